From an optimization exercise on the open Yosys and OpenROAD flow, aimed at small area; shortcuts taken in it are not production practice.
The RTL was checked by simulation tests, not by an equivalence proof against the original design.
The runs stand in the order in which they began. Some may have run side by side, so a run need not build on the results above it, and the first need not be the original design.
The series may have gaps, and a smaller design here may also do less where the tests do not look.
No activity file was given, so power comes from the tool's default toggle rates.

File: flow/config.mk
export PLATFORM = sky130hd
export DESIGN_NAME = core_pipeline
export DESIGN_NICKNAME = core_pipeline
export VERILOG_FILES = /design/flow/design.v
export SDC_FILE = /design/flow/constraint.sdc
export NUM_CORES = 4
export LEC_CHECK = 0
export CAP_MARGIN = 20
export CORE_MARGIN = 2
export CORE_UTILIZATION = 45
export PLACE_DENSITY = 0.6
export SLEW_MARGIN = 20
File: flow/constraint.sdc
create_clock -name core_clock -period 6.0 [get_ports {clk}]
set_input_delay 1.2000 -clock core_clock [delete_from_list [all_inputs] [get_ports {clk}]]
set_output_delay 1.2000 -clock core_clock [all_outputs]
set_load 0.01 [all_outputs]
File: flow/design.v
module control(
    input [15:0] instr,
    output reg memRead,
    output reg memWrite,
    output reg aluToReg,
    output reg constToReg,
    output reg aluEn,
    output reg halt,
    output reg S2Imm,
    output reg regWrite,
    output reg [2:0] op0,
    output reg [2:0] op1,
    output reg [2:0] op2
);
always @(*) begin
    memRead = 0;
    memWrite = 0;
    aluToReg = 1;
    constToReg = 0;
    aluEn = 1;
    halt = 0;
    S2Imm = 0;
    regWrite = 0;
    op0 = instr[8:6];
    op1 = instr[5:3];
    op2 = instr[2:0];
    case(instr[15:12])     
        4'b0000: begin     
                     aluEn = 0;
                     op0 = instr[2:0];
                     op1 = instr[2:0];     
                     op2 = instr[2:0];
                 end
        4'b0001: begin     
                     aluEn = 0;
                     op0 = instr[2:0];
                     op1 = instr[2:0];
                     op2 = instr[2:0];
                 end
        4'b0010: begin     
                     aluEn = 0;
                     op0 = instr[8:6];
                     op1 = instr[8:6];     
                     op2 = instr[2:0];     
                 end
        4'b0011: begin     
                     aluEn = 0;
                     op0 = instr[8:6];
                     op1 = instr[8:6];     
                     op2 = instr[8:6];
                 end
    endcase
    case(instr[15:11])     
        5'b0100_0: begin     
                       memRead = 1;
                       aluToReg = 0;
                       aluEn = 0;
                       regWrite = 1;
                       op0 = instr[10:8];     
                       op1 = instr[2:0];     
                       op2 = instr[2:0];
                   end
        5'b0100_1: begin     
                       memRead = 1;
                       memWrite = 1;
                       aluEn = 0;
                       op0 = instr[10:8];
                       op1 = instr[10:8];     
                       op2 = instr[2:0];     
                   end
        5'b0101_0: begin     
                       aluToReg = 0;
                       constToReg = 1;
                       aluEn = 0;
                       regWrite = 1;
                       op0 = instr[10:8];
                       op1 = instr[10:8];
                       op2 = instr[10:8];
                   end
    endcase
    case(instr[15:9])     
        7'b0101_100,     
        7'b0101_101,     
        7'b0101_110,     
        7'b0101_111,     
        7'b0110_000,     
        7'b0110_001,     
        7'b0110_010,     
        7'b0110_011,     
        7'b0110_100,     
        7'b0110_101: begin     
                         aluEn = 1;
                         S2Imm = 0;
                         regWrite = 1;
                         op0 = instr[8:6];
                         op1 = instr[5:3];
                         op2 = instr[2:0];
                     end
        7'b0110_110,     
        7'b0110_111,     
        7'b0111_000: begin     
                         aluEn = 1;
                         S2Imm = 1;
                         regWrite = 1;
                         op0 = instr[8:6];
                         op1 = instr[8:6];     
                         op2 = instr[8:6];     
                     end
    endcase
    case(instr)
        16'b0111_0011_1111_1111: aluEn= 0;     
        16'b0111_0010_0000_0000: begin
                                     aluEn= 0;
                                     halt = 1;     
                                 end
    endcase
end
endmodule 
module register_file #(
    parameter index_width = 3,
    parameter reg_width = 32
)(
    input rstn,
    input clk,
    input we,
    input [index_width-1 : 0] op0,     
    input [index_width-1 : 0] op1,     
    input [index_width-1 : 0] op2,     
    input  [reg_width-1 : 0] D,
    output [reg_width-1 : 0] S1,
    output [reg_width-1 : 0] S2
);
reg [reg_width-1 : 0] regs [0 : (1<<index_width)-1];
integer addr_internal;
assign S1 = regs[op1];
assign S2 = regs[op2];
always @(posedge clk) begin
    if(!rstn)
        for(addr_internal=0;  addr_internal < (1<<index_width); addr_internal=addr_internal+1)
            regs[addr_internal] <= 0;
    if(we)
        regs[op0] <= D;
end
endmodule 
module mux2 #(
    parameter data_width = 1
)(
    input [data_width-1 : 0] in0,
    input [data_width-1 : 0] in1,
    input sel,
    output [data_width-1 : 0] out
);
assign out = sel ? in1 : in0;
endmodule
module mux2hetero #(
    parameter data_width_in0out = 1,
    parameter data_width_in1 = 1
)(
    input [data_width_in0out-1 : 0] in0,
    input [data_width_in1-1 : 0] in1,
    input sel,
    output [data_width_in0out-1 : 0] out
);
assign out = sel ? in1 : in0;
endmodule
module sign_extend #(
    parameter in_width = 16,
    parameter out_width = 32
)(
    input [in_width-1 : 0] in,
    output [out_width-1 : 0] out
);
generate
if(in_width>out_width)
    $error("bad usage of sign_extend.v");
endgenerate
assign out =  in[in_width-1]  ?  {{(out_width-in_width){1'b1}}, in}  :  in;
endmodule
module agu #(
    parameter pc_width = 10,
    parameter addr_width = 16,
    parameter data_width = 32,
    parameter pc_step = 1
)(
    input halt,
    input en,
    input isPipeLoading,
    input [5:0] func,
    input [pc_width-1 : 0] pc_in,
    input [data_width-1 : 0] S1,
    input [data_width-1 : 0] S2,
    input [7:0] const_in,
    output reg isJmp,
    output reg [pc_width-1 : 0] pc_out,
    output reg [addr_width-1 : 0] addr,
    output reg [data_width-1 : 0] wr_data
);
wire [pc_width-1 : 0] offset;
reg flag;
always @(*) begin
    isJmp = 0;
    addr = 0;
    wr_data = 0;
    flag = 0;
    if(!halt) begin
        if(en) begin
            isJmp = 1;
            case(func[5:3])         
                3'b000: pc_out = S1;     
                3'b001: pc_out = pc_in + offset;     
                3'b010: begin         
                            case(func[2:0])
                                3'b000: flag = $signed(S1) < 1'sb0;
                                3'b001: flag = $signed(S1) >= 1'sb0;
                                3'b010: flag = S1==0;
                                3'b011: flag = S1!=0;
                            endcase
                            pc_out = flag ? S2 : pc_in + pc_step;
                            isJmp  = flag;
                        end
                3'b011: begin         
                            case(func[2:0])
                                3'b000: flag = $signed(S1) < 1'sb0;
                                3'b001: flag = $signed(S1) >= 1'sb0;
                                3'b010: flag = S1==0;
                                3'b011: flag = S1!=0;
                            endcase
                            pc_out = flag ? pc_in+offset : pc_in + pc_step;
                            isJmp  = flag;
                        end
                default: begin     
                    pc_out = isPipeLoading  ?  pc_in  :  pc_in + pc_step;
                    isJmp  = 0;
                end
            endcase
            addr = 0;
            wr_data = 0;
            case(func[5:2])         
                4'b1000: addr = S1;     
                4'b1001: begin     
                             addr = S1;
                             wr_data = S2;
                         end
                4'b1010: wr_data  =  {S1[data_width-1 : 24],  const_in};     
            endcase
        end
        else
            pc_out = isPipeLoading  ?  pc_in  :  pc_in + pc_step;
    end
    else begin
        pc_out = pc_in;
        isJmp  = 1;
    end
end
sign_extend #(
    .in_width(6),
    .out_width(pc_width)
)sign_extend0(
    .in(const_in[5:0]),
    .out(offset)
);
endmodule
module alu #(
    parameter data_width = 32
)(
    input [data_width-1 : 0] S1,
    input [data_width-1 : 0] S2,
    input en,
    input [4:0] func,
    output reg [data_width-1 : 0] D
);
integer val;
integer i;
always @(*) begin
    if(en)
        case(func)
            5'b01_100: D = $signed(S1) + $signed(S2);
            5'b01_101: D = 0; 
            5'b01_110: D = $signed(S1) - $signed(S2);
            5'b01_111: D = 0; 
            5'b10_000: D = S1 & S2;
            5'b10_001: D = S1 | S2;
            5'b10_010: D = S1 ^ S2;
            5'b10_011: D = ~(S1 & S2);
            5'b10_100: D = ~(S1 | S2);
            5'b10_101: D = ~(S1 ^ S2);
            5'b10_110: D = S1 >> S2;
            5'b10_111: D = $signed(S1) >>> $signed(S2);
            5'b11_000: D = S1 << S2;
            default: D = 0;
        endcase
    else
        D = 0;
end
endmodule
module wb_if_stage #(
    parameter pc_width = 10
)(
    input      clk,
    input      rstn,
    input      halt_ext,
    input      [pc_width-1 : 0] pc_wb,
    output reg [pc_width-1 : 0] pc_if     
);
always @(posedge clk)
    if (!halt_ext)
        pc_if <= (rstn) ? pc_wb : 0;
endmodule
module if_id_stage #(
    parameter pc_width = 10,
    parameter instr_width = 16
)(
    input      clk,
    input      rstn,
    input      halt_ext,
    input      isJmp,
    input      [pc_width-1 : 0] pc_next,
    output reg isPipeLoading_id,
    input      [pc_width-1 : 0] pc_curr_if,
    output reg [pc_width-1 : 0] pc_curr_id
);
always @(posedge clk)
    if (!halt_ext) begin
        pc_curr_id       <= rstn ? (isJmp ? pc_next + 3
                                          : pc_curr_if) : 3;
        isPipeLoading_id <= !rstn || isJmp;
    end
endmodule
module id_ex_stage #(
    parameter pc_width = 10,
    parameter func_width = 6,
    parameter const_width = 8,
    parameter index_width = 3,
    parameter reg_width = 32
)(
    input      clk,
    input      rstn,
    input      halt_ext,
    input      isJmp,
    input      [pc_width-1 : 0] pc_next,
    input      isPipeLoading_id,
    output reg isPipeLoading_ex,
    input      [pc_width-1 : 0] pc_curr_id,
    output reg [pc_width-1 : 0] pc_curr_ex,
    input      [func_width-1 : 0] func_id,
    output reg [func_width-1 : 0] func_ex,
    input      [const_width-1 : 0] const_id,
    output reg [const_width-1 : 0] const_ex,
    input      memRead_id,
    output reg memRead_ex,
    input      memWrite_id,
    output reg memWrite_ex,
    input      aluToReg_id,
    output reg aluToReg_ex,
    input      constToReg_id,
    output reg constToReg_ex,
    input      aluEn_id,
    output reg aluEn_ex,
    input      halt_instr_id,
    output reg halt_instr_ex,
    input      regWrite_id,
    output reg regWrite_ex,
    input      [index_width-1 : 0] op0_id,
    output reg [index_width-1 : 0] op0_ex,
    input      [reg_width-1 : 0] S1_id,
    output reg [reg_width-1 : 0] S1_ex,
    input      [reg_width-1 : 0] S2_id,
    output reg [reg_width-1 : 0] S2_ex
);
always @(posedge clk)
    if(!halt_ext) begin
        pc_curr_ex       <= rstn ? (isJmp ? pc_next + 2
                                          : pc_curr_id) : 2;
        isPipeLoading_ex <= !rstn||isJmp||isPipeLoading_id;
        func_ex          <= (rstn&&!isJmp) ? func_id       : 6'b11_1001;
        const_ex         <= (rstn&&!isJmp) ? const_id      : 8'b1111_1111;
        memRead_ex       <= (rstn&&!isJmp) ? memRead_id    : 0;
        memWrite_ex      <= (rstn&&!isJmp) ? memWrite_id   : 0;
        aluToReg_ex      <= (rstn&&!isJmp) ? aluToReg_id   : 1;
        constToReg_ex    <= (rstn&&!isJmp) ? constToReg_id : 0;
        aluEn_ex         <= (rstn&&!isJmp) ? aluEn_id      : 0;
        halt_instr_ex    <= (rstn&&!isJmp) ? halt_instr_id : 0;
        regWrite_ex      <= (rstn&&!isJmp) ? regWrite_id   : 0;
        op0_ex           <= (rstn&&!isJmp) ? op0_id        : 0;
        S1_ex            <= (rstn&&!isJmp) ? S1_id         : 0;
        S2_ex            <= (rstn&&!isJmp) ? S2_id         : 0;
    end
endmodule
module ex_wb_stage #(
    parameter pc_width = 10,
    parameter index_width = 3,
    parameter reg_width = 32
)(
    input      clk,
    input      rstn,
    input      halt_ext,
    input      isJmp_ex,
    output reg isJmp_wb,
    input      [pc_width-1 : 0] pc_next_ex,
    output reg [pc_width-1 : 0] pc_next_wb,
    input      aluToReg_ex,
    output reg aluToReg_wb,
    input      constToReg_ex,
    output reg constToReg_wb,
    input      regWrite_ex,
    output reg regWrite_wb,
    input      [index_width-1 : 0] op0_ex,
    output reg [index_width-1 : 0] op0_wb,
    input      [reg_width-1 : 0] resAlu_ex,
    output reg [reg_width-1 : 0] resAlu_wb,
    input      [7 : 0] dataConst_ex,
    output reg [7 : 0] dataConst_wb
);
always @(posedge clk)
    if (!halt_ext) begin
        isJmp_wb      <= rstn ? (isJmp_ex&&!isJmp_wb) : 0;
        pc_next_wb    <= rstn ? (isJmp_wb  ? pc_next_wb + 1
                                           : pc_next_ex)   : 1;
        aluToReg_wb   <= (rstn&&!isJmp_ex) ? aluToReg_ex   : 1;
        constToReg_wb <= (rstn&&!isJmp_ex) ? constToReg_ex : 0;
        regWrite_wb   <= (rstn&&!isJmp_ex) ? regWrite_ex   : 0;
        op0_wb        <= (rstn&&!isJmp_ex) ? op0_ex        : 0;
        resAlu_wb     <= (rstn&&!isJmp_ex) ? resAlu_ex     : 0;
        dataConst_wb  <= (rstn&&!isJmp_ex) ? dataConst_ex  : 0;
    end
endmodule
module core_pipeline(
    input rstn,
    input clk,
    input halt_ext,
    output wire [10-1 : 0] pc_curr_if,
    input wire [16-1 : 0] instr_rom_id,
    output wire memRead_ex,
    output wire memWrite_ex,
    output wire [16-1 : 0] addrRam_ex,
    output wire [32-1 : 0] wr_dataRam_ex,
    input wire [32-1 : 0] dataRam_wb
);
wire [10-1 : 0] pc_curr_id;
wire [10-1 : 0] pc_curr_ex;
wire [10-1 : 0] pc_next_ex;
wire [10-1 : 0] pc_next_wb;
wire [16-1 : 0] instr_id_run;     
reg  [16-1 : 0] last_instr_id;
wire [16-1 : 0] instr_id;
wire [7:0] const_ex;
wire [5:0] func_ex;
wire isPipeLoading_id;
wire isPipeLoading_ex;
wire isJmp_ex;
wire isJmp_wb;
reg rstn_seq;
reg halt_ext_seq;
wire memRead_id;
wire memWrite_id;
wire aluToReg_id;
wire aluToReg_ex;
wire aluToReg_wb;
wire constToReg_id;
wire constToReg_ex;
wire constToReg_wb;
wire aluEn_id;
wire aluEn_ex;
wire halt_instr_id;
wire halt_instr_ex;
wire S2Imm_id;
wire regWrite_id;
wire regWrite_ex;
wire regWrite_wb;
wire [2:0] op0_id;
wire [2:0] op0_ex;
wire [2:0] op0_wb;
wire [2:0] op1_id;
wire [2:0] op2_id;
wire [32-1 : 0] D_wb;
wire [32-1 : 0] S1_id;
wire [32-1 : 0] S1_ex;
wire [32-1 : 0] S2reg_id;
wire [32-1 : 0] S2_id;
wire [32-1 : 0] S2_ex;
wire [32-1 : 0] resAlu_ex;
wire [32-1 : 0] resAlu_wb;
wire [        7 : 0] dataConst_wb;
wire [32-1 : 0] resMem_wb;
wb_if_stage #(
    .pc_width(10)
)wb_if_stage0(
    .clk(clk),
    .rstn(rstn),
    .halt_ext(halt_ext),
    .pc_wb(pc_next_wb),
    .pc_if(pc_curr_if)     
);
always @(posedge clk)  rstn_seq <= rstn;
assign instr_id_run = (rstn_seq && !isJmp_wb) ? instr_rom_id : 16'b0111_0011_1111_1111;
if_id_stage #(
    .pc_width(10),
    .instr_width(16)
)if_id_stage0(
    .clk(clk),
    .rstn(rstn),
    .halt_ext(halt_ext),
    .isJmp(isJmp_wb),
    .pc_next(pc_next_wb),
    .isPipeLoading_id(isPipeLoading_id),
    .pc_curr_if(pc_curr_if),
    .pc_curr_id(pc_curr_id)
);
always @(posedge clk) begin     
    last_instr_id <= halt_ext_seq ? last_instr_id : instr_id_run;
    halt_ext_seq  <= halt_ext;
end
assign instr_id = halt_ext_seq ? last_instr_id : instr_id_run;     
control control0(     
    .instr(instr_id),
    .memRead(memRead_id),
    .memWrite(memWrite_id),
    .aluToReg(aluToReg_id),
    .constToReg(constToReg_id),
    .aluEn(aluEn_id),
    .halt(halt_instr_id),
    .S2Imm(S2Imm_id),
    .regWrite(regWrite_id),
    .op0(op0_id),
    .op1(op1_id),
    .op2(op2_id)
);
register_file #(     
    .index_width(3),
    .reg_width(32)
)register_file0(
    .rstn(rstn),
    .clk(clk),
    .we(regWrite_wb),
    .op0(op0_wb),     
    .op1(op1_id),     
    .op2(op2_id),     
    .D(D_wb),
    .S1(S1_id),
    .S2(S2reg_id)
);
mux2hetero #(     
    .data_width_in0out(32),
    .data_width_in1(6)
)mux2hetero0(
    .in0(S2reg_id),
    .in1(instr_id[5:0]),
    .sel(S2Imm_id),
    .out(S2_id)
);
id_ex_stage #(
    .pc_width(10),
    .func_width(6),
    .const_width(8),
    .index_width(3),
    .reg_width(32)
)id_ex_stage0(
    .clk(clk),
    .rstn(rstn),
    .halt_ext(halt_ext),
    .isJmp(isJmp_wb),
    .pc_next(pc_next_wb),
    .isPipeLoading_id(isPipeLoading_id),
    .isPipeLoading_ex(isPipeLoading_ex),
    .pc_curr_id(pc_curr_id),
    .pc_curr_ex(pc_curr_ex),
    .func_id(instr_id[14:9]),
    .func_ex(func_ex),
    .const_id(instr_id[7:0]),
    .const_ex(const_ex),
    .memRead_id(memRead_id),
    .memRead_ex(memRead_ex),
    .memWrite_id(memWrite_id),
    .memWrite_ex(memWrite_ex),
    .aluToReg_id(aluToReg_id),
    .aluToReg_ex(aluToReg_ex),
    .constToReg_id(constToReg_id),
    .constToReg_ex(constToReg_ex),
    .aluEn_id(aluEn_id),
    .aluEn_ex(aluEn_ex),
    .halt_instr_id(halt_instr_id),
    .halt_instr_ex(halt_instr_ex),
    .regWrite_id(regWrite_id),
    .regWrite_ex(regWrite_ex),
    .op0_id(op0_id),
    .op0_ex(op0_ex),
    .S1_id(S1_id),
    .S1_ex(S1_ex),
    .S2_id(S2_id),
    .S2_ex(S2_ex)
);
agu #(     
    .pc_width(10),
    .addr_width(16),
    .data_width(32),
    .pc_step(4)
)agu0(
    .halt(halt_instr_ex),
    .en(~aluEn_ex),
    .isPipeLoading(isPipeLoading_ex),
    .func(func_ex),
    .pc_in(pc_curr_ex),
    .S1(S1_ex),
    .S2(S2_ex),
    .const_in(const_ex),
    .isJmp(isJmp_ex),
    .pc_out(pc_next_ex),
    .addr(addrRam_ex),
    .wr_data(wr_dataRam_ex)
);
alu #(
    .data_width(32)
)alu0(     
    .S1(S1_ex),
    .S2(S2_ex),
    .en(aluEn_ex),
    .func(func_ex[4:0]),
    .D(resAlu_ex)
);
ex_wb_stage #(
    .pc_width(10),
    .index_width(3),
    .reg_width(32)
)ex_wb_stage0(
    .clk(clk),
    .rstn(rstn),
    .halt_ext(halt_ext),
    .isJmp_ex(isJmp_ex),
    .isJmp_wb(isJmp_wb),
    .pc_next_ex(pc_next_ex),
    .pc_next_wb(pc_next_wb),
    .aluToReg_ex(aluToReg_ex),
    .aluToReg_wb(aluToReg_wb),
    .constToReg_ex(constToReg_ex),
    .constToReg_wb(constToReg_wb),
    .regWrite_ex(regWrite_ex),
    .regWrite_wb(regWrite_wb),
    .op0_ex(op0_ex),
    .op0_wb(op0_wb),
    .resAlu_ex(resAlu_ex),
    .resAlu_wb(resAlu_wb),
    .dataConst_ex(wr_dataRam_ex[7:0]),
    .dataConst_wb(dataConst_wb)
);
mux2hetero #(     
    .data_width_in0out(32),
    .data_width_in1(8)
)mux2hetero_1(
    .in0(dataRam_wb),
    .in1(dataConst_wb),
    .sel(constToReg_wb),
    .out(resMem_wb)
);
mux2 #(     
    .data_width(32)
)mux2_0(
    .in0(resMem_wb),
    .in1(resAlu_wb),
    .sel(aluToReg_wb),
    .out(D_wb)
);
endmodule
File: flow/run.sh
#!/bin/bash
# synth_recipe.tcl (not shown) runs the flow's synth.tcl, then flattens the netlist and writes it again
# the make line also repeats each setting of config.mk as NAME=value (left out here)
make -C /OpenROAD-flow-scripts/flow DESIGN_CONFIG=/design/flow/config.mk WORK_HOME=/design/flow/orfs CLKGATE_MAP_FILE= SYNTH_SCRIPT=/design/flow/synth_recipe.tcl finish
==> results of run 1 <==
==> metrics by stage <==
stage / power [mW] / setup slack (ns) / cell area (um2)
CTS: 9.40 / 0.950 / 35800
global placement: 5.97 / 0.846 / 34000
floorplan: 5.29 / 0.859 / 31900
detailed placement: 6.00 / 0.744 / 34000
global route: 9.73 / 0.817 / 35900
finish: 9.43 / 0.919 / 35900
==> flip-flops by register name, summed over array words and instances (netlist names), 3 cells and up <==
signal / cells
id_ex_stage0.S1_ex: 32
ex_wb_stage0.op0_wb: 3
ex_wb_stage0.dataConst_wb: 8
id_ex_stage0.func_ex: 6
id_ex_stage0.const_ex: 8
last_instr_id: 16
ex_wb_stage0.resAlu_wb: 32
id_ex_stage0.S2_ex: 32
wb_if_stage0.pc_if: 10
ex_wb_stage0.pc_next_wb: 10
id_ex_stage0.pc_curr_ex: 10
id_ex_stage0.op0_ex: 3
register_file0.regs: 256
if_id_stage0.pc_curr_id: 10
==> path summary, 6_finish.rpt <==
| check | end | cells after the start |
|---|---|---|
| setup reg to reg | ex_wb_stage0.resAlu_wb[2]$_SDFFCE_PN0N_ | 9 |
| hold reg to reg | ex_wb_stage0.aluToReg_wb$_SDFFCE_PP1N_ | 1 |
| hold / removal | ex_wb_stage0.aluToReg_wb$_SDFFCE_PP1N_ | 1 |
| setup / recovery | wr_dataRam_ex[10] | 7 |
==> layer usage <==
layer  part of all wire [%]  vias up  track usage, %  wire length, um
li1                       -    12241               -                -
met1                     40    13840            46.7            51700
met2                     46     1600            53.7            58700
met3                    8.8      385            5.12            11300
met4                    5.5        6            16.6             7090
met5                  0.024        -               0               31
==> power groups by stage <==
stage / Clock (mW) / Combinational, mW / Sequential [mW]
6_report: 3.42 / 2.09 / 3.91
5_1_grt: 3.58 / 2.23 / 3.92
4_1_cts: 3.46 / 2.05 / 3.90
3_5_place_dp: 0 / 2.04 / 3.96
3_3_place_gp: 0 / 2.02 / 3.95
2_1_floorplan: 0 / 1.49 / 3.81
==> kinds of logic (layout without fill, tap and decap cells) <==
family	Yosys count	count (layout)	synth area share [%]
multiplexers	336	336	14.2
XOR/XNOR	85	85	2.33
adder cells (fa/ha/maj)	112	112	4.43
AO/OA/AOI/OAI	802	802	16.8
buffers and inverters	345	399	4.65
AND/OR/NAND/NOR	1117	1117	15.8
flip-flops	451	451	41.8
other	0	3	0
==> worst reg2reg max path, delay by kind of cell (launching register included) <==
family,cells,cell delay [ns]
and+or+nand+nor,3,1.96
AOI/OAI and AO/OA,5,1.89
DFF,1,0.57
buffers and inverters,1,0.32
==> layout by cell type, fill, tap and decap left out, types with 79 or more instances in the layout <==
| master | instances |
|---|---|
| a21oi_1 | 200 |
| clkdlybuf4s50_1 | 109 |
| ha_1 | 110 |
| o21ai_0 | 140 |
| mux4_2 | 91 |
| nand2_1 | 256 |
| nor2_1 | 501 |
| inv_1 | 87 |
| edfxtp_1 | 433 |
| buf_4 | 93 |
| o22ai_1 | 79 |
| mux2i_1 | 224 |
==> layout make-up <==
cell class / instances / area (um2) / area share [%]
antenna: 3 / 7.51 / 0.0209
clock buffer: 57 / 1280 / 3.56
clock inverter: 36 / 571 / 1.59
inverter: 97 / 369 / 1.03
multi-input combinational: 2452 / 17200 / 47.9
sequential: 451 / 13400 / 37.3
tap: 940 / 1180 / 3.28
timing repair buffer: 209 / 1910 / 5.34
==> notes.md, run 1 <==
- Summed over its instances, the top area cell type makes up 40.7% of the synthesized netlist area.
- The residual DRC count is 0.
- Counting I/O delays and the setup requirement, the final critical path takes 5.08 ns.
- The worst-case IR drop observed on VDD is 0.302 mV.
- The net switching fraction of the power is 30.7%.
- At the end of routability-driven placement, the weighted congestion stood at 1.04.
- The cell at the slowest stage of the critical path is nor4b_2.
- The count of synthesis-stage warnings from yosys is 9.
- Of all flip-flops after synthesis, the portion carrying an async set or reset was 0%.
- The slew at the pin closest to its max-slew limit is 1.16 ns.
- On the final layout, the worst hold slack is 0.515 ns.
- The tool flagged a number of max-cap violations equal to 0.
- The total of hold buffers inserted after clock tree synthesis is 0.
- Sequential cells were found to cover 41.8% of the synthesized design area.
- The average cell area after synthesis is 9.83 um2.
- The number of design-rule violations left by the first detailed-router iteration is 3658.
- In this design, the stage delay of the slowest critical-path cell is 0.84 ns.
- Among all cell types in the netlist, the one instantiated most often is nor2_1.
- The area added between synthesis and finish is 12.3%.
- In the final routed layout, each cell accounts on average for 30.3 um.
- The final number of max-transition violations was 0.
- Setup repair after global routing left no endpoint under its margin.
- Setup violations remaining at the end of the flow were counted as 0.
- The quantity of I/O buffers inserted on ports is 110.
- The worst setup path is of the flop to output pin kind.
- The sequential power share is 41.5%.
- The post-CTS clock slew at the launch and capture registers of the worst setup and hold paths is 0.06 ns.
- The commonest cells after synthesis are 502 x nor2_1, 433 x edfxtp_1, 256 x nand2_1.
- The required time of the critical path is 4.80 ns.
- The wire-length estimate of the detail-placed layout is 90.0 mm.
- 111 I/O pins were placed.
- The wire length of the first global-routing pass is 186 mm.
- The number of synthesized flops with an enable pin is 433.
- The total power density per cell area is 263 nW/um2.
- The longest clock path from root to sink contains 3 buffers.
- After detailed placement, the design holds a cell count of 4149.
- The worst setup slack for register-to-register paths is 0.93 ns.
- The number of buffer and inverter stages on the critical path is 4.
- The clock reaches the later pin of the worst-skew pair after 0.64 ns.
- Among all flip-flop cells after synthesis, the most frequent one is edfxtp_1.
- The number of distinct library cell variants in the gate-level netlist after synthesis is 98.
- Global routing used 34.3% of the available tracks across all layers.
- The highest fanout seen on the critical path is 29.
- The worst pin sits at a relative slew slack of 22.5%.
- The combinational share of power is 22.2%.
- After routing, the total negative slack on setup checks comes to 0 ns.
- The floorplan step defined a die boundary enclosing 73100 um2.
- The reported leakage power is 12.7 nW.
- The worst setup path is launched from a flop.
- By area the synthesized netlist is led by edfxtp_1 41%, mux2i_1 7.0%, mux4_2 6.4%.
- For this run, the share of the core covered by cells in the final layout is 51.1%.
- Synthesis handed over a netlist of 3248 instances.
- For this run, the post-layout net count is 3424.
- The flow ran to the end and the layout has no timing, DRC or antenna violations.
- The most prevalent standard cell on the critical path is buf_4.
- The source of the critical timing path is id_ex_stage0.func_ex[3]$_SDFFCE_PN1N_.
- The width of the die is 270 um.
- The standard-cell row count is 97.
- For this design, the sink count on the clock tree is 451.
- For this design the total switching power over the nets is 2.90 mW.
- The flip-flop and latch count after synthesis is 451.
- The initial utilization of the core area, before any placement, comes to 45.5%.
- The number of buffers inserted during clock tree synthesis is 50.
- The number of global-route vias before repair was 26930.
- The root buffer cell chosen for the clock tree is clkbuf_16.
- The final worst clock skew is 0.0661 ns.
- The count of buffers added by post-CTS timing repair for setup is 0.
- STA classifies the critical path endpoint as an output pin.
- The cell area that synthesis handed to floorplanning was 31900 um2.
- Entering global routing, the biggest net connects 104 pins.
- The final-report hold violation count was 0.
- In this run the remaining antenna-violating nets after routing total 0.
- The final worst-path cycle share is 84.7%.
- The maximum frequency from static timing analysis is 197 MHz.
- The number of antenna violations at the first check in global routing is 5.
- The startpoint identified for the worst register-to-register timing path is id_ex_stage0.S2_ex[19]$_SDFFCE_PP0N_.
- The dominant delay contributor by cell family on the critical path is buffers and inverters.
- The H-tree generated during clock tree synthesis spans 2 levels.
- The number of cells in the finished layout apart from fillers is 4245.
- The post-detailed-route via-to-cell ratio is 6.61.
- The share of cells above drive strength 1 is 10.4%.
- The class of the worst hold path is flop to flop.
- In this run the vertical extent of the chip is 270 um.
- For this block, the routed nets add up to 129 mm of wire.
- The launch instance of the worst min-delay path is id_ex_stage0.aluToReg_ex$_SDFFCE_PN1N_.
- The critical path data arrival time is 3.88 ns.
- The share of total power in the clock network is 36.3%.
- Gates resized during post-CTS repair numbered 0.
- The biggest area consumer among synthesized cells is edfxtp_1.
- The CTS tree is yes.
- The first detailed-routing pass took 7 iterations.
- The filler cells instantiated in the layout total 6452.
- The signal on the critical path passes through buf_4 -> clkinv_1 -> nor4b_2 -> buf_4 -> a22oi_1 -> nor2_1 -> clkdlybuf4s50_1.
- The remaining global-route overflow is 0.
- The floorplan core area is 70100 um2.
- The internal power of the cells totals 6.53 mW.
- The via count is 28072.
==> run 2, diff against run 1 <==
==> flow/design.v (replaced) <==
module cp_dec8(input en, input [2:0] a, output [7:0] y);
assign y = en ? (8'd1 << a) : 8'd0;
endmodule
module cp_rdport(input [255:0] rf, input [7:0] s, output [31:0] y);
assign y = ({32{s[0]}} & rf[  0+:32]) | ({32{s[1]}} & rf[ 32+:32]) |
           ({32{s[2]}} & rf[ 64+:32]) | ({32{s[3]}} & rf[ 96+:32]) |
           ({32{s[4]}} & rf[128+:32]) | ({32{s[5]}} & rf[160+:32]) |
           ({32{s[6]}} & rf[192+:32]) | ({32{s[7]}} & rf[224+:32]);
endmodule
module cp_rdportx(input [255:0] rf, input [7:0] s, input [31:0] x, output [31:0] y);
assign y = ({32{s[0]}} & rf[  0+:32]) | ({32{s[1]}} & rf[ 32+:32]) |
           ({32{s[2]}} & rf[ 64+:32]) | ({32{s[3]}} & rf[ 96+:32]) |
           ({32{s[4]}} & rf[128+:32]) | ({32{s[5]}} & rf[160+:32]) |
           ({32{s[6]}} & rf[192+:32]) | ({32{s[7]}} & rf[224+:32]) | x;
endmodule
module cp_rot(input [31:0] a, input [3:0] s1, input [3:0] s2, input [1:0] s3, output [31:0] y);
wire [31:0] r1 = ({32{s1[0]}} & a) | ({32{s1[1]}} & {a[0],   a[31:1]}) |
                 ({32{s1[2]}} & {a[1:0], a[31:2]}) | ({32{s1[3]}} & {a[2:0], a[31:3]});
wire [31:0] r2 = ({32{s2[0]}} & r1) | ({32{s2[1]}} & {r1[3:0],  r1[31:4]}) |
                 ({32{s2[2]}} & {r1[7:0], r1[31:8]}) | ({32{s2[3]}} & {r1[11:0], r1[31:12]});
assign y       = ({32{s3[0]}} & r2) | ({32{s3[1]}} & {r2[15:0], r2[31:16]});
endmodule
module cp_lu(input [31:0] a, input [31:0] b, input [3:0] t, output [31:0] y);
genvar i;
generate for (i = 0; i < 32; i = i + 1) begin : g
    assign y[i] = t[{a[i], b[i]}];
end endgenerate
endmodule
module cp_carry(input [31:0] a, input [31:0] b, input cin, output [31:0] c);
reg [31:0] G, P;
integer i, l;
always @(*) begin
    G = a & b;
    P = a ^ b;
    G[0] = G[0] | (P[0] & cin);
    for (l = 1; l < 32; l = l * 2)
        for (i = 2*l-1; i < 32; i = i + 2*l) begin
            G[i] = G[i] | (P[i] & G[i-l]);
            P[i] = P[i] & P[i-l];
        end
    for (l = 8; l >= 1; l = l / 2)
        for (i = 3*l-1; i < 32; i = i + 2*l) begin
            G[i] = G[i] | (P[i] & G[i-l]);
            P[i] = P[i] & P[i-l];
        end
end
assign c = {G[30:0], cin};
endmodule
module cp_ao2(input [31:0] a, input [31:0] b, input sa, input sb, output [31:0] y);
assign y = ({32{sa}} & a) | ({32{sb}} & b);
endmodule
module core_pipeline(
    input rstn,
    input clk,
    input halt_ext,
    output reg  [9:0]  pc_curr_if,
    input  wire [15:0] instr_rom_id,
    output reg         memRead_ex,
    output reg         memWrite_ex,
    output wire [15:0] addrRam_ex,
    output wire [31:0] wr_dataRam_ex,
    input  wire [31:0] dataRam_wb
);
integer i;
reg        rstn_seq, halt_seq;
reg [15:0] last_instr;
reg        last_nop;
reg        isPL_id;           
reg        isJmp_wb;
wire [15:0] b      = halt_seq ? last_instr : instr_rom_id;
wire        id_nop = halt_seq ? last_nop   : !rstn_seq;
always @(posedge clk) begin
    rstn_seq   <= rstn;
    halt_seq   <= halt_ext;
    last_instr <= b;
    last_nop   <= id_nop;
end
wire g0000   = b[15:12] == 4'b0000;
wire g0001   = b[15:12] == 4'b0001;
wire g0011   = b[15:12] == 4'b0011;
wire condGrp = b[15:13] == 3'b001;
wire isLoad  = b[15:11] == 5'b01000;
wire isStore = b[15:11] == 5'b01001;
wire isLoadC = b[15:11] == 5'b01010;
wire isArith = b[15:11] == 5'b01011;                
wire isF     = isArith & b[9];                       
wire isAS    = isArith & !b[9];                      
wire isLogic = b[15:12] == 4'b0110 && !(b[11] & b[10]);
wire isShR   = b[15:10] == 6'b011011;                
wire isShL   = b[15:9]  == 7'b0111000;
wire isShift = isShR | isShL;
wire isHalt  = b == 16'b0111_0010_0000_0000;
wire isJc    = condGrp & !b[11];
wire isRel   = g0001 | g0011 | isHalt;               
wire regWr   = isLoad | isLoadC | isArith | isLogic | isShift;
reg [2:0] op1;
always @(*) begin
    if (isLoad)                        op1 = b[2:0];
    else if (isStore)                  op1 = b[10:8];
    else if (isArith | isLogic)        op1 = b[5:3];
    else                               op1 = b[8:6];   
end
wire [2:0] op0 = (isLoad | isLoadC) ? b[10:8] : b[8:6];
reg q_if, q_id, q_ex, q_wb, qk_ex;
wire [9:0] pc_id = pc_curr_if + ((isPL_id | q_id) ? 10'd3 : q_if ? 10'h3fb : 10'h3ff);
wire [9:0] relT  = pc_id + {{4{b[5]}}, b[5:0]};
reg  [255:0] rf;
wire [7:0]   s1sel, s2sel;
wire         en2 = !(isRel | isLoadC | isShift | isF);
cp_dec8 u_d1(1'b1, op1, s1sel);
cp_dec8 u_d2(en2, b[2:0], s2sel);
wire [5:0] n = b[5:0];
reg  [31:0] mask;
always @(*)
    for (i = 0; i < 32; i = i + 1)
        mask[i] = n[5] | (isShL ? (i < n[4:0]) : (31 - i < n[4:0]));
reg [31:0] xt;
always @(*) begin
    xt = 32'd0;
    if (isShift)      xt = mask;
    else if (isRel)   xt[9:0] = relT;
    else if (isLoadC) xt[7:0] = b[7:0];
end
wire [31:0] S1, S2;
cp_rdport  u_p1(rf, s1sel, S1);
cp_rdportx u_p2(rf, s2sel, xt, S2);
wire [4:0] r = !isShift ? 5'd0 : isShL ? 5'd0 - n[4:0] : n[4:0];
wire [3:0] rs1 = 4'd1 << r[1:0];
wire [3:0] rs2 = 4'd1 << r[3:2];
wire [1:0] rs3 = r[4] ? 2'b10 : 2'b01;
wire [31:0] rot;
cp_rot u_rot(S1, rs1, rs2, rs3, rot);
wire fill = isShR & b[9] & S1[31];
reg [3:0] tt;
always @(*) begin
    if (isAS)             tt = b[10] ? 4'b1001 : 4'b0110;    
    else if (isShift)     tt = {fill, 1'b1, fill, 1'b0};      
    else if (isLogic)
        case (b[11:9])
            3'b000:  tt = 4'b1000;    
            3'b001:  tt = 4'b1110;    
            3'b010:  tt = 4'b0110;    
            3'b011:  tt = 4'b0111;    
            3'b100:  tt = 4'b0001;    
            default: tt = 4'b1001;    
        endcase
    else                  tt = 4'b1010;                       
end
wire [31:0] y;
cp_lu u_lu(rot, S2, tt, y);
wire        sub = b[10];
wire [31:0] c;
cp_carry u_c(S1, S2 ^ {32{sub}}, sub, c);
wire [31:0] X = y ^ (c & {32{isAS}});
wire flag = b[9] ^ (b[10] ? (S1 == 32'd0) : S1[31]);
wire jt   = g0000 | g0001 | isHalt | (isJc & flag);
reg [15:0] A_ex;
reg [31:0] X_ex;
reg        regWrite_ex, jt_ex;
reg [2:0]  op0_ex;
wire flush = !rstn | isJmp_wb | id_nop;
always @(posedge clk)
    if (!halt_ext) begin
        A_ex        <= S1[15:0];
        X_ex        <= X;
        op0_ex      <= op0;
        memRead_ex  <= !flush & (isLoad | isStore);
        memWrite_ex <= !flush & isStore;
        regWrite_ex <= !flush & regWr;
        jt_ex       <= !flush & jt;
        qk_ex       <= !flush & isPL_id & condGrp & !jt;
    end
assign addrRam_ex    = A_ex;
assign wr_dataRam_ex = X_ex;
reg [31:0] X_wb;
reg [2:0]  op0_wb;
reg        regWrite_wb, load_wb;
always @(posedge clk)
    if (!halt_ext) begin
        X_wb        <= X_ex;
        op0_wb      <= op0_ex;
        load_wb     <= memRead_ex;
        regWrite_wb <= rstn & regWrite_ex;
        isJmp_wb    <= rstn & jt_ex & !isJmp_wb;
        isPL_id     <= !rstn | isJmp_wb;
        pc_curr_if  <= !rstn ? 10'd0 : isJmp_wb ? X_wb[9:0] :
                       pc_curr_if + (q_wb ? 10'd5 : q_if ? 10'h3fd : 10'd1);
        q_if        <= rstn & !isJmp_wb & q_wb;
        q_id        <= rstn & !isJmp_wb & q_if;
        q_ex        <= rstn & !isJmp_wb & q_id;
        q_wb        <= rstn & !isJmp_wb & (q_ex | qk_ex);
    end
wire [31:0] D;
wire [7:0]  wsel;
cp_ao2  u_d(dataRam_wb, X_wb, rstn & load_wb, rstn & !load_wb, D);
cp_dec8 u_dw(regWrite_wb, op0_wb, wsel);
always @(posedge clk)
    for (i = 0; i < 8; i = i + 1)
        if (!rstn || wsel[i]) rf[i*32 +: 32] <= D;
endmodule
--- a/flow/config.mk
+++ b/flow/config.mk
@@ -11,2 +11,3 @@
 export PLACE_DENSITY = 0.6
 export SLEW_MARGIN = 20
+export SYNTH_HIERARCHICAL = 1
==> notes.md, run 2 <==
- The residual DRC count is 0.
- The maximum frequency from static timing analysis is 171 MHz.
- The detail route stage leaves a number of antenna-violating nets equal to 0.
- The final worst clock skew is 0.0407 ns.
- The pin count of the biggest net entering global routing is 48.
- The most prevalent standard cell on the critical path is buf_4.
- Global routing used 34.1% of the available tracks.
- The critical path contains buffers and inverters numbering 6 combined.
- At the end of routability-driven placement, the weighted congestion stood at 0.966.
- The cell at the slowest stage of the critical path is clkdlybuf4s50_1.
- The floorplan step defined a die boundary enclosing 51100 um2.
- Leaving out fill and tap cells, the most frequent cell in the layout is edfxtp_1.
- In this run the number of H-tree levels came out at 2.
- CTS saw 384 sinks.
- For this design the static power due to leakage is 10.6 nW.
- The first global-routing pass estimated 126 mm of wire.
- At the placement stage, the worst setup path has a slack of -0.612 ns.
- Of all nets on the critical path, the largest fanout is 8.
- The flow ran to the end and the layout has no timing, DRC or antenna violations.
- The floorplan core area is 48800 um2.
- STA puts the critical path data required time at 6.34 ns.
- The average wire per cell in the routed design is 30.2 um.
- In the final layout, the share of cells above drive strength 1 is 26.0%.
- The detailed router finished its first iteration with 2214 violations.
- The total power density per cell area is 330 nW/um2.
- The number of global-route vias before repair is 19053.
- The number of antenna violations at the first check in global routing is 3.
- The start-to-end type of the worst setup path is primary input to flop.
- Compared with the post-synthesis result, the final layout area differs by 27.0%.
- The post-layout worst setup margin is 0.136 ns.
- The total of max-cap violations is 0.
- The starting density of the core is 45.5%.
- Setup violations remaining at the end of the flow were counted as 0.
- The count of cells in the finished layout, fillers not included, comes to 2919.
- Counting along the longest clock path gives a buffer depth of 3.
- The net count reported at finish is 2325.
- The Yosys step of the flow raised 8 warnings.
- The via count is 19679.
- The CTS tree is yes.
- The width of the die is 226 um.
- Once placement completed, the tool counted placed cells totaling 2822.
- The number of buffers inserted during clock tree synthesis is 43.
- The dominant delay contributor by cell family on the critical path is compound AO/OA/AOI/OAI gates.
- In the final layout, the registers with the most flip-flops are rf: 256 flops, X_ex: 32 flops, X_wb: 32 flops.
- The final routed wirelength across all metal layers is 88.0 mm.
- The final number of max-transition violations is 0.
- IR analysis of the VDD net gives a maximum drop of 0.299 mV.
- The sort of element at the start of the critical path is a primary input.
- The post-CTS clock slew at the launch and capture registers of the worst setup and hold paths is 0.06 ns.
- CTS placed an instance of clkbuf_16 at the clock tree root.
- Headroom to the max-slew limit came out at 33.7%.
- The die is 226 um tall.
- At the worst endpoint, the arrival time is 6.20 ns.
- The category of the worst setup path capture point is a flop.
- The critical path goes through clkdlybuf4s50_1 -> mux2i_2 -> buf_4 -> buf_4 -> nand2_1 -> a2111o_1 -> a21oi_2 -> a311oi_4 -> and4b_2 -> buf_4 -> buf_4 -> a222oi_1 -> nand3_1 -> xnor2_1 -> ha_1 -> and2_4 -> a221o_1 -> o211ai_2 -> a31oi_2 -> buf_4 -> or2_2 -> a21o_1 -> nand2_1 -> xnor2_2.
- The final-report hold violation count is 0.
- During I/O placement, the number of pins put on the boundary was 111.
- On the worst path, the slowest cell contributes a delay of 0.42 ns.
- Clock latency on the worst-skew pair, taken at its later pin, is 0.61 ns.
- In this run the worst hold path is classified as flop to flop.
- Summing every instance area after synthesis gives 22200 um2.
- The number of flip-flops in the largest register is 256.
- Once detailed placement completed, the half-perimeter wirelength came to 60.5 mm.
- Counting flops per register, the top entry is rf.
- The final worst-path cycle share is 97.7%.
- The average cell area after synthesis is 12.1 um2.
- The quantity of I/O buffers inserted on ports is 110.
- After floorplanning, the core was divided into 81 placement rows.
- In the synthesized netlist, the number of instances is 1838.
- The routed design could run at a clock period as short as 5.86 ns.
- The post-layout total power is 9.30 mW.
- The slew at the pin closest to its max-slew limit is 0.995 ns.
- In the layout the commonest cells are 365 x edfxtp_1, 317 x buf_4, 154 x a22o_1.
- The remaining global-route overflow is 0.
- The first detailed-routing pass took 6 iterations.
- The post-detailed-route via-to-cell ratio is 6.74.
run 2: metrics by stage:
step | utilization, % | TNS [ns] | instance area, um2 | hold slack [ns]
2_1_floorplan | - | 0 | 22200 | 0.400
3_3_place_gp | 54.1 | -14.45 | 26400 | 0.409
3_5_place_dp | 54.1 | -14.95 | 26400 | 0.405
4_1_cts | 57.0 | 0 | 27900 | 0.423
5_1_grt | 57.7 | -0.0391 | 28200 | 0.436
6_report | 57.7 | 0 | 28200 | 0.420
run 2: cell type report:
type	count	area, um2
fill	4119	20700
sequential	384	11300
multi-input combinational	1297	10300
timing repair buffer	458	4090
clock buffer	46	1090
tap	664	831
clock inverter	33	360
inverter	32	124
antenna	5	12.5
run 2: worst register-to-register path, stage by stage (launching register included):
cell and delay, ns:
dfxtp_2 0.49, buf_6 0.38, mux2i_4 0.31, buf_4 0.17
buf_4 0.11, nand2_1 0.07, o22a_1 0.18, nor2_1 0.08
buf_4 0.15, nor3_1 0.06, a221o_2 0.42, and4b_2 0.33
buf_12 0.18, buf_4 0.22, a22oi_1 0.22, nand4_1 0.25
buf_4 0.25, a22o_1 0.28, o21ai_1 0.19, o2111ai_1 0.21
a22o_1 0.34, mux4_2 0.32, xnor2_1 0.31
run 2: report_power, final:
group	internal [mW]	switching (mW)
sequential	3.29	0.191
clock	1.59	1.14
combinational	1.44	1.65
run 2: repair_timing:
| action | 4_1_cts | 5_1_grt |
|---|---|---|
| buffers inserted | 0 | 13 |
| endpoints found under the hold margin | 0 | 0 |
| hold buffers | 0 | 0 |
| pin swaps | 0 | 36 |
| setup endpoints to repair | 1 | 30 |
| gates resized for setup | 3 | 46 |
run 2: final timing paths:
path,cells past startpoint,start,end,slack (ns)
setup / recovery,24,instr_rom_id[5],X_ex[25]$_DFFE_PN_,0.14
hold reg to reg,0,op0_ex[2]$_DFFE_PN_,op0_wb[2]$_DFFE_PN_,0.42
hold / removal,0,op0_ex[2]$_DFFE_PN_,op0_wb[2]$_DFFE_PN_,0.42
setup reg to reg,22,halt_seq$_DFF_P_,X_ex[24]$_DFFE_PN_,0.25
run 2: routing by layer:
metal  GRT usage, %  share of wire [%]
met1           43.0                 37
met2           54.0                 45
met3           6.31                 10
met4           22.2                7.2
met5              0              0.015
==> run 3, diff against run 2 <==
--- a/flow/design.v
+++ b/flow/design.v
@@ -14,10 +14,7 @@
            ({32{s[6]}} & rf[192+:32]) | ({32{s[7]}} & rf[224+:32]) | x;
 endmodule
-module cp_rot(input [31:0] a, input [3:0] s1, input [3:0] s2, input [1:0] s3, output [31:0] y);
-wire [31:0] r1 = ({32{s1[0]}} & a) | ({32{s1[1]}} & {a[0],   a[31:1]}) |
-                 ({32{s1[2]}} & {a[1:0], a[31:2]}) | ({32{s1[3]}} & {a[2:0], a[31:3]});
-wire [31:0] r2 = ({32{s2[0]}} & r1) | ({32{s2[1]}} & {r1[3:0],  r1[31:4]}) |
-                 ({32{s2[2]}} & {r1[7:0], r1[31:8]}) | ({32{s2[3]}} & {r1[11:0], r1[31:12]});
-assign y       = ({32{s3[0]}} & r2) | ({32{s3[1]}} & {r2[15:0], r2[31:16]});
+module cp_ao4(input [31:0] a, input [31:0] b, input [31:0] c, input [31:0] d,
+              input [3:0] s, output [31:0] y);
+assign y = ({32{s[0]}} & a) | ({32{s[1]}} & b) | ({32{s[2]}} & c) | ({32{s[3]}} & d);
 endmodule
 module cp_lu(input [31:0] a, input [31:0] b, input [3:0] t, output [31:0] y);
@@ -27,11 +24,11 @@
 end endgenerate
 endmodule
-module cp_carry(input [31:0] a, input [31:0] b, input cin, output [31:0] c);
+module cp_carry(input [31:0] p, input [31:0] a, input cin, input en, output [31:0] c);
 reg [31:0] G, P;
 integer i, l;
 always @(*) begin
-    G = a & b;
-    P = a ^ b;
-    G[0] = G[0] | (P[0] & cin);
+    G = a & ~p & {32{en}};
+    P = p;
+    G[0] = G[0] | (P[0] & cin & en);
     for (l = 1; l < 32; l = l * 2)
         for (i = 2*l-1; i < 32; i = i + 2*l) begin
@@ -45,8 +42,8 @@
         end
 end
-assign c = {G[30:0], cin};
-endmodule
-module cp_ao2(input [31:0] a, input [31:0] b, input sa, input sb, output [31:0] y);
-assign y = ({32{sa}} & a) | ({32{sb}} & b);
+assign c = {G[30:0], cin & en};
+endmodule
+module cp_ao2(input [31:0] a, input [31:0] b, input [1:0] s, output [31:0] y);
+assign y = ({32{s[0]}} & a) | ({32{s[1]}} & b);
 endmodule
 module core_pipeline(
@@ -114,5 +111,5 @@
 always @(*)
     for (i = 0; i < 32; i = i + 1)
-        mask[i] = n[5] | (isShL ? (i < n[4:0]) : (31 - i < n[4:0]));
+        mask[i] = n[5] | (isShL ? (31 - i < n[4:0]) : (i < n[4:0]));
 reg [31:0] xt;
 always @(*) begin
@@ -125,10 +122,4 @@
 cp_rdport  u_p1(rf, s1sel, S1);
 cp_rdportx u_p2(rf, s2sel, xt, S2);
-wire [4:0] r = !isShift ? 5'd0 : isShL ? 5'd0 - n[4:0] : n[4:0];
-wire [3:0] rs1 = 4'd1 << r[1:0];
-wire [3:0] rs2 = 4'd1 << r[3:2];
-wire [1:0] rs3 = r[4] ? 2'b10 : 2'b01;
-wire [31:0] rot;
-cp_rot u_rot(S1, rs1, rs2, rs3, rot);
 wire fill = isShR & b[9] & S1[31];
 reg [3:0] tt;
@@ -147,14 +138,11 @@
     else                  tt = 4'b1010;                       
 end
-wire [31:0] y;
-cp_lu u_lu(rot, S2, tt, y);
-wire        sub = b[10];
-wire [31:0] c;
-cp_carry u_c(S1, S2 ^ {32{sub}}, sub, c);
-wire [31:0] X = y ^ (c & {32{isAS}});
+wire [4:0] r = !isShift ? 5'd0 : isShL ? 5'd0 - n[4:0] : n[4:0];
 wire flag = b[9] ^ (b[10] ? (S1 == 32'd0) : S1[31]);
 wire jt   = g0000 | g0001 | isHalt | (isJc & flag);
-reg [15:0] A_ex;
-reg [31:0] X_ex;
+reg [31:0] S1_ex, S2_ex;
+reg [3:0]  tt_ex;
+reg [4:0]  r_ex;
+reg        as_ex, sub_ex;
 reg        regWrite_ex, jt_ex;
 reg [2:0]  op0_ex;
@@ -162,6 +150,10 @@
 always @(posedge clk)
     if (!halt_ext) begin
-        A_ex        <= S1[15:0];
-        X_ex        <= X;
+        S1_ex       <= S1;
+        S2_ex       <= S2;
+        tt_ex       <= tt;
+        r_ex        <= r;
+        as_ex       <= isAS;
+        sub_ex      <= b[10];
         op0_ex      <= op0;
         memRead_ex  <= !flush & (isLoad | isStore);
@@ -171,6 +163,18 @@
         qk_ex       <= !flush & isPL_id & condGrp & !jt;
     end
-assign addrRam_ex    = A_ex;
-assign wr_dataRam_ex = X_ex;
+assign addrRam_ex    = S1_ex[15:0];
+assign wr_dataRam_ex = S2_ex;
+wire [31:0] y;
+cp_lu u_lu(S1_ex, S2_ex, tt_ex, y);
+wire [3:0] rs1 = 4'd1 << r_ex[1:0];
+wire [3:0] rs2 = 4'd1 << r_ex[3:2];
+wire [1:0] rs3 = r_ex[4] ? 2'b10 : 2'b01;
+wire [31:0] r1, r2, z;
+cp_ao4 u_r1(y, {y[0], y[31:1]}, {y[1:0], y[31:2]}, {y[2:0], y[31:3]}, rs1, r1);
+cp_ao4 u_r2(r1, {r1[3:0], r1[31:4]}, {r1[7:0], r1[31:8]}, {r1[11:0], r1[31:12]}, rs2, r2);
+cp_ao2 u_r3(r2, {r2[15:0], r2[31:16]}, rs3, z);
+wire [31:0] c;
+cp_carry u_c(y, S1_ex, sub_ex, as_ex, c);
+wire [31:0] X_ex = z ^ c;
 reg [31:0] X_wb;
 reg [2:0]  op0_wb;
@@ -193,5 +197,5 @@
 wire [31:0] D;
 wire [7:0]  wsel;
-cp_ao2  u_d(dataRam_wb, X_wb, rstn & load_wb, rstn & !load_wb, D);
+cp_ao2  u_d(dataRam_wb, X_wb, {rstn & !load_wb, rstn & load_wb}, D);
 cp_dec8 u_dw(regWrite_wb, op0_wb, wsel);
 always @(posedge clk)
==> notes.md, run 3 <==
- The run finished with no timing, DRC or antenna violations.
- The share of the yosys chip area belonging to registers is 53.0%.
- Yosys instantiated no cell more often than edfxtp_1.
- In the synthesized netlist, mux cells make up 4.56% of the area.
- The H-tree was split into 2 levels.
- The critical path data arrival time is 5.77 ns.
- The final worst clock skew is 0.0421 ns.
- The fraction of post-synthesis cell area in the top cell type by area is 51.3%.
- Synthesis handed over a netlist of 1825 instances.
- The quantity of I/O buffers inserted on ports is 110.
- The die extent in y is 230 um.
- The post-synthesis cell area is 22900 um2.
- The CTS tree is yes.
- The first detailed-routing pass ran for 7 iterations.
- The worst path uses 90.5% of the clock period.
- The number of global-route vias before repair is 17334.
- The xor-xnor portion of the synthesized cell area is 1.87%.
- The share of cells above drive strength 1 is 17.4%.
- The net count reported at finish is 2027.
- The number of routed nets with antenna violations is 0.
- The synthesized netlist contains 117 unique library cells.
- Counting every sink on the clock net gives 411.
- Summing the areas of all fa, ha and maj instances in the mapped netlist gives 1.74% of the synthesized area.
- The CTS root buffer is clkbuf_16.
- For this run, global-route usage on met3 was measured as 6.51%.
- The average wire per cell in the routed design is 31.2 um.
- The pin count of the biggest net entering global routing is 71.
- For this design the top-level I/O count stands at 111.
- The dominant combinational cell family by area after synthesis is compound AO/OA/AOI/OAI gates.
- Counting along the longest clock path gives a buffer depth of 3.
- The post-detailed-route via-to-cell ratio is 6.93.
- The flip-flop and latch count after synthesis is 411.
- Global routing used 30.7% of the available tracks across all layers.
- The final number of max-transition violations is 0.
- The detailed router finished its first iteration with 2881 violations.
- The most used flip-flop cell after synthesis is edfxtp_1.
- The total of max-cap violations is 0.
- The final routed wirelength across all metal layers is 83.0 mm.
- The register with the highest flop count is rf.
- met2 is the most crowded layer.
- The worst path needs 5.43 ns of the cycle, external delays included.
- The floorplan core area is 50300 um2.
- In this run, synthesis inferred 392 flip-flops with an integrated enable.
- In the layout the commonest cells are 392 x edfxtp_1, 262 x a22oi_1, 130 x nand2_1.
- The worst setup path is launched from a primary input.
- For this design the ratio of total power to cell area is 334 nW/um2.
- The clock latency on the worst-skew pair is 0.61 ns.
- In this run the post-CTS setup repair buffer count came out at 0.
- The die outline area is 52800 um2.
- In the global route stage, met2 resource usage came out at 46.3%.
- The area added between synthesis and finish is 15.5%.
- The maximum frequency from static timing analysis is 184 MHz.
- The class of the worst hold path is flop to flop.
- The remaining global-route overflow is 0.
- The number of hold buffers added after CTS was 0.
- In the post-synthesis netlist, the biggest area contributors are edfxtp_1 51%, a22oi_1 8.6%, a22o_1 3.6%.
- The final-report hold violation count was 0.
- The slew at the pin closest to its max-slew limit is 1.10 ns.
- The count of instances resized after the clock tree is built is 0.
- After detailed routing, the number of remaining DRC violations is 0.
- Leaving out fill and tap cells, the most frequent cell in the layout is edfxtp_1.
- The placed cell area is 24900 um2.
- Setup violations remaining at the end of the flow were counted as 0.
- The worst IR drop on VDD is 0.210 mV.
- Routability-driven placement finished with a final weighted congestion of 0.941.
- For this block, the via count after detailed routing is 18420.
- Once detailed placement completed, the half-perimeter wirelength came to 57.6 mm.
- Summing all non-filler instances in the final layout gives an area of 26500 um2.
- On the final layout, the worst hold slack is 0.437 ns.
- The analysis attributes to cell leakage a power of 9.53 nW.
- The required time of the critical path is 6.34 ns.
- The met1 track utilization from global routing is 43.1%.
- The starting density of the core is 45.6%.
- Summing the areas of all and, or, nand and nor instances in the mapped netlist gives 10.8% of the synthesized area.
- The category of the worst setup path capture point is a flop.
- The register with the most flip-flops in the layout has 256 of them.
- The highest fanout seen on the critical path is 15.
- The worst pin sits at a relative slew slack of 26.2%.
- After synthesis, the mean cell area works out to 12.6 um2.
- After clock tree synthesis, the clock-pin slew on the worst setup and hold paths is 0.07 ns.
- Setup repair after global routing left no endpoint under its margin.
- Yosys printed 8 warnings.
- The first global-routing pass estimated 120 mm of wire.
- Summing the areas of all compound-gate instances in the mapped netlist gives 23.2% of the synthesized area.
- The start-to-end type of the worst setup path is primary input to flop.
- The biggest area contributor in the post-synthesis netlist is edfxtp_1.
- The number of antenna violations at the first check in global routing was 2.
- Summed over all failing endpoints, the final setup total negative slack is 0 ns.
- The design draws 8.84 mW.
- After filler insertion, the fill cell instance count of the layout stands at 4294.
- By count the netlist is led by 392 x edfxtp_1, 262 x a22oi_1, 130 x nand2_1.
- The die is 230 um wide.
- Buffers inserted during clock tree synthesis total 44.
- Counting flops with an async set or reset pin after synthesis yields a share of 0%.
- In this run the core area contains 82 standard-cell rows.
==> run 3: kinds of logic after synthesis <==
kind of cell / count (synthesis)
AND/OR/NAND/NOR: 437
AO/OA/AOI/OAI: 667
buffers and inverters: 175
XOR/XNOR: 49
flip-flops: 411
adder cells (fa/ha/maj): 27
other: 1
multiplexers: 58
==> run 3: through the flow <==
step,utilization [%],instances,worst slack (ns)
after global routing,52.7,2656,0.329
after detailed placement,49.6,2574,0.0820
after global placement,49.5,2573,-0.195
final,52.7,2658,0.568
after floorplan,-,1832,1.48
after CTS,52.6,2655,0.671
==> run 3: critical path, cell delays in order <==
cell             delay (ns)
clkdlybuf4s50_1        0.48
and3b_1                0.20
or2_2                  0.29
a32oi_1                0.29
nor3_1                 0.10
a311oi_2               0.74
and4b_2                0.44
buf_12                 0.21
a22oi_1                0.21
nand4_1                0.21
nor4_1                 0.41
and4_1                 0.46
a21oi_1                0.10
nand4bb_1              0.22
and4_1                 0.19
==> run 3: area by class of cell <==
class	count	area (um2)	share of cell area (%)
clock buffers	49	1120	4.23
multi-input cells	1246	9770	36.9
clock inverters	32	392	1.48
repair buffers	212	2060	7.79
well taps	672	841	3.18
diodes	2	5.00	0.0189
flip-flops and latches	411	12200	45.9
inverters	34	135	0.510
==> run 3: final timing paths <==
kind,from,to,slack [ns],depth (start not counted)
setup / recovery,instr_rom_id[13],qk_ex$_DFFE_PN_,0.57,15
setup reg to reg,halt_seq$_DFF_P_,qk_ex$_DFFE_PN_,0.91,15
hold reg to reg,op0_ex[0]$_DFFE_PN_,op0_wb[0]$_DFFE_PN_,0.44,0
hold / removal,op0_ex[0]$_DFFE_PN_,op0_wb[0]$_DFFE_PN_,0.44,0
==> run 3: where the power goes <==
part | switching [mW] | internal, mW | leakage [nW] | total [mW]
clock network | 1.22 | 1.63 | 0.732 | 2.86
logic | 1.31 | 0.811 | 4.64 | 2.12
registers | 0.279 | 3.58 | 4.16 | 3.86
==> run 3: Yosys stat by module, one instance, submodules excluded, excerpt <==
module	area [um2]	copies in the design
core_pipeline	16000	1
cp_ao2	350	2
cp_ao4	679	2
cp_carry	946	1
cp_dec8	95.1	3
cp_lu	781	1
cp_rdport	1340	1
==> run 3: layer usage <==
metal,share of wire (%),vias up
met4,4.5,2
li1,-,7788
met2,44,1214
met1,41,9234
met5,0.017,-
met3,10,182
==> run 4, diff against run 3 <==
--- a/flow/design.v
+++ b/flow/design.v
@@ -2,15 +2,29 @@
 assign y = en ? (8'd1 << a) : 8'd0;
 endmodule
+module cp_ao3n(input [31:0] a, input [31:0] b, input [31:0] c, input [2:0] s, output [31:0] y);
+assign y = ~(({32{s[0]}} & a) | ({32{s[1]}} & b) | ({32{s[2]}} & c));
+endmodule
+module cp_ao2n(input [31:0] a, input [31:0] b, input [1:0] s, output [31:0] y);
+assign y = ~(({32{s[0]}} & a) | ({32{s[1]}} & b));
+endmodule
+module cp_ao2xn(input [31:0] a, input [31:0] b, input [1:0] s, input [31:0] x, output [31:0] y);
+assign y = ~(({32{s[0]}} & a) | ({32{s[1]}} & b) | x);
+endmodule
+module cp_nand3(input [31:0] a, input [31:0] b, input [31:0] c, output [31:0] y);
+assign y = ~(a & b & c);
+endmodule
 module cp_rdport(input [255:0] rf, input [7:0] s, output [31:0] y);
-assign y = ({32{s[0]}} & rf[  0+:32]) | ({32{s[1]}} & rf[ 32+:32]) |
-           ({32{s[2]}} & rf[ 64+:32]) | ({32{s[3]}} & rf[ 96+:32]) |
-           ({32{s[4]}} & rf[128+:32]) | ({32{s[5]}} & rf[160+:32]) |
-           ({32{s[6]}} & rf[192+:32]) | ({32{s[7]}} & rf[224+:32]);
+wire [31:0] y0, y1, y2;
+cp_ao3n  u0(rf[  0+:32], rf[ 32+:32], rf[ 64+:32], s[2:0], y0);
+cp_ao3n  u1(rf[ 96+:32], rf[128+:32], rf[160+:32], s[5:3], y1);
+cp_ao2n  u2(rf[192+:32], rf[224+:32], s[7:6], y2);
+cp_nand3 u3(y0, y1, y2, y);
 endmodule
 module cp_rdportx(input [255:0] rf, input [7:0] s, input [31:0] x, output [31:0] y);
-assign y = ({32{s[0]}} & rf[  0+:32]) | ({32{s[1]}} & rf[ 32+:32]) |
-           ({32{s[2]}} & rf[ 64+:32]) | ({32{s[3]}} & rf[ 96+:32]) |
-           ({32{s[4]}} & rf[128+:32]) | ({32{s[5]}} & rf[160+:32]) |
-           ({32{s[6]}} & rf[192+:32]) | ({32{s[7]}} & rf[224+:32]) | x;
+wire [31:0] y0, y1, y2;
+cp_ao3n  u0(rf[  0+:32], rf[ 32+:32], rf[ 64+:32], s[2:0], y0);
+cp_ao3n  u1(rf[ 96+:32], rf[128+:32], rf[160+:32], s[5:3], y1);
+cp_ao2xn u2(rf[192+:32], rf[224+:32], s[7:6], x, y2);
+cp_nand3 u3(y0, y1, y2, y);
 endmodule
 module cp_ao4(input [31:0] a, input [31:0] b, input [31:0] c, input [31:0] d,
@@ -25,25 +39,49 @@
 endmodule
 module cp_carry(input [31:0] p, input [31:0] a, input cin, input en, output [31:0] c);
-reg [31:0] G, P;
-integer i, l;
-always @(*) begin
-    G = a & ~p & {32{en}};
-    P = p;
-    G[0] = G[0] | (P[0] & cin & en);
-    for (l = 1; l < 32; l = l * 2)
-        for (i = 2*l-1; i < 32; i = i + 2*l) begin
-            G[i] = G[i] | (P[i] & G[i-l]);
-            P[i] = P[i] & P[i-l];
-        end
-    for (l = 8; l >= 1; l = l / 2)
-        for (i = 3*l-1; i < 32; i = i + 2*l) begin
-            G[i] = G[i] | (P[i] & G[i-l]);
-            P[i] = P[i] & P[i-l];
-        end
-end
-assign c = {G[30:0], cin & en};
+wire [31:0] g = a & ~p & {32{en}};
+wire [8:0] bc;
+assign bc[0] = cin & en;
+genvar k;
+generate for (k = 0; k < 8; k = k + 1) begin : blk
+    wire [3:0] pp = p[4*k+3:4*k], gg = g[4*k+3:4*k];
+    wire G1 = gg[1] | pp[1] & gg[0];
+    wire G2 = gg[2] | pp[2] & G1;
+    wire G3 = gg[3] | pp[3] & G2;
+    wire P3 = &pp;
+    assign bc[k+1] = G3 | P3 & bc[k];
+    wire c1 = gg[0] | pp[0] & bc[k];
+    wire c2 = gg[1] | pp[1] & c1;
+    wire c3 = gg[2] | pp[2] & c2;
+    assign c[4*k+3:4*k] = {c3, c2, c1, bc[k]};
+end endgenerate
 endmodule
 module cp_ao2(input [31:0] a, input [31:0] b, input [1:0] s, output [31:0] y);
 assign y = ({32{s[0]}} & a) | ({32{s[1]}} & b);
+endmodule
+module cp_xt(input [5:0] n, input L, input sh, input rel, input lc, input [9:0] relT, input [7:0] k, output [31:0] xt);
+wire [4:0] m = n[4:0];
+wire [3:0] gth, eqh;
+wire [7:0] gtl;
+genvar h, l, i;
+generate
+for (h = 0; h < 4; h = h + 1) begin : gh
+    assign gth[h] = m[4:3] > h;
+    assign eqh[h] = m[4:3] == h;
+end
+for (l = 0; l < 8; l = l + 1) begin : gl
+    assign gtl[l] = L ? (m[2:0] > 7 - l) : (m[2:0] > l);
+end
+wire [3:0] G, E;
+for (h = 0; h < 4; h = h + 1) begin : gg
+    assign G[h] = sh & (n[5] | (L ? gth[3-h] : gth[h]));
+    assign E[h] = sh & (L ? eqh[3-h] : eqh[h]);
+end
+for (i = 0; i < 32; i = i + 1) begin : gb
+    wire mk = G[i/8] | (E[i/8] & gtl[i%8]);
+    if (i < 8)       assign xt[i] = mk | (rel & relT[i]) | (lc & k[i]);
+    else if (i < 10) assign xt[i] = mk | (rel & relT[i]);
+    else             assign xt[i] = mk;
+end
+endgenerate
 endmodule
 module core_pipeline(
@@ -100,6 +138,8 @@
 wire [2:0] op0 = (isLoad | isLoadC) ? b[10:8] : b[8:6];
 reg q_if, q_id, q_ex, q_wb, qk_ex;
-wire [9:0] pc_id = pc_curr_if + ((isPL_id | q_id) ? 10'd3 : q_if ? 10'h3fb : 10'h3ff);
-wire [9:0] relT  = pc_id + {{4{b[5]}}, b[5:0]};
+wire [6:0] kk    = (isPL_id | q_id) ? 7'd3 : q_if ? 7'h7b : 7'h7f;
+wire [6:0] offk  = {b[5], b[5:0]} + kk;
+wire [9:0] relT  = {{3{offk[6]}}, offk};
+wire [5:0] n     = b[5:0];
 reg  [255:0] rf;
 wire [7:0]   s1sel, s2sel;
@@ -107,16 +147,6 @@
 cp_dec8 u_d1(1'b1, op1, s1sel);
 cp_dec8 u_d2(en2, b[2:0], s2sel);
-wire [5:0] n = b[5:0];
-reg  [31:0] mask;
-always @(*)
-    for (i = 0; i < 32; i = i + 1)
-        mask[i] = n[5] | (isShL ? (31 - i < n[4:0]) : (i < n[4:0]));
-reg [31:0] xt;
-always @(*) begin
-    xt = 32'd0;
-    if (isShift)      xt = mask;
-    else if (isRel)   xt[9:0] = relT;
-    else if (isLoadC) xt[7:0] = b[7:0];
-end
+wire [31:0] xt;
+cp_xt u_xt(n, isShL, isShift, isRel, isLoadC, relT, b[7:0], xt);
 wire [31:0] S1, S2;
 cp_rdport  u_p1(rf, s1sel, S1);
@@ -126,4 +156,5 @@
 always @(*) begin
     if (isAS)             tt = b[10] ? 4'b1001 : 4'b0110;    
+    else if (isRel)       tt = 4'b0110;                       
     else if (isShift)     tt = {fill, 1'b1, fill, 1'b0};      
     else if (isLogic)
@@ -144,5 +175,5 @@
 reg [3:0]  tt_ex;
 reg [4:0]  r_ex;
-reg        as_ex, sub_ex;
+reg        as_ex;
 reg        regWrite_ex, jt_ex;
 reg [2:0]  op0_ex;
@@ -150,10 +181,9 @@
 always @(posedge clk)
     if (!halt_ext) begin
-        S1_ex       <= S1;
+        S1_ex       <= {S1[31:10], isRel ? pc_curr_if : S1[9:0]};
         S2_ex       <= S2;
         tt_ex       <= tt;
         r_ex        <= r;
-        as_ex       <= isAS;
-        sub_ex      <= b[10];
+        as_ex       <= isAS | isRel;
         op0_ex      <= op0;
         memRead_ex  <= !flush & (isLoad | isStore);
@@ -175,5 +205,5 @@
 cp_ao2 u_r3(r2, {r2[15:0], r2[31:16]}, rs3, z);
 wire [31:0] c;
-cp_carry u_c(y, S1_ex, sub_ex, as_ex, c);
+cp_carry u_c(y, S1_ex, tt_ex[3], as_ex, c);    
 wire [31:0] X_ex = z ^ c;
 reg [31:0] X_wb;
--- a/flow/config.mk
+++ b/flow/config.mk
@@ -6,8 +6,8 @@
 export NUM_CORES = 4
 export LEC_CHECK = 0
-export CAP_MARGIN = 20
+export CAP_MARGIN = 10
 export CORE_MARGIN = 2
-export CORE_UTILIZATION = 45
-export PLACE_DENSITY = 0.6
-export SLEW_MARGIN = 20
+export CORE_UTILIZATION = 55
+export PLACE_DENSITY = 0.7
+export SLEW_MARGIN = 10
 export SYNTH_HIERARCHICAL = 1
==> notes.md, run 4 <==
- The final-report hold violation count was 0.
- The final worst-path cycle share is 92.1%.
- The average cell area after synthesis is 13.0 um2.
- The flip-flop and latch count after synthesis is 410.
- The share of the yosys chip area belonging to registers is 54.6%.
- The met3 usage is 6.97%.
- After clock tree synthesis, the clock-pin slew on the worst setup and hold paths is 0.06 ns.
- The commonest cells after synthesis are 391 x edfxtp_1, 169 x a22oi_1, 128 x a222oi_1.
- The register with the most flip-flops in the layout has 256 of them.
- The pin count of the biggest net entering global routing is 68.
- The number of buffer and inverter stages on the critical path is 4.
- After detailed routing, the number of vias per cell comes to 7.35.
- Summed over all layers, the routed wires come to 69.2 mm.
- The worst setup slack for register-to-register paths is 0.83 ns.
- Global routing used 32.8% of the available tracks across all layers.
- The CTS root buffer is clkbuf_16.
- The library cells used most frequently in the layout, excluding fill and tap cells, are 391 x edfxtp_1, 169 x a22oi_1, 128 x a222oi_1.
- In this design, the stage delay of the slowest critical-path cell is 1.14 ns.
- The number of distinct library cell variants in the gate-level netlist after synthesis is 91.
- The H-tree generated during clock tree synthesis spans 2 levels.
- The total of max-cap violations is 0.
- The final number of max-transition violations is 0.
- The mapped netlist covers 22200 um2.
- The biggest area consumer among synthesized cells is edfxtp_1.
- Yosys printed 7 warnings.
- The number of hold buffers added after CTS was 0.
- Tracing the worst setup path back leads to its startpoint at instr_rom_id[12].
- Summed over its instances, the top area cell type makes up 52.9% of the synthesized netlist area.
- For this run, asynchronously set or reset flops after synthesis account for 0%.
- The flow ran to the end and the layout has no timing, DRC or antenna violations.
- The worst setup path is launched from a primary input.
- The pre-CTS setup slack is 0.0434 ns.
- From synthesis to final layout, the design area changed by 10.6%.
- The number of antenna violations at the first check in global routing is 5.
- The routed design could run at a clock period as short as 5.53 ns.
- The core region is 39800 um2.
- The busiest layer in global routing is met2.
- The register with the most flip-flops in the final layout is rf.
- The worst hold path begins at op0_ex[0]$_DFFE_PN_.
- The endpoint identified for the worst register-to-register timing path is jt_ex$_DFFE_PN_.
- Yosys mapped a number of flops with a built-in enable equal to 391.
- The start-to-end type of the worst setup path is primary input to flop.
- Yosys attributes the largest share of cell area to edfxtp_1 53%, a222oi_1 5.8%, a22oi_1 5.7%.
- The number of cells on the worst hold path is 0.
- The number of gates resized after CTS was 0.
- The required time of the critical path is 6.35 ns.
- In this run the tool buffered the top-level ports with 110 buffer cells.
- The standard-cell row count is 73.
- Summed over all cells, the static leakage comes to 8.79 nW.
- The tightest min-delay check is of the flop to flop type.
- On the critical path, the stage with the largest delay is an instance of nor4b_4.
- The share of cells above drive strength 1 is 15.1%.
- The library cell with the highest instance count after synthesis is edfxtp_1.
- Counting every sink on the clock net gives 410.
- The maximum frequency from static timing analysis is 181 MHz.
- The die is 205 um tall.
- Of all nets on the critical path, the largest fanout is 18.
- The number of global-route vias before repair is 15391.
- The net count reported at finish is 1786.
- The slew at the pin closest to its max-slew limit is 1.33 ns.
- The first detailed-routing pass ran for 11 iterations.
- The critical path data arrival time is 5.87 ns.
- Walking the worst path, the cells encountered are clkdlybuf4s50_1 -> mux2i_1 -> clkinv_1 -> a21oi_1 -> a21oi_1 -> a21oi_2 -> mux2_2 -> a21o_1 -> nor4b_4 -> buf_4 -> a222oi_1 -> nand3_1 -> nor4_1 -> nand4_1 -> o31ai_1 -> buf_4 -> xnor2_1 -> nor3_1 -> o21ba_2.
- During I/O placement, the number of pins put on the boundary was 111.
- No sink is reached through more buffers than the 3 on the longest clock path.
- The path with the worst hold slack has its endpoint at op0_wb[0]$_DFFE_PN_.
- The width of the die is 205 um.
- The number of buffers inserted during clock tree synthesis is 45.
- The placer congestion estimate is 0.955.
- The number of design-rule violations left by the first detailed-router iteration is 3207.
- The die covers 42000 um2.
- The final sum of negative setup slack is 0 ns.
- The worst setup path is captured at a flop.
- The number of routed nets with antenna violations is 0.
- The dominant delay contributor by cell family on the critical path is simple AND/OR/NAND/NOR gates.
- The count of mapped cells out of synthesis is 1702.
- Setup repair after global routing left no endpoint under its margin.
- The final worst clock skew is 0.0266 ns.
- The starting density of the core is 55.7%.
- The HPWL after detailed placement is 45.9 mm.
- Power spread over the standard cell area amounts to 343 nW/um2.
- The tightest slew margin relative to the limit is 10.7%.
- In this run the critical register-to-register path is launched from halt_seq$_DFF_P_.
- The library cell used most frequently in the layout, excluding fill and tap cells, is edfxtp_1.
- The via count is 16835.
- The met2 usage in global routing is 50.3%.
- Measured in cells, the most critical reg-to-reg path has a length of 19.
- TritonCTS built the clock tree.
- The first global-routing pass estimated 101 mm of wire.
- After global routing the overflow that remains totals 0.
- The worst IR drop on VDD is 0.220 mV.
- Setup violations remaining at the end of the flow were counted as 0.
- For this run, design rule violations remaining after detail routing come to 0.
- The post-layout worst setup margin is 0.475 ns.
- The count of buffers added by post-CTS timing repair for setup is 0.
- Among all flip-flop cells after synthesis, the most frequent one is edfxtp_1.
- The clock latency on the worst-skew pair is 0.59 ns.
- Dividing the detail-routed wire length by the instance count gives 30.2 um.
- For this run, global-route usage on met1 was measured as 46.7%.
- The post-layout total power is 8.41 mW.
- Counting the fill cells in the layout gives 3072.
==> run 4: cell count changes after synthesis, sizes merged, moves of 16 or more <==
cell	delta
a222oi	+96
a22oi	-95
buf	+52
a21oi	-40
a22o	-31
nand3	+31
nand4	-29
mux2	+18
nor2	-18
nand2	-16
==> run 4: cell type report <==
| class | count | area [um2] | area share, % |
|---|---|---|---|
| Tap cell | 525 | 657 | 2.68 |
| Sequential cell | 410 | 12100 | 49.4 |
| Clock buffer | 54 | 1200 | 4.90 |
| Antenna cell | 1 | 2.50 | 0.0102 |
| Inverter | 30 | 118 | 0.479 |
| Multi-Input combinational cell | 1079 | 8630 | 35.2 |
| Clock inverter | 28 | 275 | 1.12 |
| Timing Repair Buffer | 162 | 1530 | 6.23 |
==> run 4: Yosys stat by module, one instance, submodules excluded, excerpt <==
module,cell area [um2],cells inside,flip-flops and latches,times used
cp_dec8,95.1,8,0,3
cp_carry,998,159,0,1
cp_ao2xn,531,38,0,1
core_pipeline,14400,739,410,1
cp_ao2n,289,38,0,1
cp_ao3n,403,41,0,4
cp_xt,920,140,0,1
cp_ao4,679,108,0,2
cp_lu,781,44,0,1
cp_nand3,160,32,0,2
cp_ao2,350,38,0,2
==> run 4: power breakdown <==
| group | switching (mW) | internal (mW) | leakage (nW) |
|---|---|---|---|
| combinational | 1.09 | 0.686 | 3.93 |
| sequential | 0.259 | 3.58 | 4.15 |
| clock | 1.15 | 1.64 | 0.712 |
| total | 2.50 | 5.91 | 8.79 |
==> run 4: cell families (layout without fill, tap and decap cells) <==
logic type / Yosys count / in the layout / share of synthesized area [%]
fa+ha+maj: 7 / 7 / 0.395
compound gates: 577 / 577 / 21.7
buf+inv: 220 / 274 / 6.89
xor+xnor: 45 / 45 / 1.78
mux: 75 / 75 / 5.49
flops: 410 / 410 / 54.6
simple gates: 367 / 367 / 9.12
other cells: 1 / 9 / 0.0169
==> run 4: worst max-delay path by stage <==
| stage | endpoint | cells past startpoint |
|---|---|---|
| after floorplan | jt_ex$_DFFE_PN_ | 17 |
| after global placement | jt_ex$_DFFE_PN_ | 19 |
| after detailed placement | jt_ex$_DFFE_PN_ | 19 |
| after CTS | jt_ex$_DFFE_PN_ | 19 |
| after global routing | qk_ex$_DFFE_PN_ | 20 |
| final | jt_ex$_DFFE_PN_ | 19 |
==> run 4: worst register-to-register path, stage by stage, from the launching register on <==
cell	delay [ns]
dfxtp_1	0.32
buf_4	0.23
mux2i_1	0.33
clkinv_1	0.14
a21oi_1	0.15
a21oi_1	0.10
a21oi_2	0.26
mux2_2	0.38
a21o_1	0.25
nor4b_4	1.14
buf_4	0.42
a222oi_1	0.15
nand3_1	0.21
nor4_1	0.09
nand4_1	0.10
o31ai_1	0.08
buf_4	0.15
xnor2_1	0.14
nor3_1	0.07
o21ba_2	0.23
==> run 4: metal layers <==
metal	vias up	routed length, um	share of wire, %
met5	-	36	0.052
met4	6	2280	3.3
met3	189	9150	13
met2	1323	31300	45
met1	8196	26400	38
li1	7121	-	-
==> run 4: metrics by stage <==
step / std cells / hold WS, ns / instance area [um2] / util [%]
after floorplan: 1709 / 0.400 / 22200 / -
after global placement: 2206 / 0.404 / 23100 / 57.9
after detailed placement: 2206 / 0.409 / 23100 / 57.9
after CTS: 2288 / 0.423 / 24500 / 61.6
after global routing: 2288 / 0.423 / 24500 / 61.6
final: 2289 / 0.422 / 24500 / 61.6
==> run 5, diff against run 4 <==
--- a/flow/design.v
+++ b/flow/design.v
@@ -7,7 +7,4 @@
 module cp_ao2n(input [31:0] a, input [31:0] b, input [1:0] s, output [31:0] y);
 assign y = ~(({32{s[0]}} & a) | ({32{s[1]}} & b));
-endmodule
-module cp_ao2xn(input [31:0] a, input [31:0] b, input [1:0] s, input [31:0] x, output [31:0] y);
-assign y = ~(({32{s[0]}} & a) | ({32{s[1]}} & b) | x);
 endmodule
 module cp_nand3(input [31:0] a, input [31:0] b, input [31:0] c, output [31:0] y);
@@ -21,10 +18,10 @@
 cp_nand3 u3(y0, y1, y2, y);
 endmodule
-module cp_rdportx(input [255:0] rf, input [7:0] s, input [31:0] x, output [31:0] y);
+module cp_rdportx(input [255:0] rf, input [7:0] s, input [31:0] xn, output [31:0] y);
 wire [31:0] y0, y1, y2;
 cp_ao3n  u0(rf[  0+:32], rf[ 32+:32], rf[ 64+:32], s[2:0], y0);
 cp_ao3n  u1(rf[ 96+:32], rf[128+:32], rf[160+:32], s[5:3], y1);
-cp_ao2xn u2(rf[192+:32], rf[224+:32], s[7:6], x, y2);
-cp_nand3 u3(y0, y1, y2, y);
+cp_ao2n  u2(rf[192+:32], rf[224+:32], s[7:6], y2);
+cp_nand4 u3(y0, y1, y2, xn, y);
 endmodule
 module cp_ao4(input [31:0] a, input [31:0] b, input [31:0] c, input [31:0] d,
@@ -59,8 +56,8 @@
 assign y = ({32{s[0]}} & a) | ({32{s[1]}} & b);
 endmodule
-module cp_xt(input [5:0] n, input L, input sh, input rel, input lc, input [9:0] relT, input [7:0] k, output [31:0] xt);
+module cp_xtdec(input [5:0] n, input L, input sh, input rel, input lc, input [9:0] relT, input [7:0] k,
+                output [3:0] G, output [3:0] E, output [7:0] gtl, output [9:0] Gx);
 wire [4:0] m = n[4:0];
 wire [3:0] gth, eqh;
-wire [7:0] gtl;
 genvar h, l, i;
 generate
@@ -72,16 +69,19 @@
     assign gtl[l] = L ? (m[2:0] > 7 - l) : (m[2:0] > l);
 end
-wire [3:0] G, E;
 for (h = 0; h < 4; h = h + 1) begin : gg
     assign G[h] = sh & (n[5] | (L ? gth[3-h] : gth[h]));
     assign E[h] = sh & (L ? eqh[3-h] : eqh[h]);
 end
-for (i = 0; i < 32; i = i + 1) begin : gb
-    wire mk = G[i/8] | (E[i/8] & gtl[i%8]);
-    if (i < 8)       assign xt[i] = mk | (rel & relT[i]) | (lc & k[i]);
-    else if (i < 10) assign xt[i] = mk | (rel & relT[i]);
-    else             assign xt[i] = mk;
+for (i = 0; i < 10; i = i + 1) begin : gx
+    if (i < 8) assign Gx[i] = G[i/8] | (rel & relT[i]) | (lc & k[i]);
+    else       assign Gx[i] = G[i/8] | (rel & relT[i]);
 end
 endgenerate
+endmodule
+module cp_a21oi(input [31:0] a, input [31:0] b, input [31:0] c, output [31:0] y);
+assign y = ~((a & b) | c);
+endmodule
+module cp_nand4(input [31:0] a, input [31:0] b, input [31:0] c, input [31:0] d, output [31:0] y);
+assign y = ~(a & b & c & d);
 endmodule
 module core_pipeline(
@@ -147,9 +147,20 @@
 cp_dec8 u_d1(1'b1, op1, s1sel);
 cp_dec8 u_d2(en2, b[2:0], s2sel);
-wire [31:0] xt;
-cp_xt u_xt(n, isShL, isShift, isRel, isLoadC, relT, b[7:0], xt);
+wire [3:0]  xG, xE;
+wire [7:0]  xgtl;
+wire [9:0]  xGx;
+cp_xtdec u_xd(n, isShL, isShift, isRel, isLoadC, relT, b[7:0], xG, xE, xgtl, xGx);
+reg  [31:0] xa, xb, xc;
+always @(*)
+    for (i = 0; i < 32; i = i + 1) begin
+        xa[i] = xE[i/8];
+        xb[i] = xgtl[i%8];
+        xc[i] = (i < 10) ? xGx[i] : xG[i/8];
+    end
+wire [31:0] xtn;
+cp_a21oi u_xt(xa, xb, xc, xtn);
 wire [31:0] S1, S2;
 cp_rdport  u_p1(rf, s1sel, S1);
-cp_rdportx u_p2(rf, s2sel, xt, S2);
+cp_rdportx u_p2(rf, s2sel, xtn, S2);
 wire fill = isShR & b[9] & S1[31];
 reg [3:0] tt;
--- a/flow/config.mk
+++ b/flow/config.mk
@@ -9,4 +9,7 @@
 export CORE_MARGIN = 2
 export CORE_UTILIZATION = 55
+export CTS_BUF_LIST = sky130_fd_sc_hd__clkbuf_8
+export CTS_CLUSTER_DIAMETER = 50
+export CTS_CLUSTER_SIZE = 12
 export PLACE_DENSITY = 0.7
 export SLEW_MARGIN = 10
==> notes.md, run 5 <==
- For this run, the top clock speed supported by timing is 174 MHz.
- The final worst-path cycle share is 95.8%.
- The mapped netlist covers 21700 um2.
- The floorplan core area is 38800 um2.
- The number of cells on the worst hold path is 0.
- The count of instances resized after the clock tree is built is 0.
- Yosys attributes the largest share of cell area to edfxtp_1 54%, a22oi_1 6.6%, a222oi_1 5.9%.
- For the worst setup path, the data required time is 6.39 ns.
- The final route contains 16725 vias.
- The die is 203 um tall.
- Across the run, the number of max-cap violations was 0.
- The tightest slew margin relative to the limit is 14.4%.
- The class of the worst hold path is flop to flop.
- Setup repair after global routing left no endpoint under its margin.
- The floorplan has 72 rows.
- For this run, the leading register cell type out of synthesis is edfxtp_1.
- The final number of max-transition violations was 0.
- The fraction of post-synthesis cell area in the top cell type by area is 54.0%.
- The remaining global-route overflow is 0.
- The cell at the slowest stage of the critical path is mux2i_1.
- In this run the critical register-to-register path is launched from halt_seq$_DFF_P_.
- The biggest area consumer among synthesized cells is edfxtp_1.
- The count of buffers added by post-CTS timing repair for setup is 0.
- Clock skew on the completed layout was measured at 0.0341 ns.
- The pre-CTS setup slack is -0.153 ns.
- The worst setup slack for register-to-register paths is 0.43 ns.
- The tree is rooted in a clkbuf_8.
- The most numerous cell type found on the critical path is mux2i_1.
- The worst setup path is launched from a primary input.
- In this run the number of H-tree levels came out at 2.
- The starting density of the core is 56.0%.
- The count of nets left with antenna violations once routing finished came out at 0.
- The average cell area after synthesis is 13.2 um2.
- The residual DRC count is 0.
- The library cell used most frequently in the layout, excluding fill and tap cells, is edfxtp_1.
- The first routing iteration left 3524 violations.
- After detailed routing, the number of vias per cell comes to 7.41.
- Along the worst path, the maximum fanout reaches 32.
- The placer congestion estimate is 0.995.
- The worst path meets setup with 0.250 ns of slack.
- From synthesis to final layout, the design area changed by 9.07%.
- The average wire per cell in the routed design is 31.0 um.
- The path with the worst hold slack has its endpoint at op0_wb[0]$_DFFE_PN_.
- The TritonCTS sink count is 410.
- STA puts the critical path data arrival time at 6.14 ns.
- The quantity of I/O buffers inserted on ports is 110.
- The final routed wirelength across all metal layers is 69.8 mm.
- The width of the die is 203 um.
- Counting flops with an async set or reset pin after synthesis yields a share of 0%.
- The end of the worst register-to-register path is jt_ex$_DFFE_PN_.
- Of the synthesized area, sequential elements account for 55.8%.
- The launch instance of the worst min-delay path is op0_ex[0]$_DFFE_PN_.
- Among all cell types in the netlist, the one instantiated most often is edfxtp_1.
- The number of global-route vias before repair is 15573.
- Power spread over the standard cell area amounts to 315 nW/um2.
- The clock latency on the worst-skew pair is 0.63 ns.
- In this design, the stage delay of the slowest critical-path cell is 0.60 ns.
- rf holds more flip-flops than any other register.
- VDD sags by at most 0.205 mV.
- The first global-routing pass estimated 102 mm of wire.
- Synthesis handed over a netlist of 1652 instances.
- Total power for the finished layout comes to 7.47 mW.
- For the finished layout, the period the worst path requires is 5.75 ns.
- In this run, CTS created clock tree buffers numbering 45.
- For the pin with the worst max-slew slack, the measured transition is 1.28 ns.
- The share of cells above drive strength 1 is 15.3%.
- During I/O placement, the number of pins put on the boundary was 111.
- The wire-length estimate of the detail-placed layout is 46.8 mm.
- In the synthesized netlist, the cells that appear most often are 391 x edfxtp_1, 192 x a22oi_1, 128 x a222oi_1.
- Clock-pin slew was measured on the worst setup and hold paths at 0.08 ns.
- In this run the static leakage power is 8.42 nW.
- The worst reg-to-reg path cell count is 18.
- The run finished with no timing, DRC or antenna violations.
- The CTS tree is yes.
- The number of distinct library cell variants in the gate-level netlist after synthesis is 87.
- The number of antenna violations at the first check in global routing is 4.
- The final count of negative-setup-slack endpoints is 0.
- In the layout the commonest cells are 391 x edfxtp_1, 192 x a22oi_1, 128 x a222oi_1.
- The final-report hold violation count is 0.
- The flip-flop and latch count after synthesis is 410.
- The pin count of the biggest net entering global routing is 104.
- The critical path is of the primary input to flop type.
- In this run the deepest clock path goes through 3 buffers.
- Traced cell by cell, the critical path runs through clkdlybuf4s50_1 -> mux2i_1 -> clkinv_1 -> a21oi_1 -> a21oi_1 -> a21oi_2 -> mux2i_1 -> mux2i_1 -> and4bb_1 -> buf_12 -> a222oi_1 -> nand3_1 -> nor4_1 -> nand4_1 -> o31ai_1 -> buf_4 -> xnor2_1 -> nor3_1 -> o21ba_2.
- For this design, the CTS-stage hold fixing added 0 buffers.
- The net count reported at finish is 1777.
- In the global route stage, overall resource usage came out at 33.5%.
- The worst setup path is captured at a flop.
- Measured on the finished design, the core utilization comes to 61.1%.
- The first TritonRoute pass finished after 12 iterations.
- The die covers 41100 um2.
- In this run, synthesis inferred 391 flip-flops with an integrated enable.
- The number of flip-flops in the largest register is 256.
- During synthesis, Yosys emitted a total of 7 warnings.
==> run 5: where the power goes <==
part	switching, mW	internal (mW)
logic	1.08	0.694
registers	0.314	3.58
clock network	0.994	0.806
==> run 5: cells by family after synthesis <==
logic type	share of synthesized area [%]
AO/OA/AOI/OAI	20.9
XOR/XNOR	1.81
adder cells (fa/ha/maj)	0.403
buffers and inverters	5.99
flip-flops	55.8
multiplexers	5.61
other	0.0173
AND/OR/NAND/NOR	9.52
==> run 5: critical path, delay by kind of cell <==
kind                   cells  cell delay [ns]
AO/OA/AOI/OAI              6             1.49
AND/OR/NAND/NOR            5             1.42
multiplexers               3             0.98
buffers and inverters      4             0.90
XOR/XNOR                   1             0.11
==> run 5: worst max-delay path by stage <==
stage | start | slack [ns] | to | cells after the start
CTS | instr_rom_id[12] | 0.45 | jt_ex$_DFFE_PN_ | 19
finish | instr_rom_id[12] | 0.25 | jt_ex$_DFFE_PN_ | 19
global route | instr_rom_id[12] | 0.04 | jt_ex$_DFFE_PN_ | 19
detailed placement | instr_rom_id[12] | -0.15 | jt_ex$_DFFE_PN_ | 19
global placement | instr_rom_id[12] | -0.09 | jt_ex$_DFFE_PN_ | 19
floorplan | instr_rom_id[11] | 1.29 | jt_ex$_DFFE_PN_ | 17
==> run 5: cell type report <==
| class | count | area (um2) |
|---|---|---|
| tap | 518 | 648 |
| timing repair buffer | 170 | 1600 |
| antenna | 1 | 2.50 |
| clock inverter | 19 | 169 |
| multi-input combinational | 1065 | 8430 |
| clock buffer | 46 | 633 |
| sequential | 410 | 12100 |
| fill | 2980 | 15100 |
| inverter | 27 | 106 |
==> run 5: per-layer routing <==
layer	up-vias	share of wire (%)	global-route usage (%)
met3	211	14	7.99
met5	-	0.019	0
met4	2	4.1	11.9
li1	7011	-	-
met1	8105	39	48.6
met2	1396	43	49.4
==> run 5: Yosys stat by module, one instance, submodules excluded, excerpt <==
module         cells  cell area, um2
cp_a21oi          32             280
cp_dec8            8            95.1
cp_carry         159             998
cp_nand4          32             200
cp_ao4           108             679
cp_ao2            38             350
core_pipeline    739           14400
cp_ao2n           38             289
cp_xtdec          58             385
cp_ao3n           41             403
cp_nand3          32             160
==> run 5: through the flow <==
stage | TNS, ns | instances | hold WS, ns | instance area, um2
5_1_grt | 0 | 2255 | 0.445 | 23700
3_3_place_gp | -0.126 | 2190 | 0.403 | 22900
6_report | 0 | 2256 | 0.425 | 23700
4_1_cts | 0 | 2255 | 0.427 | 23700
3_5_place_dp | -0.257 | 2190 | 0.420 | 22900
2_1_floorplan | 0 | 1659 | 0.400 | 21800
==> run 6, diff against run 5 <==
--- a/flow/config.mk
+++ b/flow/config.mk
@@ -8,9 +8,9 @@
 export CAP_MARGIN = 10
 export CORE_MARGIN = 2
-export CORE_UTILIZATION = 55
+export CORE_UTILIZATION = 60
 export CTS_BUF_LIST = sky130_fd_sc_hd__clkbuf_8
 export CTS_CLUSTER_DIAMETER = 50
 export CTS_CLUSTER_SIZE = 12
-export PLACE_DENSITY = 0.7
+export PLACE_DENSITY = 0.75
 export SLEW_MARGIN = 10
 export SYNTH_HIERARCHICAL = 1
==> notes.md, run 6 <==
- The run finished with no timing, DRC or antenna violations.
- The combinational share of power is 23.9%.
- The analysis attributes to net switching a power of 2.37 mW.
- The H-tree generated during clock tree synthesis spans 2 levels.
- The detail route stage leaves a number of antenna-violating nets equal to 0.
- Along the worst path, the maximum fanout reaches 32.
- The CTS root buffer is clkbuf_8.
- The final-report hold violation count is 0.
- The number of buffers inserted during clock tree synthesis is 46.
- For the pin with the worst max-slew slack, the measured transition is 1.40 ns.
- Yosys mapped a number of flops with a built-in enable equal to 391.
- The number of design-rule violations left by the first detailed-router iteration is 3693.
- The maximum buffer depth of the clock tree is 3.
- The average cell area after synthesis is 13.2 um2.
- The remaining global-route overflow is 0.
- The critical path is of the primary input to flop type.
- The area added between synthesis and finish is 8.59%.
- In the routed layout, each cell is associated on average with a via count of 7.70.
- Per report_power, the clock group accounts for 24.0% of the total.
- The share of total power dissipated in sequential elements is 52.1%.
- The first-pass iteration count of the detailed router is 27.
- The most frequently used flop master after synthesis is edfxtp_1.
- The number of setup buffers added after CTS is 0.
- The filler cell count in the final layout is 2518.
- The finished layout holds 2201 standard cells, fillers aside.
- edfxtp_1 is the most common cell in the netlist.
- The placed cell area is 22800 um2.
- The critical path data arrival time is 5.99 ns.
- Entering global routing, the biggest net connects 100 pins.
- The worst IR drop on VDD is 0.148 mV.
- After clock tree synthesis, the clock-pin slew on the worst setup and hold paths is 0.08 ns.
- For this run, design rule violations remaining after detail routing come to 0.
- Buffers placed on the I/O ports in this run total 110.
- Yosys printed 7 warnings.
- The number of flip-flops in the largest register is 256.
- The biggest area contributor in the post-synthesis netlist is edfxtp_1.
- Setup repair after global routing left no endpoint under its margin.
- The number of hold buffers added after CTS was 0.
- After floorplanning, the core was divided into 69 placement rows.
- In this run, post-CTS repair resized a total of 0 instances.
- The post-layout worst setup margin is 0.377 ns.
- The die covers 37800 um2.
- In this run the static leakage power is 8.38 nW.
- Leaving out fill and tap cells, the most frequent cell in the layout is edfxtp_1.
- The die extent in y is 194 um.
- By count the netlist is led by 391 x edfxtp_1, 192 x a22oi_1, 128 x a222oi_1.
- The cell-internal power is 5.03 mW.
- Routability-driven placement finished with a final weighted congestion of 0.984.
- The register with the highest flop count is rf.
- The clock drives 410 sinks.
- Dividing total power by cell area gives a power density of 314 nW/um2.
- The later pin in the worst-skew pair is clocked with a latency of 0.62 ns.
- The design draws 7.40 mW.
- Global routing used 34.9% of the available tracks.
- The net switching fraction of the power is 32.1%.
- Counting flops and latches in the post-synthesis netlist gives 410.
- The area of all placed cells without fillers is 23600 um2.
- The final worst clock skew is 0.0272 ns.
- The final routed wirelength across all metal layers is 67.6 mm.
- The final count of negative-setup-slack endpoints is 0.
- The top cell types in the final layout, fill and taps aside, are 391 x edfxtp_1, 192 x a22oi_1, 128 x a222oi_1.
- The floorplan step defined a core boundary enclosing 35700 um2.
- The final number of max-transition violations is 0.
- The first global-routing pass estimated 98.8 mm of wire.
- The pre-CTS setup slack is -0.0869 ns.
- The number of global-route vias before repair is 15556.
- The worst setup path is launched from a primary input.
- The floorplan step set the die width to 194 um.
- The net count reported at finish is 1773.
- The maximum single-stage delay on the critical path is 0.58 ns.
- The number of buffer and inverter stages on the critical path is 4.
- The cell count after synthesis came out at 1652.
- Among all stages on the critical path, the largest delay is contributed by mux2i_1.
- Summing over every cut layer, the via total after detailed routing is 16945.
- The estimated wirelength of the detail-placed design is 44.8 mm.
- The number of distinct library cell variants in the gate-level netlist after synthesis is 87.
- TritonCTS built the clock tree.
- The tightest min-delay check is of the flop to flop type.
- The maximum frequency from static timing analysis is 178 MHz.
- The dominant delay contributor by cell family on the critical path is simple AND/OR/NAND/NOR gates.
- In the post-synthesis netlist, the biggest area contributors are edfxtp_1 54%, a22oi_1 6.6%, a222oi_1 5.9%.
- The number of placed I/O pins is 111.
- The fraction of post-synthesis cell area in the top cell type by area is 54.0%.
- The category of the worst setup path capture point is a flop.
- The final worst-path cycle share is 93.7%.
- Max-cap violations in this run came to 0.
- The critical path goes through clkdlybuf4s50_1 -> mux2_2 -> nor3_1 -> a21oi_1 -> a21oi_2 -> mux2i_1 -> mux2i_1 -> and4bb_1 -> buf_12 -> a222oi_1 -> nand3_1 -> nor4_1 -> buf_4 -> nand4_1 -> o31ai_1 -> buf_4 -> xnor2_1 -> nor3_1 -> o21ba_2.
- Counting tap cells, the placed design contains a total of 2127 instances.
- In the final layout, the share of cells above drive strength 1 is 15.2%.
- For this run, the register share of the synthesized area comes to 55.8%.
- The tightest hold path in the finished design has a slack of 0.416 ns.
- The starting density of the core is 61.0%.
- In the final routed layout, each cell accounts on average for 30.7 um.
- The worst path needs 5.62 ns of the cycle, external delays included.
- The tightest slew margin relative to the limit is 6.81%.
- Summing every instance area after synthesis gives 21700 um2.
- The number of antenna violations at the first check in global routing is 4.
- After synthesis, the share of flip-flops with an asynchronous set or reset is 0%.
- The required time of the critical path is 6.37 ns.
-- run 6: cell counts after synthesis --
No cell type changed its count.
-- run 6: cell type report --
type	count	area (um2)	share of cell area [%]
clock buffers	48	661	2.80
flip-flops and latches	410	12100	51.4
clock inverters	23	150	0.636
diodes	2	5.00	0.0212
multi-input cells	1065	8410	35.6
inverters	27	106	0.451
well taps	461	577	2.44
repair buffers	165	1570	6.66
-- run 6: Yosys stat by module (local to each module, per instance), a selection --
module         area (um2)  copies in the design
core_pipeline       14400                     1
cp_carry              998                     1
cp_lu                 781                     1
cp_ao4                679                     2
cp_ao3n               403                     4
cp_xtdec              385                     1
cp_ao2                350                     2
cp_ao2n               289                     2
cp_a21oi              280                     1
cp_nand4              200                     1
cp_nand3              160                     1
cp_dec8              95.1                     3
-- run 6: routing by layer --
metal	vias up	GRT usage (%)	part of all wire, %
li1	7020	-	-
met2	1562	52.9	44
met4	2	13.0	4.5
met1	8127	49.0	36
met3	234	8.87	15
met5	-	0	0.019
-- run 6: cells by family (layout without fill, tap and decap cells) --
group | count (synthesis) | after routing | share of synthesized area (%)
buffers and inverters | 184 | 263 | 5.99
muxes | 75 | 75 | 5.61
AOI/OAI and AO/OA | 562 | 562 | 20.9
other | 1 | 10 | 0.0173
and+or+nand+nor | 368 | 368 | 9.52
xor gates and xnor gates | 45 | 45 | 1.81
DFF | 410 | 410 | 55.8
adders and majority gates | 7 | 7 | 0.403
-- run 6: final timing paths --
check,slack (ns),end,depth (start not counted),from
worst max-delay path,0.38,jt_ex$_DFFE_PN_,19,instr_rom_id[13]
worst min-delay path,0.42,op0_wb[2]$_DFFE_PN_,0,op0_ex[2]$_DFFE_PN_
worst max register to register,0.55,jt_ex$_DFFE_PN_,18,halt_seq$_DFF_P_
worst min register to register,0.42,op0_wb[2]$_DFFE_PN_,0,op0_ex[2]$_DFFE_PN_
-- run 6: power by group through the flow --
stage / sequential, mW / clock (mW) / combinational [mW]
after floorplan: 3.79 / 0 / 1.15
after CTS: 3.84 / 1.78 / 1.71
after detailed placement: 3.90 / 0 / 1.70
after global routing: 3.88 / 1.88 / 1.85
after global placement: 3.89 / 0 / 1.67
final: 3.85 / 1.78 / 1.77
-- run 6: metrics by stage --
step / util (%) / TNS (ns)
final: 66.2 / 0
after global routing: 66.2 / 0
after CTS: 66.1 / 0
after detailed placement: 63.8 / -0.133
after global placement: 63.8 / 0
after floorplan: - / 0
==> run 7, diff against run 6 <==
--- a/flow/config.mk
+++ b/flow/config.mk
@@ -8,9 +8,9 @@
 export CAP_MARGIN = 10
 export CORE_MARGIN = 2
-export CORE_UTILIZATION = 60
+export CORE_UTILIZATION = 55
 export CTS_BUF_LIST = sky130_fd_sc_hd__clkbuf_8
-export CTS_CLUSTER_DIAMETER = 50
-export CTS_CLUSTER_SIZE = 12
-export PLACE_DENSITY = 0.75
+export CTS_CLUSTER_DIAMETER = 55
+export CTS_CLUSTER_SIZE = 15
+export PLACE_DENSITY = 0.7
 export SLEW_MARGIN = 10
 export SYNTH_HIERARCHICAL = 1
==> notes.md, run 7 <==
- Once layout is complete, the cells apart from fillers number 2247.
- The instance count after placement with tap cells included is 2190.
- STA classifies the critical path startpoint as a primary input.
- In the routed layout, each cell is associated on average with a via count of 7.46.
- The dominant combinational cell family by area after synthesis is compound AO/OA/AOI/OAI gates.
- The register with the most flip-flops in the layout has 256 of them.
- Cell internal power was estimated by the tool at 5.02 mW.
- Detailed placement ended at an HPWL of 46.8 mm.
- Buffers inserted during clock tree synthesis total 38.
- Of all cell types, the one taking the most synthesized area is edfxtp_1.
- The area added between synthesis and finish is 8.78%.
- Wires add up to 69.9 mm.
- The fraction of synthesized area in multiplexers is 5.61%.
- The total of hold buffers inserted after clock tree synthesis is 0.
- The start-to-end type of the worst setup path is primary input to flop.
- By count the netlist is led by 391 x edfxtp_1, 192 x a22oi_1, 128 x a222oi_1.
- The count of synthesis-stage warnings from yosys is 7.
- The analysis attributes to cell leakage a power of 8.37 nW.
- The number of placed I/O pins is 111.
- Per report_power, the clock group accounts for 23.5% of the total.
- Setup repair after global routing left no endpoint under its margin.
- For this run, the total global-route usage over all layers was measured as 33.6%.
- A synthesized cell averages 13.2 um2.
- The residual DRC count is 0.
- The highest fanout seen on the critical path is 32.
- The total net switching power is 2.38 mW.
- Yosys attributes the largest share of cell area to edfxtp_1 54%, a22oi_1 6.6%, a222oi_1 5.9%.
- The sequential power share is 52.5%.
- The pin count of the biggest net entering global routing is 104.
- The standard-cell row count is 72.
- Of the total synthesized cell area, the portion taken by AND, OR, NAND and NOR gates is 9.52%.
- Combinational logic burns 24.0% of the power.
- The count of antenna diodes in the layout is 0.
- The number of synthesized flops with an enable pin is 391.
- The critical path data arrival time is 6.01 ns.
- The post-synthesis cell area is 21700 um2.
- The number of antenna violations at the first check in global routing is 2.
- Measured along the y axis, the die boundary spans 203 um.
- The most common cell after layout, fill and taps aside is edfxtp_1.
- In this run the remaining antenna-violating nets after routing total 0.
- Clock latency on the worst-skew pair, taken at its later pin, is 0.66 ns.
- The placer congestion estimate is 0.995.
- The total of max-cap violations is 0.
- The run finished with no timing, DRC or antenna violations.
- At the end of the flow the core is filled with cells to 60.9%.
- The number of global-route vias before repair is 15520.
- Of the available clock period, the critical path in the final layout requires 93.7%.
- The maximum buffer depth of the clock tree is 3.
- The final count of negative-setup-slack endpoints is 0.
- Among all cell types in the netlist, the one instantiated most often is edfxtp_1.
- The routed design could run at a clock period as short as 5.62 ns.
- The class of the worst hold path is flop to flop.
- Synthesis handed over a netlist of 1652 instances.
- The initial utilization of the core area, before any placement, comes to 56.0%.
- For this run, the top clock speed supported by timing is 178 MHz.
- After detailed routing, the average wire length per cell comes to 31.1 um.
- After synthesis, the largest area contributor takes up 54.0% of total cell area.
- The first-pass iteration count of the detailed router is 12.
- The final-report hold violation count is 0.
- In this run switching power makes up 32.1% of total power.
- The total power density per cell area is 313 nW/um2.
- The count of H-tree levels built during CTS is 2.
- The via count is 16756.
- The final number of max-transition violations is 0.
- The post-CTS clock slew at the launch and capture registers of the worst setup and hold paths is 0.09 ns.
- The adder and majority gate portion of the synthesized area is 0.403%.
- The final hold slack is 0.429 ns.
- After synthesis the netlist holds a flip-flop and latch count of 410.
- The tightest slew margin relative to the limit is 12.8%.
- The final layout contains 1770 nets.
- The wire length of the first global-routing pass is 102 mm.
- Summing the areas of all compound-gate instances in the mapped netlist gives 20.9% of the synthesized area.
- The floorplan core area is 38800 um2.
- For this run the aggregate overflow at the end of global routing stands at 0.
- The share of the yosys chip area belonging to registers is 55.8%.
- The xor-xnor portion of the synthesized cell area is 1.81%.
- The number of design-rule violations left by the first detailed-router iteration is 3640.
- The width of the die is 203 um.
- In the layout the commonest cells are 391 x edfxtp_1, 192 x a22oi_1, 128 x a222oi_1.
- The worst IR drop on VDD is 0.207 mV.
- For the pin with the worst max-slew slack, the measured transition is 1.29 ns.
- The TritonCTS sink count is 410.
- The CTS tree is yes.
- The share of cells above drive strength 1 is 15.0%.
- The most frequently used flop master after synthesis is edfxtp_1.
- Counting flops per register, the top entry is rf.
- The final worst clock skew is 0.0616 ns.
- STA classifies the critical path endpoint as a flop.
- The netlist uses 87 different library cells.
- The quantity of I/O buffers inserted on ports is 110.
- The root buffer cell chosen for the clock tree is clkbuf_8.
- The required time of the critical path is 6.39 ns.
- The floorplan step defined a die boundary enclosing 41100 um2.
- For this run, asynchronously set or reset flops after synthesis account for 0%.
[run 7: cell counts after synthesis]
No cell type changed its count.
[run 7: power groups by stage]
| stage | logic, mW | clock network [mW] | registers [mW] |
|---|---|---|---|
| after global placement | 1.69 | 0 | 3.93 |
| after floorplan | 1.15 | 0 | 3.79 |
| after global routing | 1.87 | 1.87 | 3.91 |
| after CTS | 1.72 | 1.76 | 3.87 |
| final | 1.77 | 1.74 | 3.89 |
| after detailed placement | 1.71 | 0 | 3.93 |
[run 7: modules after synthesis (local to each module, per instance), a selection]
| module | cells | times used | cell area, um2 | flops+latches |
|---|---|---|---|---|
| core_pipeline | 739 | 1 | 14400 | 410 |
| cp_a21oi | 32 | 1 | 280 | 0 |
| cp_ao2 | 38 | 2 | 350 | 0 |
| cp_ao2n | 38 | 2 | 289 | 0 |
| cp_ao3n | 41 | 4 | 403 | 0 |
| cp_ao4 | 108 | 2 | 679 | 0 |
| cp_carry | 159 | 1 | 998 | 0 |
| cp_dec8 | 8 | 3 | 95.1 | 0 |
| cp_lu | 44 | 1 | 781 | 0 |
| cp_nand3 | 32 | 1 | 160 | 0 |
| cp_nand4 | 32 | 1 | 200 | 0 |
| cp_xtdec | 58 | 1 | 385 | 0 |
[run 7: area by class of cell]
| cell class | count | area, um2 |
|---|---|---|
| Sequential cell | 410 | 12100 |
| Clock inverter | 18 | 200 |
| Tap cell | 518 | 648 |
| Inverter | 27 | 106 |
| Timing Repair Buffer | 170 | 1600 |
| Fill cell | 2966 | 15200 |
| Clock buffer | 39 | 537 |
| Multi-Input combinational cell | 1065 | 8430 |
[run 7: stage by stage]
stage	area (um2)	TNS, ns	total power [mW]	worst slack [ns]
6_report	23600	0	7.41	0.376
5_1_grt	23600	0	7.65	0.130
4_1_cts	23600	0	7.35	0.501
3_5_place_dp	22900	-0.257	5.64	-0.153
3_3_place_gp	22900	-0.126	5.62	-0.0880
2_1_floorplan	21800	0	4.94	1.29
[run 7: final timing paths]
kind / from / endpoint / slack [ns] / depth (start not counted)
min: op0_ex[0]$_DFFE_PN_ / op0_wb[0]$_DFFE_PN_ / 0.43 / 0
max reg2reg: halt_seq$_DFF_P_ / jt_ex$_DFFE_PN_ / 0.54 / 18
max: instr_rom_id[12] / jt_ex$_DFFE_PN_ / 0.38 / 19
min reg2reg: op0_ex[0]$_DFFE_PN_ / op0_wb[0]$_DFFE_PN_ / 0.43 / 0
[run 7: cells by family (layout without fill, tap and decap cells)]
family                     count (synthesis)  after routing
buffers and inverters                    184            254
adders and majority gates                  7              7
other                                      1              8
and+or+nand+nor                          368            368
DFF                                      410            410
xor gates and xnor gates                  45             45
AOI/OAI and AO/OA                        562            562
muxes                                     75             75
[run 7: worst max-delay path: stages]
cell	delay, ns
clkdlybuf4s50_1	0.41
mux2i_1	0.23
clkinv_1	0.13
a21oi_1	0.14
a21oi_1	0.10
a21oi_2	0.26
mux2_2	0.39
a21o_1	0.25
and4b_1	0.26
buf_12	0.18
a222oi_1	0.37
nand3_1	0.20
nor4_1	0.50
nand4_1	0.34
o31ai_1	0.41
buf_4	0.19
xnor2_1	0.11
nor3_1	0.08
o21ba_2	0.22
[run 7: routing by layer]
metal / wire [um] / GRT usage (%) / vias up
met4: 2600 / 11.7 / 0
met3: 9430 / 8.36 / 182
met5: 0 / 0 / -
met1: 27000 / 48.6 / 8228
met2: 30800 / 49.8 / 1364
li1: - / - / 6982
[run 7: what timing repair did]
action                     in CTS  in global routing
setup endpoints to repair       0                  1
setup buffers                   0                  0
resized for setup               0                  1

==> afterwards: timing with drivers on the ports <==
How much do the figures lean on ideal ports? The routed layouts below were timed once more, with nothing changed but the port constraints. Step 1 assumes that a clkbuf_16 drives the clock port and a buf_2 every other input. Step 2 also shifts input and output timing later by t, the mid clock arrival at the registers, as if the neighbouring blocks saw the same clock. Slacks: ideal ports / drivers / drivers and shift; pairs: ideal ports / drivers.
| run | shift t [ns] | setup slack, ns | clock arrival spread, ns | slew at the worst register clock pin (ns) | worst slew at a driven data input, ns |
|---|---|---|---|---|---|
| run 1 | 0.674 | 0.919 / 0.852 / 0.718 | 0.066 / 0.066 | 0.07 / 0.07 | 0.04 |
| run 2 | 0.645 | 0.136 / 0.162 / -0.484 | 0.041 / 0.041 | 0.06 / 0.06 | 0.15 |
| run 3 | 0.652 | 0.568 / 0.612 / -0.040 | 0.042 / 0.042 | 0.07 / 0.07 | 0.04 |
| run 4 | 0.639 | 0.475 / 0.510 / -0.130 | 0.027 / 0.027 | 0.06 / 0.06 | 0.04 |
| run 5 | 0.669 | 0.250 / 0.280 / -0.389 | 0.034 / 0.035 | 0.09 / 0.09 | 0.04 |
| run 6 | 0.662 | 0.377 / 0.408 / -0.254 | 0.031 / 0.030 | 0.08 / 0.08 | 0.04 |
| run 7 | 0.687 | 0.376 / 0.407 / -0.280 | 0.062 / 0.062 | 0.10 / 0.10 | 0.04 |
With both steps, setup timing fails in 6 of these runs, where it was met with ideal ports. The setup slack of run 7, which loses most, moves by +0.031 ns with the drivers and by -0.656 ns with both steps.
